Source: an optimization exercise on an open RTL-to-GDS flow (aim: small area). Production flows keep margins and buffers that such runs may drop. At most, simulation tests tie the RTL to the original design; equivalence was not proved. The runs stand in the order in which they began. Some may have run side by side, so a run need not build on the results above it, and the first need not be the original design. Not every run is shown, and edits may drop behaviour that the tests do not exercise. The RTL of runs 9 to 11 and 13 was laid out without a check of its function. Power is estimated from default activity; no workload was simulated.

--- flow/design.v ---
module FIFO #(parameter WIDTH=16,DEPTH=32)(
            input clk,rst,
            input [WIDTH-1:0]data_in,
            input wr,rd,
            output reg[WIDTH-1:0]data_out,
            output reg empty,
            output reg full
            );
localparam AW=$clog2(DEPTH);
reg [AW-1:0] wr_ptr;
reg [AW-1:0] rd_ptr;
reg [WIDTH-1:0] mem[DEPTH-1:0];
wire do_wr = wr & !full & !(rd & empty);
wire do_rd = rd & !empty & !(wr & full);
wire [AW-1:0] wr_nxt = wr_ptr + 1'b1;
wire [AW-1:0] rd_nxt = rd_ptr + 1'b1;
reg [WIDTH-1:0] rdata;
integer k;
always @* begin
  rdata = {WIDTH{1'b0}};
  for (k = 0; k < DEPTH; k = k + 1)
    rdata = rdata | (mem[k] & {WIDTH{rd_ptr == k}});
end
always @(posedge clk)
  if (do_wr) mem[wr_ptr] <= data_in;
always @(posedge clk or negedge rst)
begin
  if (!rst) begin
    data_out <= 0;
    wr_ptr <= 0;
    rd_ptr <= 0;
    empty <= 1'b1;
    full <= 1'b0;
  end else begin
    if (do_rd) begin
      data_out <= rdata;
      rd_ptr <= rd_nxt;
    end
    if (do_wr) wr_ptr <= wr_nxt;
    if (do_wr & !do_rd) begin
      empty <= 1'b0;
      full <= (wr_nxt == rd_ptr);
    end else if (do_rd & !do_wr) begin
      full <= 1'b0;
      empty <= (rd_nxt == wr_ptr);
    end
  end
end
endmodule
--- flow/run.sh ---
#!/bin/bash
# synth_recipe.tcl (not shown) runs the flow's synth.tcl, then flattens the netlist and writes it again
# the make line also repeats each setting of config.mk as NAME=value (left out here)
make -C /OpenROAD-flow-scripts/flow DESIGN_CONFIG=/design/flow/config.mk WORK_HOME=/design/flow/orfs CLKGATE_MAP_FILE= SYNTH_SCRIPT=/design/flow/synth_recipe.tcl finish
--- flow/config.mk ---
export PLATFORM = sky130hd
export DESIGN_NAME = FIFO
export DESIGN_NICKNAME = FIFO
export VERILOG_FILES = /design/flow/design.v
export SDC_FILE = /design/flow/constraint.sdc
export NUM_CORES = 4
export LEC_CHECK = 0
export CAP_MARGIN = 20
export CORE_MARGIN = 2
export CORE_UTILIZATION = 40
export SLEW_MARGIN = 20
--- flow/constraint.sdc ---
create_clock -name core_clock -period 5.0 [get_ports {clk}]
set_input_delay 1.0000 -clock core_clock [delete_from_list [all_inputs] [get_ports {clk}]]
set_output_delay 1.0000 -clock core_clock [all_outputs]
set_load 0.01 [all_outputs]
==> notes.md, run 1 <==
final worst slack=1638 ps; largest net degree at the start of global routing=51; Initial Util=40.40%; via count=11830; PwrDens=531.6 nW/µm²; clk sinks=540; Tightest Pin Transition=1070 ps; Worst Skew=16.11 ps; row count=83; switch share=30.29%; Worst-path clk slew=60 ps; DR WL met3=4147 µm; initial antenna violation count=0; # fillers=4419; met2 routed WL=25240 µm; # DRC=0; CP Data Required Time=5490 ps; TritonCTS buffer count=55; Final setup viols=0; area leader, netlist=edfxtp_1; sequential element share of the synthesized area=between 70% and 80%; CP bufs+invs=1; critical path peak fanout=50; worst reg2reg path startpoint=rd_ptr[4]; f_max=297.5 MHz; CP endpoint kind=flop; Routed WL per cell=26.68 µm; Comb power frac=23.0%; Hold EP=empty; Synth Flop Type=edfxtp_1; Area Overhead vs Synth=16.10%; die height=231.6 µm; Worst-Skew Late Latency=roughly 600 ps; Inserted Diodes=0; DRT iter0 DRCs=1244; Net Sw Power=3874 µW; netlist area before placement=between 20000 and 25000 µm²; DR pass1 iterations=5; leading post-synthesis cells by cell area=edfxtp_1, a22oi_1, dfrtp_1; critical path class=flop to flop; reg2reg path depth=6; first-pass GRT wire length=roughly 79000 µm; htree depth=2; pins over their slew limit=0; leak pwr=0.007811 µW; clk buf depth=3; DRT Wirelength=53730 µm; critical path's top delay family=flip-flops; status=no timing/DRC/antenna violations; core area=51300 µm²; # IOs=38; Tcrit/Tclk final=67.23%; crit path from=rd_ptr[4]; Synth cell types=61; crit-path max cell delay=980 ps; Setup Buffers After CTS=0; Worst slew margin=between 20 and 30%; Clock power frac=32.7%; CTS tree=built; P_int=8916 µW; Post-synth EDFFs=between 500 and 600; RSZ-0062 raised after global routing=no; vias in the first global route=11810; GRT Total Usage=20.12%; cell chain of the critical path=inv_1 -> ha_1 -> a22oi_1 -> o2111ai_1 -> or4_1 -> o32a_1; Avg Cell Area, Syn=17.31 µm²; vias per cell=5.871; reg2reg end=data_out[4]; Port Buffers=37; Max Cap Viol=0; ANT nets after route=0; placed cell count=1912; Final nets=around 1300; Post-CTS Resized=0; Max IR drop VDD=~0.28 mV; register bit total from synthesis=540; commonest cells after routing, fill and taps aside=edfxtp_1, a22oi_1, buf_4; Synth warnings=1; Slowest-stage cell, CP=dfrtp_4; hold path start=empty; Syn Nets=around 1200; grt ovf=0; Worst setup SP type=flop; WP data arrival=3850 ps; DP Worst Slack=around 1500 ps; DPL Wire Length=33950 µm; GPL Wtd Cong=0.8699; register-to-register setup slack=1640 ps; endpoints failing hold=0; Post-CTS Hold Buffers=0; layout cells sized above 1=around 16%; Flop pwr share=between 40% and 50%; Die ar.=about 54000 µm²; path category of the worst min-delay check=flop to flop; commonest non-fill, non-tap cell in the layout=edfxtp_1; routed length on met1=22880 µm; Period minus WS final=approximately 3400 ps; final std cells w/o fill=between 2000 and 2500; share of the synthesized area in the top cell type=74.19%; Root Buffer=clkbuf_16; hold depth=2; Post-Route Setup TNS=0 ps; DR top layer=met4; fraction of registers with async set/reset=a little over 5%; Post-Syn Instances=approximately 1200; Die W=231.6 µm
-- cell families (layout without fill, tap and decap cells) --
group | after synthesis | after routing | synth area share, %
AOI/OAI and AO/OA | 300 | 300 | 11.24
and+or+nand+nor | 194 | 194 | 5.011
muxes | 58 | 58 | 3.121
adders and majority gates | 11 | 11 | 0.6641
xor gates and xnor gates | 14 | 14 | 0.5917
buffers and inverters | 80 | 217 | 1.793
DFF | 540 | 540 | 77.58
-- Yosys cell counts, drive strengths merged, types with 11 or more instances --
cell and count:
nand2 46, nor2 56, mux2i 17, a221oi 11, edfxtp 512, xnor2 11, o2111ai 11, a22o 54
dfrtp 27, nand4 22, a31oi 11, a211oi 11, a22oi 149, o22ai 16, buf 33, ha 11
mux2 41, clkbuf 38
-- state kept, by name (all words and copies together) (netlist names) --
register,cells
mem,512
data_out,16
rd_ptr,5
wr_ptr,5
empty,1
full,1
-- cell type report --
cell class              count  area (µm²)  share of cell area (%)
clock inverters            35       376.6                   1.565
clock buffers              67        1483                   6.163
repair buffers            106       888.4                   3.692
well taps                 680       850.8                   3.536
flip-flops and latches    540       16080                   66.84
multi-input cells         577        4345                   18.06
inverters                   9       33.78                  0.1404
-- worst max path at each step --
stage,end,slack [ps],cells past startpoint
floorplan,mem[31][0],2090,5
global placement,mem[26][14],1590,7
detailed placement,mem[26][14],1530,7
CTS,data_out[4],1640,6
global route,data_out[4],1470,6
finish,data_out[4],1640,6
-- power by group through the flow --
stage	Sequential, µW	Clock [µW]	Combinational, µW
2_1_floorplan	5560	0	1830
3_3_place_gp	5740	0	2860
3_5_place_dp	5760	0	2890
4_1_cts	5670	4250	2900
5_1_grt	5710	4430	3130
6_report	5670	4190	2940
-- through the flow --
step                hold slack (ps)  util [%]  total power (µW)  cell area, µm²
global placement              528.6     43.23              8603           22180
finish                        540.0     46.90             12790           24060
detailed placement            545.3     43.26              8647           22190
global route                  578.8     46.90             13260           24060
floorplan                     500.0         -              7390           20720
CTS                           553.5     46.88             12810           24050
-- metal layers --
layer	vias up	global-route usage (%)
met3	91	4.072
li1	5106	-
met5	-	0
met4	0	6.671
met2	472	31.53
met1	6156	28.19
-- tightest hold or removal path, cell delays in order (launching register included) --
cell	delay, ps
dfstp_2	400
nand2_1	60
o21ai_0	80
==> run 2, diff against run 1 <==
==> flow/design.v (replaced) <==
module FIFO #(parameter WIDTH=16,DEPTH=32)(
            input clk,rst,
            input [WIDTH-1:0]data_in,
            input wr,rd,
            output reg[WIDTH-1:0]data_out,
            output reg empty,
            output reg full
            );
localparam AW=$clog2(DEPTH);
reg [AW-1:0] idx;
reg [WIDTH-1:0] mem[DEPTH-1:0];
wire do_wr = wr & !full & !(rd & empty);
wire do_rd = rd & !empty & !(wr & full);
reg [WIDTH-1:0] rdata;
integer k;
always @* begin
  rdata = {WIDTH{1'b0}};
  for (k = 0; k < DEPTH; k = k + 1)
    rdata = rdata | (mem[k] & {WIDTH{idx == k}});
end
always @(posedge clk)
  if (do_wr) begin
    mem[0] <= data_in;
    for (k = 1; k < DEPTH; k = k + 1)
      mem[k] <= mem[k-1];
  end
always @(posedge clk or negedge rst)
begin
  if (!rst) begin
    data_out <= 0;
    idx <= {AW{1'b1}};
    empty <= 1'b1;
    full <= 1'b0;
  end else begin
    if (do_rd)
      data_out <= rdata;
    if (do_wr & !do_rd) begin
      idx <= idx + 1'b1;
      empty <= 1'b0;
      full <= (idx == DEPTH-2);
    end else if (do_rd & !do_wr) begin
      idx <= idx - 1'b1;
      full <= 1'b0;
      empty <= (idx == 0);
    end
  end
end
endmodule
--- a/flow/config.mk
+++ b/flow/config.mk
@@ -9,3 +9,5 @@
 export CORE_MARGIN = 2
 export CORE_UTILIZATION = 40
+export CTS_BUF_LIST = sky130_fd_sc_hd__clkbuf_8
+export CTS_CLUSTER_SIZE = 20
 export SLEW_MARGIN = 20
==> run 2 against run 1 <==
  * Still clean on timing, DRC and antenna
  * First-iteration DRC count is 24% higher
  * Design area shrank 3.7%
  * Setup slack lost 140 ps
  * Wire length up 3.7%
  * Critical path depth grew 2
==> notes.md, run 2 <==
Seq. cell area=15970 µm²; first-pass GRT wire length=79870 µm; via count=11880; critical path class=flop to flop; crit path from=idx[0]; Post-synth EDFFs=512; Setup Buffers After CTS=0; netlist area before placement=roughly 20000 µm²; endpoints failing hold=0; Top reg by flops=mem; status=no timing/DRC/antenna violations; Area Overhead vs Synth=14.24%; Final nets=1277; Tcrit/Tclk final=70.11%; DR pass1 iterations=8; Root Buffer=clkbuf_8; pins over their slew limit=0; die height=229.2 µm; path category of the worst min-delay check=flop to flop; ANT nets after route=0; Worst-path clk slew=60 ps; Post-Syn Instances=1157; max FFs per register=512; Max Cap Viol=0; clk sinks=roughly 540; CP endpoint kind=flop; WP data arrival=4060 ps; Worst Setup EP=data_out[15]; Max IR drop VDD=0.2855 mV; DPL Wire Length=31820 µm; leak pwr=0.007981 µW; Post-CTS Hold Buffers=0; fraction of registers with async set/reset=4.299%; Final setup viols=0; CP Data Required Time=5550 ps; register bit total from synthesis=approximately 540; core area=50070 µm²; Synth Flop Type=edfxtp_1; Post-CTS Resized=0; CTS tree=built; multi-input logic area=4081 µm²; hold_ws=437.9 ps; Top Registers=mem x512, data_out x16, idx x5; Synth warnings=2; Routed WL per cell=27.98 µm; leading post-synthesis cells by cell area=edfxtp_1, a22oi_1, mux2i_1; htree depth=3; Worst Skew=28.06 ps; clk buf depth=3; DRT iter0 DRCs=1547; row count=82; RSZ-0062 raised after global routing=no; Syn Nets=1185; initial antenna violation count=0; sequential element share of the synthesized area=78.69%; fin area=~23000 µm²; reg2reg path depth=8; vias per cell=5.964; commonest cells after routing, fill and taps aside=edfxtp_1, a22oi_1, clkbuf_8; critical path peak fanout=18; Inserted Diodes=0; PwrDens=538.9 nW/µm²; Tightest Pin Transition=1228 ps; # DRC=0; DRT Wirelength=55730 µm; TritonCTS buffer count=87; # IOs=38; count leader, synth=edfxtp_1; Initial Util=40.50%; Period minus WS final=3505 ps; Avg Cell Area, Syn=17.53 µm²; Die ar.=52520 µm²; fin util=46.27%; largest net degree at the start of global routing=115; layout cells sized above 1=13.41%; commonest non-fill, non-tap cell in the layout=edfxtp_1; Area after DPL=about 22000 µm²; # fillers=roughly 4400; GPL Wtd Cong=0.8294; Port Buffers=37; Worst slew margin=17.83%; grt ovf=0; Worst-Skew Late Latency=670 ps; reg2reg end=data_out[15]; share of the synthesized area in the top cell type=75.81%; area leader, netlist=edfxtp_1; GRT Total Usage=21.10%; Synth cell types=63; Worst setup SP type=flop; f_max=between 200 and 300 MHz; Die W=about 230 µm; top cells by count, synth=edfxtp_1, a22oi_1, nand2_1, clkbuf_1, mux2i_1; register-to-register setup slack=1490 ps; worst reg2reg path startpoint=idx[0]; vias in the first global route=around 12000
-- run 2: cell count changes after synthesis, moves of 12 or more --
cell,change
mux2_2,-27
a221o_1,+15
a22oi_1,-46
mux2i_1,+28
a22o_1,-13
nor4_1,+12
o21ai_0,+15
nor2_1,-16
a32o_1,+20
-- run 2: worst min path at each step --
stage	startpoint	end	slack, ps	cells past startpoint
after floorplan	mem[22][15]	mem[23][15]	420	0
after global placement	mem[22][15]	mem[23][15]	430	0
after detailed placement	mem[1][5]	mem[2][5]	430	0
after CTS	rst	data_out[15]	440	1
after global routing	mem[30][7]	mem[31][7]	450	0
final	mem[30][11]	mem[31][11]	440	0
-- run 2: layout make-up --
cell class | count | share of cell area [%]
flip-flops and latches | 535 | 68.91
repair buffers | 74 | 3.100
well taps | 672 | 3.629
clock inverters | 70 | 1.296
inverters | 6 | 0.09721
clock buffers | 90 | 5.347
multi-input cells | 545 | 17.62
-- run 2: worst max-delay path: stages (launching register included) --
cell,delay (ps)
dfstp_2,390
ha_1,500
and3_1,360
ha_1,560
a22o_1,360
a211oi_1,200
nand3_1,130
or4_1,520
o32a_1,360
-- run 2: metrics by stage --
step / setup WS, ps / instances / setup TNS (ps) / total power (µW)
after floorplan: -10650 / 1157 / -4846910 / 7858
after global placement: 1571 / 1831 / 0 / 9040
after detailed placement: 1490 / 1831 / 0 / 9067
after CTS: 1487 / 1991 / 0 / 12500
after global routing: 1430 / 1992 / 0 / 12940
final: 1495 / 1992 / 0 / 12480
-- run 2: cell families after synthesis --
logic type	share of synthesized area, %
AOI/OAI and AO/OA	10.88
muxes	2.906
DFF	78.69
buffers and inverters	1.709
xor gates and xnor gates	0.1728
adders and majority gates	0.4936
and+or+nand+nor	5.152
-- run 2: metal layers --
layer | global-route usage [%] | routed length, µm | part of all wire, % | up-vias
li1 | - | - | - | 4988
met1 | 28.60 | 22470 | 40 | 6034
met2 | 31.45 | 24900 | 45 | 714
met3 | 6.375 | 6073 | 11 | 144
met4 | 9.436 | 2283 | 4.1 | 0
met5 | 0 | 0 | 0 | -
-- run 2: power by group --
part	internal [µW]	leakage (µW)	switching, µW	total (µW)
clock	1670	0.000921	1750	3430
combinational	1020	0.00180	1770	2790
sequential	5650	0.00526	614	6260
==> run 3, diff against run 2 <==
==> flow/flow/run.sh (new file) <==
#!/bin/bash
cp standard.sh out/standard.sh.txt 2>/dev/null
bash standard.sh > standard.log 2>&1
==> flow/standard.sh (new file) <==
#!/bin/bash
# synth_recipe.tcl (not shown) runs the flow's synth.tcl, then flattens the netlist and writes it again
# the make line also repeats each setting of config.mk as NAME=value (left out here)
make -C /OpenROAD-flow-scripts/flow DESIGN_CONFIG=/design/flow/config.mk WORK_HOME=/design/flow/orfs CLKGATE_MAP_FILE= SYNTH_SCRIPT=/design/flow/synth_recipe.tcl "${@:-finish}"
--- a/flow/config.mk
+++ b/flow/config.mk
@@ -9,5 +9,3 @@
 export CORE_MARGIN = 2
 export CORE_UTILIZATION = 40
-export CTS_BUF_LIST = sky130_fd_sc_hd__clkbuf_8
-export CTS_CLUSTER_SIZE = 20
 export SLEW_MARGIN = 20
removed: flow/run.sh
==> run 3 against run 2 <==
  * Clock-buffer cell count decreased by 25
  * Clock skew decreased by 5.1 ps
  * Combinational power about the same
  * Global-route usage decreased by 0.38 points
  * Clock power increased by 19%
  * Critical endpoint unchanged
  * Highest routed layer unchanged
  * Setup slack improved by 5.8 ps
  * Largest cell class unchanged
==> notes.md, run 3 <==
status=no timing/DRC/antenna violations; Tightest Pin Transition=between 1000 and 1500 ps; RSZ-0062 raised after global routing=no; sequential element share of the synthesized area=78.69%; Area after DPL=between 20000 and 25000 µm²; clk buf depth=3; leak pwr=0.007924 µW; cell chain of the critical path=ha_1 -> and3_1 -> ha_1 -> a22o_1 -> a211oi_1 -> nand3_1 -> or4_1 -> o32a_1; endpoints failing hold=0; cell mode on critical path=ha_1; Hold EP=mem[24][7]; reg2reg end=data_out[15]; worst reg2reg path startpoint=idx[0]; Die W=between 200 and 250 µm; via count=11580; commonest cells after routing, fill and taps aside=edfxtp_1, a22oi_1, nand2_1, clkbuf_16, mux2i_1; Syn Nets=roughly 1200; area leader, netlist=edfxtp_1; hold depth=0; Post-CTS Resized=0; Setup Buffers After CTS=0; CP bufs+invs=0; critical path class=flop to flop; layout cells sized above 1=between 10% and 20%; Synth Flop Type=edfxtp_1; f_max=285.7 MHz; Slowest-stage cell, CP=ha_1; path category of the worst min-delay check=flop to flop; pins over their slew limit=0; clk sinks=approximately 540; register-to-register setup slack=1500 ps; Root Buffer=clkbuf_16; Top reg by flops=mem; Final nets=between 1000 and 1500; Post-Syn Instances=between 1000 and 1500; Inserted Diodes=0; Period minus WS final=3500 ps; Routed WL per cell=approximately 28 µm; Worst-path clk slew=60 ps; Initial Util=40.50%; Final setup viols=0; GPL Wtd Cong=around 0.83; core area=50070 µm²; Tcrit/Tclk final=69.99%; DRT iter0 DRCs=around 1600; Area Overhead vs Synth=15.30%; # DRC=0; commonest non-fill, non-tap cell in the layout=edfxtp_1; Max Cap Viol=0; Synth cell types=between 60 and 70; CTS tree=built; DPL Wire Length=approximately 32000 µm; initial antenna violation count=0; critical path peak fanout=18; Port Buffers=37; grt ovf=0; reg2reg path depth=8; Post-synth EDFFs=512; vias in the first global route=roughly 11000; fraction of registers with async set/reset=4.299%; netlist area before placement=around 20000 µm²; vias per cell=6.005; CP endpoint kind=flop; Avg Cell Area, Syn=17.53 µm²; top cells by count, synth=edfxtp_1, a22oi_1, nand2_1, clkbuf_1, mux2i_1; critical path's top delay family=adder cells; Synth warnings=2; DRT Wirelength=54870 µm; largest net degree at the start of global routing=roughly 120; hold_ws=445.2 ps; crit-path max cell delay=560 ps; leading post-synthesis cells by cell area=edfxtp_1, a22oi_1, mux2i_1; CP Data Required Time=~5500 ps; htree depth=2; die height=229.2 µm; ANT nets after route=0; TritonCTS buffer count=54; count leader, synth=edfxtp_1; DR pass1 iterations=6; Worst slew margin=between 20% and 30%; # IOs=38; max FFs per register=512; share of the synthesized area in the top cell type=between 70% and 80%; Die ar.=52520 µm²; Max IR drop VDD=0.2859 mV; GRT Total Usage=20.72%; Worst setup SP type=flop; Worst Skew=22.97 ps; register bit total from synthesis=535; Worst-Skew Late Latency=between 600 and 700 ps; fin area=approximately 23000 µm²; first-pass GRT wire length=approximately 79000 µm; Post-CTS Hold Buffers=0; WP data arrival=4000 ps; PwrDens=between 500 and 600 nW/µm²; row count=82; Top Registers=mem x512, data_out x16, idx x5; hold path start=mem[23][7]
-- run 3: cell counts after synthesis --
Identical to the previous run, type by type.
-- run 3: metal layers --
metal,vias up,part of all wire (%),wire length [µm],global-route usage (%)
li1,4892,-,-,-
met1,5955,42,22910,29.14
met2,637,46,25130,31.71
met3,99,9.5,5227,5.092
met4,0,2.9,1599,6.879
met5,-,0,0,0
-- run 3: logic make-up (layout without fill, tap and decap cells) --
logic type	after synthesis	count (layout)	synth area share, %
compound gates	282	282	10.88
fa+ha+maj	8	8	0.4936
mux	56	56	2.906
buf+inv	77	177	1.709
xor+xnor	4	4	0.1728
simple gates	195	195	5.152
flops	535	535	78.69
-- run 3: worst max-delay path by stage --
stage | to | from | depth (start not counted)
6_report | data_out[15] | idx[0] | 8
5_1_grt | data_out[15] | idx[0] | 8
4_1_cts | data_out[15] | idx[0] | 8
3_5_place_dp | data_out[15] | idx[0] | 8
3_3_place_gp | data_out[15] | idx[0] | 8
2_1_floorplan | idx[3] | rd | 5
-- run 3: metrics by stage --
step	std cells	utilization (%)	power, µW	setup TNS (ps)	setup WS, ps
finish	1929	46.70	13090	0	1500
global route	1929	46.70	13550	0	1405
CTS	1929	46.69	13130	0	1466
detailed placement	1831	43.16	9067	0	1490
global placement	1831	43.16	9040	0	1571
floorplan	1157	-	7858	-4846910	-10650
-- run 3: layout make-up --
type                       count  area [µm²]
fill                        4347       26690
tap                          672       840.8
sequential                   535       15970
clock buffer                  65        1444
multi-input combinational    545        4081
inverter                       6       22.52
clock inverter                33       325.3
timing repair buffer          73       701.9
-- run 3: where the power goes --
part	internal (µW)	leakage, µW	switching [µW]
Sequential	5650	0.00526	609
Combinational	1020	0.00179	1750
Clock	2360	0.000872	1710
==> run 4, diff against run 3 <==
==> flow/flow/run.sh (replaced) <==
#!/bin/bash
# Standard ORFS flow (standard.sh) with:
#  - an area-oriented ABC script in synthesis (flow/synth.tcl, flow/area.abc)
#  - CTS with smaller clock buffers and no dummy loads
D=$(pwd)
export MY_ABC_SCRIPT=$D/flow/area.abc
export CTS_ARGS="-sink_clustering_enable -repair_clock_nets -dont_use_dummy_load -buf_list {sky130_fd_sc_hd__clkbuf_4 sky130_fd_sc_hd__clkbuf_8}"
bash standard.sh SYNTH_SCRIPT=$D/flow/synth.tcl finish > $D/flow.log 2>&1
==> flow/flow/area.abc (new file) <==
strash
&get -n
&fraig -x
&put
scorr
dc2
strash
&get -n
&dch -f
&nf -R 1000
&put
==> flow/flow/synth.tcl (new file) <==
# The standard flow's synthesis (synth_recipe.tcl) with the ABC script swapped for an
# area-oriented one; everything else, including dfflibmap, is unchanged.
proc synth {args} { yosys synth -nofsm -noshare {*}$args }
proc my_abc_args {a} {
  set i [lsearch -exact $a -script]
  return [lreplace $a [expr {$i+1}] [expr {$i+1}] $::env(MY_ABC_SCRIPT)]
}
set f [open $::env(SCRIPTS_DIR)/synth.tcl r]; set s [read $f]; close $f
set s [string map [list {log_cmd abc {*}$abc_args} {log_cmd abc {*}[my_abc_args $abc_args]}] $s]
set f [open $::env(OBJECTS_DIR)/synth_patched.tcl w]; puts $f $s; close $f
source $::env(OBJECTS_DIR)/synth_patched.tcl
# left out here: clear keep_hierarchy, flatten, clean up, hide names made inside functions, write 1_2_yosys.v
==> run 4 against run 3 <==
  * Sequential cell count unchanged
  * Clock power decreased by 26%
  * Clock skew increased by 30 ps
  * Global-route usage about the same
  * First-iteration DRC count increased by 33%
  * Sequential share of layout area increased by 5.7 points
  * Area after synthesis decreased by 7.1%
  * Setup slack improved by 140 ps
  * Maximum frequency increased by 4.2%
  * Still clean
  * Non-clock buffer count increased by 3
==> notes.md, run 4 <==
status=no timing/DRC/antenna violations; Post-Syn Instances=930; Root Buffer=clkbuf_8; Synth Area in Simple Gates=about 4.2%; Top Registers=mem x512, data_out x16, idx x5; path category of the worst min-delay check=flop to flop; Port Buffers=37; grt ovf=0; via count=10880; P_int=around 8000 µW; cell chain of the critical path=clkinv_1 -> and3_1 -> buf_4 -> a221oi_1 -> and4_1 -> nand4_1 -> o32a_1; TritonCTS buffer count=86; Period minus WS final=3360 ps; commonest non-fill, non-tap cell in the layout=edfxtp_1; crit-path max cell delay=780 ps; first-pass GRT wire length=74050 µm; leading post-synthesis cells by cell area=edfxtp_1, a222oi_1, dfrtp_1; clk sinks=535; Flop pwr share=56.2%; Slowest-stage cell, CP=dfstp_2; DR pass1 iterations=8; Synth Area in XOR/XNOR=less than 1%; Worst Skew=53.44 ps; fraction of registers with async set/reset=4.299%; top cells by count, synth=edfxtp_1, a222oi_1, nand2_1, a22oi_1, nor2_1; count leader, synth=edfxtp_1; reg2reg path depth=7; PwrDens=513.1 nW/µm²; Initial Util=between 40% and 50%; largest net degree at the start of global routing=126; Post-synth EDFFs=512; critical path class=flop to flop; Top reg by flops=mem; Syn Nets=958; Worst-path clk slew=about 60 ps; Setup Buffers After CTS=0; WP data arrival=3870 ps; Tcrit/Tclk final=about two thirds; endpoints failing hold=0; commonest cells after routing, fill and taps aside=edfxtp_1, a222oi_1, clkbuf_8; f_max=297.6 MHz; critical path peak fanout=19; clk buf depth=3; netlist area before placement=18830 µm²; register bit total from synthesis=535; Post-CTS Hold Buffers=0; vias per cell=roughly 6.4; # IOs=38; area leader, netlist=edfxtp_1; GRT Total Usage=20.71%; die height=221.0 µm; CP Data Required Time=around 5500 ps; Area after DPL=20380 µm²; Routed WL per cell=approximately 30 µm; Worst-Skew Late Latency=630 ps; row count=79; htree depth=3; vias in the first global route=11020; Worst slew margin=30.54%; Clock power frac=between 20 and 30%; initial antenna violation count=0; Max Cap Viol=0; Tightest Pin Transition=1042 ps; Inserted Diodes=0; largest family of logic cells by synthesized area=compound AO/OA/AOI/OAI gates; Synth cell types=29; CP endpoint kind=flop; Synth Flop Type=edfxtp_1; core area=between 40000 and 50000 µm²; Die W=about 220 µm; share of the synthesized area in the top cell type=81.63%; sequential element share of the synthesized area=between 80% and 90%; # fillers=3898; DPL Wire Length=29560 µm; Avg Cell Area, Syn=20.25 µm²; Compound-Gate Fraction of Synth Area=10.30%; Final nets=between 1000 and 1500; Comb power frac=16.5%; Max IR drop VDD=around 0.26 mV; GPL Wtd Cong=0.7888; Die ar.=48840 µm²; layout cells sized above 1=between 10 and 15%; Area Overhead vs Synth=14.50%; Worst setup SP type=flop; pins over their slew limit=0; CTS tree=built; post-synthesis mux area share=0%; Seq. cell area=15960 µm²; # DRC=0; leak pwr=0.007119 µW; fin area=21570 µm²; DRT iter0 DRCs=approximately 2200; RSZ-0062 raised after global routing=no; max FFs per register=512; Synth warnings=2; fin util=between 40% and 50%; DRT Wirelength=51190 µm; Net Sw Power=3105 µW; Final setup viols=0; ANT nets after route=0; multi-input logic area=2925 µm²; switch share=28.06%; hold depth=0; Post-Synth Adder-Cell Area=0.5315%; Post-CTS Resized=0
[run 4: cell type report]
cell class | instances | area share, %
Clock buffer | 86 | 5.489
Tap cell | 607 | 3.522
Timing Repair Buffer | 76 | 3.342
Sequential cell | 535 | 74.00
Multi-Input combinational cell | 390 | 13.56
Inverter | 5 | 0.08703
[run 4: worst paths after layout]
kind	startpoint	endpoint	slack (ps)
hold / removal	mem[21][13]	mem[22][13]	420
hold reg to reg	mem[21][13]	mem[22][13]	420
min in group asynchronous	rst	data_out[15]	530
max in group asynchronous	rst	data_out[2]	3810
setup / recovery	idx[4]	data_out[8]	1640
setup reg to reg	idx[4]	data_out[8]	1640
[run 4: per-layer routing]
metal	vias to the layer above	part of all wire (%)	GRT usage, %
met5	-	0	0
met4	0	3.5	7.339
met3	138	12	5.351
met2	799	43	29.31
met1	5516	41	30.93
li1	4427	-	-
[run 4: stage by stage]
stage	setup TNS [ps]	total power (µW)	std cells	setup WS, ps	hold WS [ps]
after floorplan	-2128130	7192	930	-5181	421.1
after global placement	0	8052	1613	1590	429.5
after detailed placement	0	8081	1613	1592	428.9
after CTS	0	11120	1699	1732	412.0
after global routing	0	11510	1699	1514	418.8
final	0	11070	1699	1640	415.6
[run 4: critical path, delay by kind of cell (launching register included)]
| kind | cells | cell delay [ps] |
|---|---|---|
| compound gates | 2 | 590 |
| simple gates | 3 | 980 |
| flops | 1 | 780 |
| buf+inv | 2 | 890 |
[run 4: power groups by stage]
stage / registers, µW / logic, µW / clock network, µW
floorplan: 6250 / 945 / 0
global placement: 6280 / 1770 / 0
detailed placement: 6280 / 1800 / 0
CTS: 6210 / 1800 / 3100
global route: 6290 / 1930 / 3290
finish: 6220 / 1820 / 3020
[run 4: logic make-up (layout without fill, tap and decap cells)]
group / count (synthesis) / after routing
xor gates and xnor gates: 3 / 3
buffers and inverters: 5 / 167
AOI/OAI and AO/OA: 217 / 217
DFF: 535 / 535
adders and majority gates: 8 / 8
and+or+nand+nor: 162 / 162
==> run 5, diff against run 4 <==
--- a/flow/config.mk
+++ b/flow/config.mk
@@ -8,4 +8,4 @@
 export CAP_MARGIN = 20
 export CORE_MARGIN = 2
-export CORE_UTILIZATION = 40
+export CORE_UTILIZATION = 65
 export SLEW_MARGIN = 20
==> run 5 against run 4 <==
  * Total power shrank 1.1%
  * First-iteration DRC count rose by 10%
  * Synthesized cell count unchanged
  * Utilization is 28 points higher
  * Global-route usage grew 13 points
  * Wire length is 2.4% lower
  * Critical path depth is 1 higher
  * Clock skew up 2.0 ps
  * Critical endpoint unchanged
==> notes.md, run 5 <==
Post-synth EDFFs=approximately 500; Worst-Skew Late Latency=610 ps; Max IR drop VDD=0.2729 mV; Tcrit/Tclk final=70.46%; leading post-synthesis cells by cell area=edfxtp_1, a222oi_1, dfrtp_1; Worst Skew=55.40 ps; TritonCTS buffer count=82; layout cells sized above 1=13.14%; cell chain of the critical path=clkinv_1 -> and3_1 -> buf_4 -> a22o_1 -> a221oi_1 -> and4_1 -> nand4_1 -> o32a_1; DPL Wire Length=29110 µm; Max Cap Viol=0; Port Buffers=37; critical path's top delay family=simple AND/OR/NAND/NOR gates; Post-Syn Instances=930; Slowest-stage cell, CP=dfstp_2; Root Buffer=clkbuf_8; Synth warnings=2; die height=174.2 µm; CP bufs+invs=2; clk buf depth=3; Flop pwr share=56.9%; status=no timing/DRC/antenna violations; DRT Wirelength=approximately 50000 µm; Die ar.=30350 µm²; endpoints failing hold=0; max FFs per register=512; ANT nets after route=0; DR pass1 iterations=7; fraction of registers with async set/reset=4.299%; commonest non-fill, non-tap cell in the layout=edfxtp_1; DRT iter0 DRCs=2406; clk sinks=535; P_int=roughly 8000 µW; grt ovf=0; Worst setup SP type=flop; critical path class=flop to flop; CP endpoint kind=flop; Top reg by flops=mem; Worst slew margin=roughly a fifth; switch share=27.88%; Period minus WS final=3523 ps; f_max=283.8 MHz; Post-CTS Hold Buffers=0; CP Data Required Time=between 5000 and 6000 ps; register bit total from synthesis=535; Inserted Diodes=0; vias in the first global route=10940; Seq. cell area=between 15000 and 20000 µm²; # fillers=1661; CTS tree=built; top cells by count, synth=edfxtp_1, a222oi_1, nand2_1, a22oi_1, nor2_1; Comb power frac=16.5%; area leader, netlist=edfxtp_1; Avg Cell Area, Syn=20.25 µm²; fin util=74.24%; core area=28630 µm²; WP data arrival=approximately 4000 ps; via count=11110; Post-CTS Resized=0; Final setup viols=0; DP Worst Slack=1581 ps; Routed WL per cell=around 34 µm; count leader, synth=edfxtp_1; multi-input logic area=between 2000 and 3000 µm²; Tightest Pin Transition=1199 ps; # IOs=38; share of the synthesized area in the top cell type=81.63%; RSZ-0062 raised after global routing=no; critical path peak fanout=19; first-pass GRT wire length=72070 µm; vias per cell=roughly 7.5; path category of the worst min-delay check=flop to flop; netlist area before placement=about 19000 µm²; Clock power frac=26.6%; largest net degree at the start of global routing=100; htree depth=3; Final nets=1118; row count=slightly above 60; crit-path max cell delay=around 770 ps; GRT Total Usage=about a third; Worst-path clk slew=60 ps; Setup Buffers After CTS=0; Syn Nets=958; Initial Util=65.80%; Top Registers=mem x512, data_out x16, idx x5; commonest cells after routing, fill and taps aside=edfxtp_1, a222oi_1, clkbuf_8; pins over their slew limit=0; final worst slack=~1500 ps; GPL Wtd Cong=about 0.95; Synth cell types=29; sequential element share of the synthesized area=84.73%; Synth Flop Type=edfxtp_1; PwrDens=515.2 nW/µm²; Die W=174.2 µm; initial antenna violation count=0; leak pwr=around 0.0071 µW; Net Sw Power=just over 3000 µW; Area Overhead vs Synth=12.83%; # DRC=0
## run 5: power by group through the flow
stage / Sequential (µW) / Clock, µW / Combinational [µW]
finish: 6230 / 2910 / 1810
detailed placement: 6290 / 0 / 1760
global route: 6280 / 3120 / 1900
floorplan: 6250 / 0 / 945
CTS: 6220 / 2940 / 1760
global placement: 6250 / 0 / 1710
## run 5: cell type report
cell class	instances	share of cell area, %
clock buffers	82	5.311
inverters	5	0.08831
repair buffers	76	3.474
flip-flops and latches	535	75.09
multi-input cells	390	13.78
well taps	384	2.261
## run 5: path summary, 6_finish.rpt
| check | start | end | slack (ps) | cells after the start |
|---|---|---|---|---|
| max | idx[4] | data_out[8] | 1480 | 8 |
| max reg2reg | idx[4] | data_out[8] | 1480 | 8 |
| min in group asynchronous | rst | data_out[10] | 860 | 2 |
| min reg2reg | mem[0][10] | mem[1][10] | 410 | 0 |
| max in group asynchronous | rst | idx[0] | 3710 | 2 |
| min | mem[0][10] | mem[1][10] | 410 | 0 |
## run 5: per-stage QoR
step	std cells	power (µW)	cell area, µm²	hold slack (ps)	TNS (ps)
2_1_floorplan	930	7192	18850	421.1	-2128130
3_3_place_gp	1390	7964	20120	431.1	0
3_5_place_dp	1390	8043	20120	435.0	0
4_1_cts	1472	10920	21250	409.5	0
5_1_grt	1472	11300	21250	417.2	0
6_report	1472	10950	21250	408.8	0
## run 5: cell families (layout without fill, tap and decap cells)
logic type | Yosys count | after routing | share of synthesized area [%]
and+or+nand+nor | 162 | 162 | 4.205
DFF | 535 | 535 | 84.73
buffers and inverters | 5 | 163 | 0.09966
xor gates and xnor gates | 3 | 3 | 0.1395
adders and majority gates | 8 | 8 | 0.5315
AOI/OAI and AO/OA | 217 | 217 | 10.30
## run 5: routing by layer
metal	global-route usage (%)	share of wire [%]	vias to the layer above
met3	8.377	14	156
li1	-	-	4420
met1	47.49	36	5535
met5	0	0	-
met2	50.02	46	996
met4	14.22	4.2	0
==> run 6, diff against run 5 <==
==> flow/flow/run.sh (replaced) <==
#!/bin/bash
# Standard ORFS flow (standard.sh) with:
#  - an area-oriented ABC script in synthesis (flow/synth.tcl, flow/area.abc)
#  - CTS with larger sink clusters of clkbuf_8 and no dummy loads
#  - port buffers made with buf_1
D=$(pwd)
export MY_ABC_SCRIPT=$D/flow/area.abc
export CTS_ARGS="-sink_clustering_enable -repair_clock_nets -dont_use_dummy_load -buf_list {sky130_fd_sc_hd__clkbuf_8} -sink_clustering_size 16 -sink_clustering_max_diameter 60"
export BUFFER_PORTS_ARGS="-buffer_cell sky130_fd_sc_hd__buf_1"
bash standard.sh SYNTH_SCRIPT=$D/flow/synth.tcl finish > $D/flow.log 2>&1
--- a/flow/config.mk
+++ b/flow/config.mk
@@ -8,4 +8,4 @@
 export CAP_MARGIN = 20
 export CORE_MARGIN = 2
-export CORE_UTILIZATION = 65
+export CORE_UTILIZATION = 40
 export SLEW_MARGIN = 20
==> run 6 against run 5 <==
  * Still clean on timing, DRC and antenna
  * Clock power is 27% lower
  * Critical path depth stayed put
  * Die area is 61% higher
  * Final cell count is 12% higher
  * Register-to-register slack better by 130 ps
  * Total power is 8.4% lower
  * Wire length is 2.7% higher
  * Maximum frequency is 3.8% higher
  * Combinational power is 6% lower
  * Hold slack worse by 2.4 ps
  * Clock-buffer cell count is 40 lower
  * Synthesized cell count stayed put
==> notes.md, run 6 <==
count leader, synth=edfxtp_1; Inserted Diodes=0; layout cells sized above 1=approximately 9.8%; vias in the first global route=10310; Period minus WS final=3393 ps; endpoints failing hold=0; GRT Total Usage=20.33%; Synth warnings=2; largest net degree at the start of global routing=163; critical path class=flop to flop; Worst-Skew Late Latency=about 630 ps; RSZ-0062 raised after global routing=no; # DRC=0; first-pass GRT wire length=just over 70000 µm; Final nets=1071; cell chain of the critical path=clkinv_1 -> nor2_2 -> buf_4 -> a22oi_1 -> nand3_1 -> a221oi_1 -> nand3_1 -> o32a_1; met3 Resource Use GR=5.484%; top cells by count, synth=edfxtp_1, a222oi_1, nand2_1, a22oi_1, nor2_1; fin area=20660 µm²; vias per cell=between 6 and 7; Die ar.=between 40000 and 50000 µm²; share of the synthesized area in the top cell type=approximately 82%; pins over their slew limit=0; final std cells w/o fill=1648; Post-Route Setup TNS=0 ps; fraction of registers with async set/reset=between 4 and 5%; ANT nets after route=0; Seq. cell area=15960 µm²; Port Buffers=37; CP endpoint kind=flop; GR peak layer=met1; commonest cells after routing, fill and taps aside=edfxtp_1, a222oi_1, clkbuf_8; Top Registers=mem x512, data_out x16, idx x5; Post-Syn Instances=930; netlist area before placement=18830 µm²; register bit total from synthesis=535; Max Cap Viol=0; initial antenna violation count=0; DR pass1 iterations=9; path category of the worst min-delay check=flop to flop; Post-synth EDFFs=about 510; # IOs=38; Max IR drop VDD=approximately 0.30 mV; global routing met1 resource utilization=between 30% and 40%; leak pwr=0.006654 µW; critical path peak fanout=19; Syn Nets=958; Top reg by flops=mem; core area=about 47000 µm²; WP data arrival=3930 ps; leading post-synthesis cells by cell area=edfxtp_1, a222oi_1, dfrtp_1; Area after DPL=around 20000 µm²; Synth cell types=29; # fillers=3937; multi-input logic area=2943 µm²; PwrDens=485.6 nW/µm²; CP Data Required Time=around 5500 ps; status=no timing/DRC/antenna violations; clk sinks=535; Worst-path clk slew=about 100 ps; Synth Flop Type=edfxtp_1; crit-path max cell delay=1100 ps; cell mode on critical path=nand3_1; Worst setup SP type=flop; fin util=between 40% and 50%; GPL Wtd Cong=slightly above 0.8; Post-CTS Resized=0; grt ovf=0; f_max=slightly below 300 MHz; via count=10660; Final setup viols=0; Area Overhead vs Synth=9.706%; row count=79; htree depth=2; DRT Wirelength=51290 µm; max FFs per register=between 500 and 600; Tightest Pin Transition=1188 ps; TritonCTS buffer count=42; placed cell count=1606; Post-CTS Hold Buffers=0; clk buf depth=3; Avg Cell Area, Syn=20.25 µm²; Slowest-stage cell, CP=nor2_2; Initial Util=40.46%; met2 Use GR=approximately 29%; Setup Buffers After CTS=0; Worst Skew=43.90 ps; sequential element share of the synthesized area=84.73%; DPL Wire Length=28330 µm; Worst slew margin=20.73%; die height=221.0 µm; CTS tree=built; DRT iter0 DRCs=2324; commonest non-fill, non-tap cell in the layout=edfxtp_1; Tcrit/Tclk final=67.86%; Die W=221.0 µm; Root Buffer=clkbuf_8; area leader, netlist=edfxtp_1; Routed WL per cell=31.13 µm
[run 6: cell counts after synthesis]
No cell type changed its count.
[run 6: logic make-up after synthesis]
kind of cell               Yosys count  share of synthesized area (%)
DFF                                535                          84.73
adders and majority gates            8                         0.5315
buffers and inverters                5                        0.09966
and+or+nand+nor                    162                          4.205
AOI/OAI and AO/OA                  217                          10.30
xor gates and xnor gates             3                         0.1395
[run 6: worst paths after layout]
| kind | slack [ps] | cells after the start | endpoint | from |
|---|---|---|---|---|
| setup / recovery | 1610 | 8 | data_out[11] | idx[4] |
| hold / removal | 410 | 0 | mem[2][1] | mem[1][1] |
| setup reg to reg | 1610 | 8 | data_out[11] | idx[4] |
| hold reg to reg | 410 | 0 | mem[2][1] | mem[1][1] |
| max in group asynchronous | 3800 | 1 | full | rst |
| min in group asynchronous | 540 | 1 | data_out[13] | rst |
[run 6: metal layers]
metal / wire, µm / up-vias
met4: 1802 / 0
met2: 21980 / 773
met5: 0 / -
met1: 20640 / 5447
li1: - / 4316
met3: 6874 / 123
[run 6: layout make-up]
cell class	instances	share of cell area (%)
inverter	5	0.09083
tap	607	3.676
clock buffer	42	2.798
sequential	535	77.23
timing repair buffer	69	1.962
multi-input combinational	390	14.24
[run 6: power by group]
group | leakage (µW) | switching (µW) | internal [µW]
Sequential | 0.00526 | 429 | 5790
Clock | 0.000302 | 1360 | 756
Combinational | 0.00109 | 1160 | 537
[run 6: critical path: cells and delay by family, from the launching register on]
kind	cells	cell delay (ps)
DFF	1	800
AOI/OAI and AO/OA	3	280
buffers and inverters	2	930
and+or+nand+nor	3	1300
[run 6: metrics by stage]
step	hold WS (ps)	total power (µW)	setup WS, ps
6_report	406.4	10030	1607
3_3_place_gp	428.5	7931	1813
4_1_cts	412.4	10050	1702
3_5_place_dp	433.2	7965	1737
2_1_floorplan	421.1	7192	-5181
5_1_grt	424.9	10390	1476
==> run 7, diff against run 6 <==
--- a/flow/config.mk
+++ b/flow/config.mk
@@ -6,6 +6,6 @@
 export NUM_CORES = 4
 export LEC_CHECK = 0
-export CAP_MARGIN = 20
+export CAP_MARGIN = 5
 export CORE_MARGIN = 2
 export CORE_UTILIZATION = 40
-export SLEW_MARGIN = 20
+export SLEW_MARGIN = 5
==> run 7 against run 6 <==
  * Synthesized cell count is the same
  * Clock skew down 1.7 ps
  * Wire length up 0.13%
  * Still clean
  * Largest power group unchanged
  * Final cell count is the same
  * Global-route usage unchanged
  * Combinational power about the same
  * Die area did not move
  * Maximum frequency increased by 0.43%
  * Clock power barely moved
  * Sequential cell count is the same
  * Hold slack hardly changed
  * Critical path type unchanged
==> notes.md, run 7 <==
vias in the first global route=just over 10000; Die ar.=48840 µm²; Hold EP=mem[2][1]; Max IR drop VDD=0.2968 mV; fraction of registers with async set/reset=4.299%; Root Buffer=clkbuf_8; DRT Wirelength=51360 µm; Tightest Pin Transition=1173 ps; reg2reg end=data_out[11]; PwrDens=485.7 nW/µm²; Port Buffers=37; CP bufs+invs=2; Final setup viols=0; hold depth=0; top cells by count, synth=edfxtp_1, a222oi_1, nand2_1, a22oi_1, nor2_1; Slowest-stage cell, CP=nor2_2; Avg Cell Area, Syn=20.25 µm²; placed cell count=1606; DR pass1 iterations=7; DPL Wire Length=28330 µm; via count=10660; Area Overhead vs Synth=9.706%; Synth warnings=2; endpoints failing hold=0; Worst Skew=about 42 ps; Max Cap Viol=0; Worst setup SP type=flop; RSZ-0062 raised after global routing=no; die height=221.0 µm; ANT nets after route=0; critical path's top delay family=simple AND/OR/NAND/NOR gates; pins over their slew limit=0; Setup Buffers After CTS=0; final std cells w/o fill=1648; Post-synth EDFFs=512; crit-path max cell delay=1090 ps; commonest cells after routing, fill and taps aside=edfxtp_1, a222oi_1, clkbuf_8; layout cells sized above 1=9.798%; Top Registers=mem x512, data_out x16, idx x5; GRT Total Usage=20.33%; area leader, netlist=edfxtp_1; leading post-synthesis cells by cell area=edfxtp_1, a222oi_1, dfrtp_1; register-to-register setup slack=1620 ps; Tcrit/Tclk final=approximately two thirds; Synth cell types=29; hold path start=mem[1][1]; Worst-path clk slew=100 ps; max FFs per register=512; commonest non-fill, non-tap cell in the layout=edfxtp_1; sequential element share of the synthesized area=84.73%; netlist area before placement=roughly 19000 µm²; hold_ws=406.3 ps; WP data arrival=3920 ps; leak pwr=0.006654 µW; Post-Syn Instances=930; row count=79; Worst-Skew Late Latency=630 ps; core area=46560 µm²; Post-CTS Resized=0; fin util=between 40 and 50%; critical path class=flop to flop; DRT iter0 DRCs=2324; grt ovf=0; Die W=221.0 µm; # IOs=38; CTS tree=built; Inserted Diodes=0; initial antenna violation count=0; status=no timing/DRC/antenna violations; Post-CTS Hold Buffers=0; number of cells on the critical path=8; critical path peak fanout=19; Worst slew margin=21.69%; Routed WL per cell=31.17 µm; # DRC=0; largest net degree at the start of global routing=163; reg2reg path depth=8; clk buf depth=3; CP Data Required Time=5540 ps; worst reg2reg path startpoint=idx[4]; htree depth=2; share of the synthesized area in the top cell type=81.63%; f_max=a little under 300 MHz; vias per cell=6.471; GPL Wtd Cong=0.8049; Final nets=between 1000 and 1500; cell mode on critical path=nand3_1; TritonCTS buffer count=42; clk sinks=roughly 540; Top reg by flops=mem; Period minus WS final=3378 ps; CP endpoint kind=flop; register bit total from synthesis=~540; Synth Flop Type=edfxtp_1; count leader, synth=edfxtp_1; Initial Util=between 40% and 50%; cell chain of the critical path=clkinv_1 -> nor2_2 -> buf_4 -> a22oi_1 -> nand3_1 -> a221oi_1 -> nand3_1 -> o32a_1; first-pass GRT wire length=72260 µm; path category of the worst min-delay check=flop to flop; Syn Nets=958
run 7: cell types whose count changed in the layout (fill, tap and decap cells not counted):
cell,before,now
buf_2,1,0
clkbuf_2,0,1
run 7: logic make-up after synthesis:
kind of cell / synth area share (%)
AOI/OAI and AO/OA: 10.30
adders and majority gates: 0.5315
DFF: 84.73
xor gates and xnor gates: 0.1395
and+or+nand+nor: 4.205
buffers and inverters: 0.09966
run 7: layout make-up:
type / instances / area (µm²)
multi-input cells: 390 / 2943
well taps: 607 / 759.5
clock buffers: 42 / 578.1
fillers: 3937 / 25890
repair buffers: 69 / 405.4
flip-flops and latches: 535 / 15960
inverters: 5 / 18.77
run 7: how the worst max path moves through the flow:
stage / from / endpoint / slack [ps]
after floorplan: rd / idx[2] / -5180
after global placement: idx[4] / data_out[9] / 1810
after detailed placement: idx[4] / data_out[9] / 1740
after CTS: idx[4] / data_out[9] / 1700
after global routing: idx[4] / data_out[0] / 1480
final: idx[4] / data_out[11] / 1620
run 7: routing by layer:
metal | vias to the layer above | GRT usage [%] | share of wire (%)
li1 | 4314 | - | -
met1 | 5445 | 30.32 | 40
met2 | 788 | 28.53 | 43
met3 | 117 | 5.484 | 13
met4 | 0 | 7.491 | 3.5
met5 | - | 0 | 0
run 7: metrics by stage:
stage | worst slack (ps) | power [µW] | setup TNS (ps) | cell area, µm²
after floorplan | -5181 | 7192 | -2128130 | 18850
after global placement | 1813 | 7931 | 0 | 20080
after detailed placement | 1737 | 7965 | 0 | 20080
after CTS | 1702 | 10050 | 0 | 20660
after global routing | 1476 | 10390 | 0 | 20660
final | 1622 | 10030 | 0 | 20660
run 7: worst register-to-register path, cell delays in order, from the launching register on:
cell      delay (ps)
dfstp_2          790
clkinv_1         580
nor2_2          1090
buf_4            360
a22oi_1           90
nand3_1           90
a221oi_1          50
nand3_1          110
o32a_1           140
run 7: power by group:
group / total, µW / switching, µW / internal [µW]
logic: 1700 / 1160 / 537
registers: 6220 / 429 / 5790
clock network: 2120 / 1360 / 756
==> run 8, diff against run 7 <==
--- a/flow/config.mk
+++ b/flow/config.mk
@@ -6,6 +6,7 @@
 export NUM_CORES = 4
 export LEC_CHECK = 0
-export CAP_MARGIN = 5
+export CAP_MARGIN = 20
 export CORE_MARGIN = 2
 export CORE_UTILIZATION = 40
-export SLEW_MARGIN = 5
+export GPL_TIMING_DRIVEN = 0
+export SLEW_MARGIN = 20
==> run 8 against run 7 <==
  * Clock skew grew 6.3 ps
  * Largest cell class unchanged
  * Final cell count is 0.24% higher
  * Setup slack lost 360 ps
  * Combinational power up 12%
  * Die area unchanged
  * Critical endpoint is now data_out[8]
  * Clock power decreased by 2%
  * Sequential power fell by 0.6%
==> notes.md, run 8 <==
Post-Route Setup TNS=0 ps; Slowest-stage cell, CP=dfstp_2; Routed WL per cell=30.27 µm; sequential element share of the synthesized area=84.73%; DR pass1 iterations=6; initial antenna violation count=1; number of cells on the critical path=7; share of the synthesized area in the top cell type=81.63%; via count=10650; Root Buffer=clkbuf_8; Worst-path clk slew=~100 ps; Top Registers=mem x512, data_out x16, idx x5; core area=46560 µm²; TritonCTS buffer count=42; WP data arrival=4270 ps; critical path's top delay family=simple AND/OR/NAND/NOR gates; path category of the worst min-delay check=input pin to asynchronous set/reset pin; vias in the first global route=10400; reg2reg path depth=7; critical path peak fanout=19; cell chain of the critical path=clkinv_1 -> and3_2 -> a22o_1 -> a221oi_1 -> and4_1 -> nand4_1 -> o32a_1; DRT Wirelength=50010 µm; Worst slew margin=36.02%; Synth Flop Type=edfxtp_1; Period minus WS final=~3700 ps; Post-CTS Hold Buffers=0; final std cells w/o fill=1652; fin util=45.84%; clk buf depth=3; pins over their slew limit=0; Worst Skew=48.44 ps; Final nets=about 1100; fin area=approximately 21000 µm²; row count=~80; netlist area before placement=18830 µm²; Max IR drop VDD=~0.23 mV; endpoints failing hold=0; placed cell count=around 1600; max FFs per register=between 500 and 600; Post-Syn Instances=just over 900; die height=221.0 µm; Synth cell types=29; Tightest Pin Transition=953.8 ps; ANT nets after route=0; Avg Cell Area, Syn=just over 20 µm²; GRT Total Usage=20.13%; count leader, synth=edfxtp_1; clk sinks=535; Max Cap Viol=0; Worst-Skew Late Latency=630 ps; Worst setup SP type=flop; fraction of registers with async set/reset=under 10%; htree depth=2; PwrDens=476.1 nW/µm²; register bit total from synthesis=535; CP Data Required Time=5530 ps; top cells by count, synth=edfxtp_1, a222oi_1, nand2_1, a22oi_1, nor2_1; Area Overhead vs Synth=13.32%; Post-CTS Resized=0; leak pwr=0.006857 µW; Inserted Diodes=0; Port Buffers=37; f_max=267.3 MHz; # IOs=38; leading post-synthesis cells by cell area=edfxtp_1, a222oi_1, dfrtp_1; CTS tree=built; first-pass GRT wire length=71820 µm; Tcrit/Tclk final=74.83%; Die W=221.0 µm; Final setup viols=0; Initial Util=40.46%; commonest non-fill, non-tap cell in the layout=edfxtp_1; critical path class=flop to flop; Top reg by flops=mem; RSZ-0062 raised after global routing=no; Synth warnings=2; status=no timing/DRC/antenna violations; area leader, netlist=edfxtp_1; DRT iter0 DRCs=2038; layout cells sized above 1=about an eighth; commonest cells after routing, fill and taps aside=edfxtp_1, a222oi_1, clkbuf_8; Area after DPL=20760 µm²; Syn Nets=958; DPL Wire Length=28980 µm; CP bufs+invs=1; vias per cell=6.444; GPL Wtd Cong=0.7592; DP Worst Slack=897.0 ps; Die ar.=48840 µm²; final worst slack=1259 ps; largest net degree at the start of global routing=31; # DRC=0; crit-path max cell delay=~900 ps; Post-synth EDFFs=512; CP endpoint kind=flop; grt ovf=0; Setup Buffers After CTS=0
==> run 8: cell count changes in the layout (fill, tap and decap cells not counted), moves of 2 or more <==
cell    previous run  this run
ha_1               8         6
buf_4             30         0
buf_12             2        14
and3_2             2        16
ha_2               0         2
nor2_4             6        16
and3_1            18         4
nor2_2            10         0
buf_16             0        21
==> run 8: cell families (layout without fill, tap and decap cells) <==
kind of cell / after synthesis / count (layout) / share of synthesized area (%)
adder cells (fa/ha/maj): 8 / 8 / 0.5315
buffers and inverters: 5 / 120 / 0.09966
AND/OR/NAND/NOR: 162 / 162 / 4.205
AO/OA/AOI/OAI: 217 / 217 / 10.30
flip-flops: 535 / 535 / 84.73
XOR/XNOR: 3 / 3 / 0.1395
==> run 8: power breakdown <==
part / internal (µW) / leakage [µW] / switching [µW]
clock: 755 / 0.000302 / 1330
sequential: 5780 / 0.00526 / 405
combinational: 677 / 0.00130 / 1220
==> run 8: final timing paths <==
kind | from | to | slack (ps)
worst min register to register | mem[11][5] | mem[12][5] | 420
worst max-delay path | idx[4] | data_out[8] | 1260
max in group asynchronous | rst | empty | 4110
worst max register to register | idx[4] | data_out[8] | 1260
worst min-delay path | rst | data_out[4] | 310
min in group core_clock | mem[11][5] | mem[12][5] | 420
==> run 8: layer usage <==
layer	up-vias	GRT usage, %	wire length [µm]
li1	4336	-	-
met4	0	5.629	1173
met2	693	29.72	22400
met1	5527	29.23	20510
met5	-	0	0
met3	90	5.776	5926
==> run 8: final cells by class <==
cell class	count	area (µm²)
inverter	5	18.77
sequential	535	15960
timing repair buffer	73	1013
clock buffer	42	578.1
tap	607	759.5
fill	3881	25210
multi-input combinational	390	3015
==> run 8: stage by stage <==
stage	hold slack (ps)	power (µW)
6_report	311.1	10160
5_1_grt	308.2	10560
4_1_cts	299.7	10200
3_5_place_dp	432.0	8143
3_3_place_gp	429.3	7993
2_1_floorplan	421.1	7192
==> run 9, diff against run 8 <==
==> flow/design.v (replaced) <==
module FIFO #(parameter WIDTH=16,DEPTH=32)(
            input clk,rst,
            input [WIDTH-1:0]data_in,
            input wr,rd,
            output reg[WIDTH-1:0]data_out,
            output empty,
            output reg full
            );
localparam AW=$clog2(DEPTH);
reg [AW-1:0] nidx;
wire [AW-1:0] idx = ~nidx;
reg nempty;
assign empty = !nempty;
reg [WIDTH-1:0] mem[DEPTH-1:0];
wire do_wr = wr & !full & !(rd & empty);
wire do_rd = rd & nempty & !(wr & full);
reg [WIDTH-1:0] rdata;
integer k;
always @* begin
  rdata = data_out & {WIDTH{!do_rd}};
  for (k = 0; k < DEPTH; k = k + 1)
    rdata = rdata | (mem[k] & {WIDTH{do_rd && idx == k}});
end
always @(posedge clk)
  if (do_wr) begin
    mem[0] <= data_in;
    for (k = 1; k < DEPTH; k = k + 1)
      mem[k] <= mem[k-1];
  end
always @(posedge clk or negedge rst)
begin
  if (!rst) begin
    data_out <= 0;
    nidx <= {AW{1'b0}};
    nempty <= 1'b0;
    full <= 1'b0;
  end else begin
    data_out <= rdata;
    if (do_wr & !do_rd) begin
      nidx <= nidx - 1'b1;
      nempty <= 1'b1;
      full <= (idx == DEPTH-2);
    end else if (do_rd & !do_wr) begin
      nidx <= nidx + 1'b1;
      full <= 1'b0;
      nempty <= (idx != 0);
    end
  end
end
endmodule
--- a/flow/config.mk
+++ b/flow/config.mk
@@ -9,4 +9,3 @@
 export CORE_MARGIN = 2
 export CORE_UTILIZATION = 40
-export GPL_TIMING_DRIVEN = 0
 export SLEW_MARGIN = 20
==> run 9 against run 8 <==
  * Final cell count fell by 0.67%
  * Clock-buffer cell count fell by 1
  * Die area fell by 0.47%
  * Non-clock buffer count rose by 10
  * Maximum frequency rose by 15%
  * Largest cell class unchanged
  * Design area fell by 2.6%
  * Highest routed layer unchanged
==> notes.md, run 9 <==
GRT Total Usage=20.43%; Setup Buffers After CTS=0; largest net degree at the start of global routing=198; vias in the first global route=10130; area leader, netlist=edfxtp_1; row count=79; Worst-path clk slew=100 ps; clk buf depth=3; Synth Flop Type=edfxtp_1; Worst-Skew Late Latency=610 ps; f_max=306.1 MHz; DRT iter0 DRCs=~2200; vias per cell=6.427; Root Buffer=clkbuf_8; worst reg2reg path startpoint=full; sequential element share of the synthesized area=roughly 85%; Final nets=1061; DPL Wire Length=between 20000 and 30000 µm; Post-Route Setup TNS=0 ps; reg2reg end=data_out[3]; htree depth=2; Routed WL per cell=29.93 µm; RSZ-0062 raised after global routing=no; Max Cap Viol=0; endpoints failing hold=0; grt ovf=0; DRT Wirelength=49120 µm; Worst slew margin=between 20% and 30%; critical path peak fanout=11; cell chain of the critical path=buf_1 -> nand2_1 -> nand4_1 -> nor4_2 -> buf_4 -> a222oi_1 -> nand4_1 -> a211oi_1 -> nand4_1; hold path start=mem[25][9]; hold_ws=395.2 ps; pins over their slew limit=0; # IOs=38; Die W=220.5 µm; Worst Skew=47.24 ps; # DRC=0; initial antenna violation count=0; Avg Cell Area, Syn=20.60 µm²; crit-path max cell delay=between 1000 and 1500 ps; layout cells sized above 1=12.19%; DR pass1 iterations=6; via count=10550; TritonCTS buffer count=41; Top reg by flops=mem; Initial Util=about two fifths; Tightest Pin Transition=1134 ps; clk sinks=535; Synth cell types=30; placed cell count=1600; path category of the worst min-delay check=flop to flop; Max IR drop VDD=approximately 0.19 mV; CP endpoint kind=flop; register-to-register setup slack=1850 ps; Die ar.=approximately 50000 µm²; count leader, synth=edfxtp_1; # fillers=3937; Syn Nets=935; GPL Wtd Cong=around 0.82; Slowest-stage cell, CP=nor4_2; Synth warnings=2; CP Data Required Time=~5500 ps; Area Overhead vs Synth=10.91%; die height=220.5 µm; ANT nets after route=0; Post-CTS Resized=0; critical path class=input pin to flop; reg2reg path depth=8; Post-synth EDFFs=512; status=no timing/DRC/antenna violations; crit path from=wr; final std cells w/o fill=1641; share of the synthesized area in the top cell type=between 80 and 90%; Port Buffers=37; leak pwr=0.006683 µW; CTS tree=built; WP data arrival=between 3000 and 4000 ps; Final setup viols=0; register bit total from synthesis=535; Hold EP=mem[26][9]; commonest cells after routing, fill and taps aside=edfxtp_1, a222oi_1, a22oi_1; commonest non-fill, non-tap cell in the layout=edfxtp_1; PwrDens=454.7 nW/µm²; Inserted Diodes=0; Post-Syn Instances=910; cell mode on critical path=nand4_1; Worst setup SP type=input pin; hold depth=0; Post-CTS Hold Buffers=0; top cells by count, synth=edfxtp_1, a222oi_1, a22oi_1, nand3_1, nand4_1; Period minus WS final=between 3000 and 4000 ps; Tot Pwr=9453 µW; Top Registers=mem x512, data_out x16, nidx x5; core area=46360 µm²; Tcrit/Tclk final=around two thirds; first-pass GRT wire length=71090 µm; leading post-synthesis cells by cell area=edfxtp_1, a222oi_1, a22oi_1; fraction of registers with async set/reset=about 4.3%; max FFs per register=512; netlist area before placement=18740 µm²
## run 9: changes by cell type after synthesis, sizes merged, moves of 9 or more
cell,change
a22o,-16
and3,-20
nand3,+18
nand2,-14
a22oi,+39
a221oi,-14
nor4,+9
nor2,-31
## run 9: logic make-up after synthesis
logic type,synth area share (%)
buf+inv,0.1001
xor+xnor,0.1869
fa+ha+maj,0.3738
flops,85.09
compound gates,10.58
simple gates,3.665
## run 9: cell type report
type                       instances  area [µm²]  area share (%)
inverter                           5       33.78          0.1625
clock buffer                      41       564.3           2.714
sequential                       535       15950           76.72
multi-input combinational        370        2972           14.29
timing repair buffer              83       510.5           2.455
tap                              607       759.5           3.653
## run 9: worst max-delay path, delay by kind of cell
family          cells  cell delay [ps]
compound gates      2              210
simple gates        5             2010
buf+inv             2              580
## run 9: through the flow
step	area [µm²]	util (%)	setup WS [ps]
floorplan	18790	-	-11310
global placement	20220	43.61	1110
detailed placement	20230	43.63	1178
CTS	20790	44.85	1827
global route	20790	44.85	1633
finish	20790	44.85	1733
## run 9: how the worst max path moves through the flow
stage / endpoint / cells after the start
2_1_floorplan: nidx[4] / 11
3_3_place_gp: data_out[11] / 8
3_5_place_dp: data_out[3] / 9
4_1_cts: data_out[3] / 9
5_1_grt: data_out[11] / 10
6_report: data_out[3] / 9
## run 9: power breakdown
group / switching (µW) / internal, µW / total [µW]
Sequential: 437 / 5680 / 6120
Clock: 1330 / 738 / 2070
Combinational: 849 / 421 / 1270
## run 9: layer usage
metal  vias up  track usage (%)  part of all wire [%]
li1       4307                -                     -
met1      5483            31.00                    41
met2       679            29.81                    44
met3        78            4.220                    12
met4         0            5.973                   2.5
met5         -                0                     0
==> run 10, diff against run 9 <==
==> flow/flow/run.sh (replaced) <==
#!/bin/bash
# Standard ORFS flow (standard.sh) with:
#  - an area-oriented ABC script in synthesis (flow/synth.tcl, flow/area.abc)
#  - CTS with larger sink clusters of clkbuf_4 and no dummy loads
#  - port buffers made with buf_1
D=$(pwd)
export MY_ABC_SCRIPT=$D/flow/area.abc
export CTS_ARGS="-sink_clustering_enable -repair_clock_nets -dont_use_dummy_load -buf_list {sky130_fd_sc_hd__clkbuf_4} -sink_clustering_size 10 -sink_clustering_max_diameter 40"
export BUFFER_PORTS_ARGS="-buffer_cell sky130_fd_sc_hd__buf_1"
bash standard.sh SYNTH_SCRIPT=$D/flow/synth.tcl finish > $D/flow.log 2>&1
==> run 10 against run 9 <==
  * Total power increased by 0.39%
  * Largest power group unchanged
  * Register-to-register slack gained 20 ps
  * Clock power barely moved
  * Die area unchanged
  * Sequential share of layout area decreased by 0.11 points
  * Clock-buffer cell count rose by 37
  * Critical path type is now flop to flop
  * Maximum frequency up 4.2%
  * Setup slack gained 130 ps
  * Critical path depth down 1
==> notes.md, run 10 <==
status=no timing/DRC/antenna violations; vias per cell=~6.4; crit-path max cell delay=approximately 1100 ps; Final setup viols=0; critical path class=flop to flop; largest net degree at the start of global routing=198; Initial Util=40.43%; pins over their slew limit=0; Avg Cell Area, Syn=20.60 µm²; # DRC=0; Worst slew margin=20.57%; Tightest Pin Transition=1191 ps; critical path peak fanout=11; endpoints failing hold=0; Setup Buffers After CTS=0; Top Registers=mem x512, data_out x16, nidx x5; Worst Skew=72.52 ps; TritonCTS buffer count=78; Slowest-stage cell, CP=nor4_2; register bit total from synthesis=about 540; GRT Total Usage=about 21%; row count=79; CP Data Required Time=5680 ps; Synth warnings=2; share of the synthesized area in the top cell type=~80%; Top reg by flops=mem; DP Worst Slack=1178 ps; critical path's top delay family=simple AND/OR/NAND/NOR gates; Worst-path clk slew=roughly 100 ps; DPL Wire Length=28340 µm; htree depth=3; commonest cells after routing, fill and taps aside=edfxtp_1, a222oi_1, clkbuf_4; DR pass1 iterations=9; count leader, synth=edfxtp_1; final worst slack=1866 ps; Area Overhead vs Synth=11.07%; Synth Flop Type=edfxtp_1; Post-CTS Hold Buffers=0; cell mode on critical path=nand4_1; max FFs per register=512; grt ovf=0; Final nets=between 1000 and 1500; Port Buffers=37; Period minus WS final=3134 ps; Worst setup SP type=flop; # IOs=38; GPL Wtd Cong=0.8170; DRT Wirelength=49650 µm; Root Buffer=clkbuf_4; Routed WL per cell=29.53 µm; layout cells sized above 1=15.22%; Worst-Skew Late Latency=780 ps; area leader, netlist=edfxtp_1; sequential element share of the synthesized area=between 80 and 90%; cell chain of the critical path=nand2_1 -> nand4_1 -> nor4_2 -> buf_4 -> a222oi_1 -> nand4_1 -> a211oi_1 -> nand4_1; fin area=20820 µm²; clk buf depth=3; top cells by count, synth=edfxtp_1, a222oi_1, a22oi_1, nand3_1, nand4_1; PwrDens=455.8 nW/µm²; Post-synth EDFFs=512; Die ar.=48610 µm²; Post-CTS Resized=0; via count=10700; vias in the first global route=about 11000; Synth cell types=30; CP bufs+invs=1; commonest non-fill, non-tap cell in the layout=edfxtp_1; CP endpoint kind=flop; first-pass GRT wire length=about 72000 µm; netlist area before placement=between 15000 and 20000 µm²; initial antenna violation count=2; leading post-synthesis cells by cell area=edfxtp_1, a222oi_1, a22oi_1; CTS tree=built; DRT iter0 DRCs=2276; Max IR drop VDD=0.2126 mV; die height=220.5 µm; clk sinks=between 500 and 600; Die W=220.5 µm; Max Cap Viol=0; path category of the worst min-delay check=input pin to flop; leak pwr=0.006747 µW; Syn Nets=roughly 940; ANT nets after route=0; Tcrit/Tclk final=62.69%; Post-Syn Instances=roughly 900; fraction of registers with async set/reset=4.299%; Area after DPL=just over 20000 µm²; core area=46360 µm²; WP data arrival=approximately 3800 ps; f_max=319.0 MHz; RSZ-0062 raised after global routing=no
==> run 10: cell types whose count changed in the layout (fill, tap and decap cells not counted), sizes merged <==
| cell | change |
|---|---|
| clkbuf | +37 |
| diode | +3 |
==> run 10: worst paths after layout <==
kind	startpoint	endpoint	slack, ps	cells after the start
worst max-delay path	full	data_out[3]	1870	8
max in group asynchronous	rst	data_out[1]	3870	1
worst min-delay path	data_in[2]	mem[0][2]	390	1
min in group asynchronous	rst	data_out[7]	410	1
worst max register to register	full	data_out[3]	1870	8
worst min register to register	mem[30][0]	mem[31][0]	390	0
==> run 10: stage by stage <==
| step | setup TNS [ps] | hold WS [ps] | total power [µW] | std cells | util, % |
|---|---|---|---|---|---|
| after floorplan | -4864660 | 425.2 | 6916 | 910 | - |
| after global placement | 0 | 425.9 | 7421 | 1600 | 43.61 |
| after detailed placement | 0 | 432.7 | 7467 | 1600 | 43.63 |
| after CTS | 0 | 330.3 | 9561 | 1678 | 44.89 |
| after global routing | 0 | 340.9 | 9916 | 1681 | 44.91 |
| final | 0 | 386.2 | 9490 | 1681 | 44.91 |
==> run 10: logic make-up after synthesis <==
kind of cell               count (synthesis)  synth area share (%)
and+or+nand+nor                          132                 3.665
buffers and inverters                      5                0.1001
adders and majority gates                  5                0.3738
AOI/OAI and AO/OA                        229                 10.58
xor gates and xnor gates                   4                0.1869
DFF                                      535                 85.09
==> run 10: routing by layer <==
metal  track usage (%)  wire length, µm  vias up
li1                  -                -     4403
met1             30.94            20480     5502
met2             30.07            22040      700
met3             4.976             5882       97
met4             6.107             1249        0
met5                 0                0        -
==> run 10: final cells by class <==
type                    instances  area [µm²]
well taps                     607       759.5
repair buffers                 83       510.5
fillers                      3965       25540
inverters                       5       33.78
multi-input cells             370        2972
diodes                          3       7.507
clock buffers                  78       585.6
flip-flops and latches        535       15950
==> run 10: report_power, final <==
group	internal (µW)	switching [µW]	total [µW]	leakage [µW]
Combinational	421	849	1270	0.00111
Clock	718	1380	2100	0.000359
Sequential	5680	438	6120	0.00528
Total	6820	2670	9490	0.00675
==> run 11, diff against run 10 <==
--- a/flow/config.mk
+++ b/flow/config.mk
@@ -8,4 +8,4 @@
 export CAP_MARGIN = 20
 export CORE_MARGIN = 2
-export CORE_UTILIZATION = 40
+export CORE_UTILIZATION = 60
 export SLEW_MARGIN = 20
==> run 11 against run 10 <==
  * Clock power fell by 9%
  * Synthesized cell count did not move
  * Largest power group unchanged
  * Clock skew fell by 12 ps
==> notes.md, run 11 <==
top cells by count, synth=edfxtp_1, a222oi_1, a22oi_1, nand3_1, nand4_1; f_max=approximately 300 MHz; share of the synthesized area in the top cell type=about 82%; WP data arrival=3840 ps; Syn Nets=935; commonest non-fill, non-tap cell in the layout=edfxtp_1; CTS tree=built; Final nets=1094; Slowest-stage cell, CP=dfrtp_1; Worst slew margin=between 20% and 30%; layout cells sized above 1=between 10 and 15%; status=no timing/DRC/antenna violations; critical path peak fanout=12; CP endpoint kind=flop; via count=10780; Comb power frac=about 14%; Worst Skew=60.60 ps; DR pass1 iterations=8; Synth Area in Simple Gates=3.665%; commonest cells after routing, fill and taps aside=edfxtp_1, a222oi_1, a22oi_1; final worst slack=1704 ps; Synth warnings=2; Max IR drop VDD=0.2197 mV; register-to-register setup slack=around 1700 ps; row count=64; Post-synth EDFFs=512; hold_ws=400.7 ps; area leader, netlist=edfxtp_1; Clock power frac=slightly above 20%; count leader, synth=edfxtp_1; final std cells w/o fill=1464; Post-CTS Resized=0; # IOs=38; Worst setup SP type=flop; Die ar.=around 33000 µm²; initial antenna violation count=1; switch share=28.05%; netlist area before placement=18740 µm²; Die W=180.8 µm; DRT iter0 DRCs=2195; register bit total from synthesis=535; GRT Total Usage=30.54%; Post-CTS Hold Buffers=0; largest family of logic cells by synthesized area=compound AO/OA/AOI/OAI gates; DRT Wirelength=49670 µm; DPL Wire Length=28640 µm; DP Worst Slack=1391 ps; htree depth=3; Setup Buffers After CTS=0; Root Buffer=clkbuf_4; Tightest Pin Transition=1168 ps; core area=30670 µm²; critical path class=flop to flop; cell mode on critical path=or3_1; Avg Cell Area, Syn=20.60 µm²; Tot Pwr=9335 µW; Post-Synth Adder-Cell Area=0.3738%; clk sinks=535; vias in the first global route=10760; crit-path max cell delay=730 ps; clk buf depth=3; pins over their slew limit=0; cell chain of the critical path=clkinv_1 -> nand2_1 -> or3_1 -> nor2_2 -> buf_4 -> a221o_1 -> a221oi_1 -> nand4_1 -> or3_1; Max Cap Viol=0; Post-Syn Instances=910; largest net degree at the start of global routing=206; Synth Area in XOR/XNOR=0.1869%; Initial Util=61.12%; die height=180.8 µm; Period minus WS final=3296 ps; CP Data Required Time=5540 ps; Synth cell types=30; leak pwr=a little under 0.007 µW; TritonCTS buffer count=66; endpoints failing hold=0; vias per cell=7.365; Net Sw Power=2618 µW; Top reg by flops=mem; Final setup viols=0; GPL Wtd Cong=0.8479; leading post-synthesis cells by cell area=edfxtp_1, a222oi_1, a22oi_1; RSZ-0062 raised after global routing=no; # DRC=0; placed cell count=1397; Worst-path clk slew=approximately 110 ps; Area Overhead vs Synth=9.425%; Synth Flop Type=edfxtp_1; Worst-Skew Late Latency=about 700 ps; Flop pwr share=65.4%; sequential element share of the synthesized area=85.09%; Tcrit/Tclk final=65.92%; Port Buffers=37; post-synthesis mux area share=0%; path category of the worst min-delay check=flop to flop; Routed WL per cell=33.92 µm; Top Registers=mem x512, data_out x16, nidx x5; grt ovf=0; max FFs per register=512; first-pass GRT wire length=71770 µm; fraction of registers with async set/reset=approximately 4.3%; PwrDens=455.1 nW/µm²; ANT nets after route=0; Compound-Gate Fraction of Synth Area=10.58%; P_int=between 6000 and 7000 µW
run 11: cell counts after synthesis:
Identical to the previous run, type by type.
run 11: worst max-delay path, delay by kind of cell (launching register included):
family	cells	cell delay [ps]
AO/OA/AOI/OAI	2	570
buffers and inverters	2	510
flip-flops	1	730
AND/OR/NAND/NOR	5	1300
run 11: logic make-up after synthesis:
| logic type | count (synthesis) |
|---|---|
| flip-flops | 535 |
| AND/OR/NAND/NOR | 132 |
| AO/OA/AOI/OAI | 229 |
| adder cells (fa/ha/maj) | 5 |
| buffers and inverters | 5 |
| XOR/XNOR | 4 |
run 11: layer usage:
metal	wire (µm)	part of all wire [%]	track usage (%)	vias to the layer above
met1	18620	37	43.74	5382
met2	22150	45	44.53	861
met4	1827	3.7	10.45	0
met5	0	0	0	-
li1	-	-	-	4407
met3	7068	14	10.58	132
run 11: power groups by stage:
stage	Combinational (µW)	Sequential, µW	Clock (µW)
CTS	1290	6090	1970
floorplan	723	6190	0
detailed placement	1290	6180	0
global placement	1250	6160	0
finish	1310	6100	1920
global route	1400	6160	2140
run 11: layout make-up:
class | count | area (µm²)
Fill cell | 2058 | 10160
Tap cell | 396 | 495.5
Sequential cell | 535 | 15950
Timing Repair Buffer | 91 | 570.5
Clock buffer | 66 | 495.5
Antenna cell | 1 | 2.502
Multi-Input combinational cell | 370 | 2963
Inverter | 5 | 33.78
run 11: through the flow:
step	instance area, µm²	setup TNS (ps)	util [%]
after floorplan	18790	-4864660	-
after global placement	20010	0	65.25
after detailed placement	20010	0	65.25
after CTS	20510	0	66.87
after global routing	20510	0	66.88
final	20510	0	66.88
run 11: worst paths after layout:
kind,startpoint,to,depth (start not counted)
worst max-delay path,nidx[1],data_out[6],9
worst min-delay path,mem[16][12],mem[17][12],0
worst max register to register,nidx[1],data_out[6],9
worst min register to register,mem[16][12],mem[17][12],0
max in group asynchronous,rst,data_out[6],1
min in group asynchronous,rst,data_out[14],1
==> run 12, diff against run 11 <==
==> flow/design.v (replaced) <==
module FIFO #(parameter WIDTH=16,DEPTH=32)(
            input clk,rst,
            input [WIDTH-1:0]data_in,
            input wr,rd,
            output reg[WIDTH-1:0]data_out,
            output reg empty,
            output reg full
            );
localparam AW=$clog2(DEPTH);
reg [AW-1:0] idx;
reg [WIDTH-1:0] mem[DEPTH-1:0];
wire do_wr = wr & !full & !(rd & empty);
wire do_rd = rd & !empty & !(wr & full);
reg [WIDTH-1:0] rdata;
integer k;
always @* begin
  rdata = {WIDTH{1'b0}};
  for (k = 0; k < DEPTH; k = k + 1)
    rdata = rdata | (mem[k] & {WIDTH{idx == k}});
end
always @(posedge clk)
  if (do_wr) begin
    mem[0] <= data_in;
    for (k = 1; k < DEPTH; k = k + 1)
      mem[k] <= mem[k-1];
  end
always @(posedge clk or negedge rst)
begin
  if (!rst) begin
    data_out <= 0;
    idx <= {AW{1'b1}};
    empty <= 1'b1;
    full <= 1'b0;
  end else begin
    if (do_rd)
      data_out <= rdata;
    if (do_wr & !do_rd) begin
      idx <= idx + 1'b1;
      empty <= 1'b0;
      full <= (idx == DEPTH-2);
    end else if (do_rd & !do_wr) begin
      idx <= idx - 1'b1;
      full <= 1'b0;
      empty <= (idx == 0);
    end
  end
end
endmodule
==> flow/flow/run.sh (replaced) <==
#!/bin/bash
# Standard ORFS flow (standard.sh) with:
#  - an area-oriented ABC script in synthesis (flow/synth.tcl, flow/area.abc)
#  - CTS with larger sink clusters of clkbuf_8 and no dummy loads
#  - port buffers made with buf_1
D=$(pwd)
export MY_ABC_SCRIPT=$D/flow/area.abc
export CTS_ARGS="-sink_clustering_enable -repair_clock_nets -dont_use_dummy_load -buf_list {sky130_fd_sc_hd__clkbuf_8} -sink_clustering_size 16 -sink_clustering_max_diameter 60"
export BUFFER_PORTS_ARGS="-buffer_cell sky130_fd_sc_hd__buf_1"
bash standard.sh SYNTH_SCRIPT=$D/flow/synth.tcl finish > $D/flow.log 2>&1
==> run 12 against run 11 <==
  * Still clean on timing, DRC and antenna
  * Setup slack got worse by 200 ps
  * First-iteration DRC count rose by 2.5%
  * Area after synthesis rose by 0.48%
  * Clock-buffer cell count fell by 27
  * Synthesized cell count rose by 2.2%
  * Via count rose by 0.17%
  * Non-clock buffer count fell by 23
  * Wire length rose by 1.9%
  * Combinational power rose by 31%
  * Critical endpoint is now data_out[12]
==> notes.md, run 12 <==
Worst Skew=a little under 30 ps; Synth Flop Type=edfxtp_1; first-pass GRT wire length=slightly above 70000 µm; final worst slack=approximately 1500 ps; vias per cell=7.537; # DRC=0; DR pass1 iterations=8; status=no timing/DRC/antenna violations; netlist area before placement=18830 µm²; clk buf depth=3; max FFs per register=512; Avg Cell Area, Syn=20.25 µm²; initial antenna violation count=1; Top Registers=mem x512, data_out x16, idx x5; row count=64; DPL Wire Length=about 29000 µm; critical path class=flop to flop; top cells by count, synth=edfxtp_1, a222oi_1, nand2_1, a22oi_1, nor2_1; commonest cells after routing, fill and taps aside=edfxtp_1, a222oi_1, clkbuf_8; Final setup viols=0; Inserted Diodes=0; DP Worst Slack=1633 ps; core area=30750 µm²; Max IR drop VDD=0.2590 mV; TritonCTS buffer count=39; Worst-Skew Late Latency=580 ps; leading post-synthesis cells by cell area=edfxtp_1, a222oi_1, dfrtp_1; die height=181.2 µm; via count=10800; Period minus WS final=about 3500 ps; Post-Syn Instances=930; clk sinks=between 500 and 600; Final nets=1067; Die ar.=32820 µm²; Slowest-stage cell, CP=dfstp_2; Post-CTS Resized=0; leak pwr=0.006638 µW; count leader, synth=edfxtp_1; Area Overhead vs Synth=8.251%; ANT nets after route=0; CTS tree=built; Synth cell types=29; Syn Nets=958; area leader, netlist=edfxtp_1; Post-synth EDFFs=512; path category of the worst min-delay check=flop to flop; cell chain of the critical path=clkinv_1 -> and3_1 -> buf_4 -> a222oi_1 -> nand4_1 -> nor3_1 -> nor2_1; sequential element share of the synthesized area=84.73%; fin util=approximately two thirds; vias in the first global route=10450; Top reg by flops=mem; register bit total from synthesis=535; grt ovf=0; Synth warnings=2; critical path peak fanout=19; CP Data Required Time=5430 ps; RSZ-0062 raised after global routing=no; Post-Route Setup TNS=0 ps; htree depth=2; Worst setup SP type=flop; WP data arrival=3930 ps; Routed WL per cell=35.30 µm; GRT Total Usage=roughly 31%; Tcrit/Tclk final=69.96%; Port Buffers=37; DRT Wirelength=50590 µm; Worst-path clk slew=110 ps; commonest non-fill, non-tap cell in the layout=edfxtp_1; f_max=285.9 MHz; largest net degree at the start of global routing=~150; Root Buffer=clkbuf_8; share of the synthesized area in the top cell type=between 80% and 90%; Initial Util=61.25%; DRT iter0 DRCs=approximately 2200; endpoints failing hold=0; # IOs=38; layout cells sized above 1=under 10%; Post-CTS Hold Buffers=0; Worst slew margin=27.90%; Max Cap Viol=0; Setup Buffers After CTS=0; GPL Wtd Cong=about 0.88; crit-path max cell delay=800 ps; Tightest Pin Transition=roughly 1100 ps; PwrDens=486.1 nW/µm²; Die W=about 180 µm; CP endpoint kind=flop; fraction of registers with async set/reset=4.299%; pins over their slew limit=0
## run 12: changes by cell type after synthesis, moves of 9 or more
cell and change:
a22oi_1 -39, a22o_1 +16, nor2_1 +31, nor4_1 -9
and3_1 +20, nand3_1 -18, nand2_1 +14, a221oi_1 +14
## run 12: metal layers
metal	global-route usage, %	part of all wire (%)	vias up
met3	8.043	14	122
li1	-	-	4312
met2	46.64	46	852
met1	44.48	37	5514
met5	0	0	-
met4	10.83	3.7	0
## run 12: cell type report
type	count	area, µm²
Fill cell	2078	10360
Tap cell	396	495.5
Sequential cell	535	15960
Inverter	5	18.77
Timing Repair Buffer	68	422.9
Multi-Input combinational cell	390	2957
Clock buffer	39	536.8
## run 12: kinds of logic after synthesis
family | Yosys count | synth area share [%]
XOR/XNOR | 3 | 0.1395
AO/OA/AOI/OAI | 217 | 10.30
adder cells (fa/ha/maj) | 8 | 0.5315
flip-flops | 535 | 84.73
buffers and inverters | 5 | 0.09966
AND/OR/NAND/NOR | 162 | 4.205
## run 12: critical path, delay by kind of cell (launching register included)
kind                   cells  cell delay, ps
buffers and inverters      2             910
AOI/OAI and AO/OA          1             480
DFF                        1             800
and+or+nand+nor            4            1140
## run 12: metrics by stage
stage,instance area (µm²),total power [µW],hold WS (ps),instances
floorplan,18850,7192,421.1,930
global placement,19850,7905,430.5,1394
detailed placement,19850,7969,433.4,1394
CTS,20390,9913,452.4,1433
global route,20390,10270,459.7,1433
finish,20390,9912,446.9,1433
## run 12: final timing paths
kind,start,to,slack (ps),depth (start not counted)
setup / recovery,idx[4],data_out[12],1500,7
setup reg to reg,idx[4],data_out[12],1500,7
hold reg to reg,mem[9][6],mem[10][6],450,0
hold / removal,mem[9][6],mem[10][6],450,0
min in group asynchronous,rst,data_out[0],590,1
max in group asynchronous,rst,data_out[4],3740,1
## run 12: power breakdown
| group | internal (µW) | switching, µW | total, µW | leakage (µW) |
|---|---|---|---|---|
| sequential | 5780 | 423 | 6210 | 0.00526 |
| clock | 705 | 1290 | 1990 | 0.000280 |
| combinational | 547 | 1170 | 1710 | 0.00110 |
| total | 7040 | 2880 | 9910 | 0.00664 |
==> run 13, diff against run 12 <==
--- a/flow/design.v
+++ b/flow/design.v
@@ -4,12 +4,15 @@
             input wr,rd,
             output reg[WIDTH-1:0]data_out,
-            output reg empty,
+            output empty,
             output reg full
             );
 localparam AW=$clog2(DEPTH);
-reg [AW-1:0] idx;
+reg [AW-1:0] nidx;
+wire [AW-1:0] idx = ~nidx;
+reg nempty;
+assign empty = !nempty;
 reg [WIDTH-1:0] mem[DEPTH-1:0];
 wire do_wr = wr & !full & !(rd & empty);
-wire do_rd = rd & !empty & !(wr & full);
+wire do_rd = rd & nempty & !(wr & full);
 reg [WIDTH-1:0] rdata;
 integer k;
@@ -29,6 +32,6 @@
   if (!rst) begin
     data_out <= 0;
-    idx <= {AW{1'b1}};
-    empty <= 1'b1;
+    nidx <= {AW{1'b0}};
+    nempty <= 1'b0;
     full <= 1'b0;
   end else begin
@@ -36,11 +39,11 @@
       data_out <= rdata;
     if (do_wr & !do_rd) begin
-      idx <= idx + 1'b1;
-      empty <= 1'b0;
+      nidx <= nidx - 1'b1;
+      nempty <= 1'b1;
       full <= (idx == DEPTH-2);
     end else if (do_rd & !do_wr) begin
-      idx <= idx - 1'b1;
+      nidx <= nidx + 1'b1;
       full <= 1'b0;
-      empty <= (idx == 0);
+      nempty <= (idx != 0);
     end
   end
--- a/flow/config.mk
+++ b/flow/config.mk
@@ -8,4 +8,4 @@
 export CAP_MARGIN = 20
 export CORE_MARGIN = 2
-export CORE_UTILIZATION = 60
+export CORE_UTILIZATION = 40
 export SLEW_MARGIN = 20
==> run 13 against run 12 <==
  * Still clean on timing, DRC and antenna
  * Via count decreased by 2.1%
  * Clock skew increased by 8.6 ps
  * Non-clock buffer count increased by 13
  * Wire length increased by 0.25%
  * Sequential share of layout area decreased by 1.4 points
  * Maximum frequency increased by 15%
  * Total power increased by 13%
  * Sequential cell count unchanged
  * Design area increased by 1.8%
  * Clock-buffer cell count increased by 2
  * Register-to-register slack improved by 450 ps
  * Critical endpoint unchanged
  * Largest cell class unchanged
  * Largest power group unchanged
==> notes.md, run 13 <==
Worst slew margin=24.11%; max FFs per register=512; Tot Pwr=11210 µW; met2 Use GR=about 31%; reg2reg path depth=10; Tcrit/Tclk final=61.00%; clk buf depth=3; Final setup viols=0; WP data arrival=roughly 3600 ps; hold_ws=423.4 ps; # DRC=0; vias in the first global route=10300; critical path class=flop to flop; Tightest Pin Transition=1132 ps; Post-Syn Instances=a little over 900; DPL Wire Length=about 29000 µm; first-pass GRT wire length=72250 µm; Slowest-stage cell, CP=and3_1; critical path's top delay family=simple AND/OR/NAND/NOR gates; Final nets=1071; hold path start=mem[6][4]; Top Registers=mem x512, data_out x16, nidx x5; worst reg2reg path startpoint=nidx[0]; commonest non-fill, non-tap cell in the layout=edfxtp_1; Max IR drop VDD=0.2731 mV; endpoints failing hold=0; Area after DPL=20190 µm²; clk sinks=535; PwrDens=540.1 nW/µm²; ANT nets after route=0; GR peak layer=met2; Max Cap Viol=0; CP Data Required Time=5530 ps; Worst setup SP type=flop; netlist area before placement=18800 µm²; TritonCTS buffer count=41; Synth cell types=31; die height=~220 µm; fin area=20760 µm²; Top reg by flops=mem; GRT Total Usage=a little over a fifth; Synth warnings=2; DRT iter0 DRCs=2133; path category of the worst min-delay check=flop to flop; layout cells sized above 1=10.44%; CP endpoint kind=flop; final worst slack=1950 ps; core area=about 46000 µm²; CP bufs+invs=2; fraction of registers with async set/reset=4.299%; Seq. cell area=approximately 16000 µm²; pins over their slew limit=0; Period minus WS final=between 3000 and 4000 ps; vias per cell=between 6 and 7; Worst-path clk slew=approximately 100 ps; grt ovf=0; row count=79; # fillers=4048; Avg Cell Area, Syn=around 20 µm²; Setup Buffers After CTS=0; Inserted Diodes=0; register-to-register setup slack=slightly below 2000 ps; register bit total from synthesis=~540; largest net degree at the start of global routing=160; status=no timing/DRC/antenna violations; Worst Skew=37.79 ps; DRT Wirelength=50720 µm; Worst-Skew Late Latency=~600 ps; initial antenna violation count=1; Port Buffers=37; htree depth=2; CTS tree=built; Root Buffer=clkbuf_8; Post-CTS Hold Buffers=0; Syn Nets=947; Hold EP=mem[7][4]; area leader, netlist=edfxtp_1; multi-input logic area=between 2000 and 3000 µm²; leading post-synthesis cells by cell area=edfxtp_1, a222oi_1, dfrtp_1; hold depth=0; Post-synth EDFFs=512; top cells by count, synth=edfxtp_1, a222oi_1, nand2_1, a22oi_1, nand4_1; Routed WL per cell=30.72 µm; Initial Util=40.47%; commonest cells after routing, fill and taps aside=edfxtp_1, a222oi_1, nand2_1; RSZ-0062 raised after global routing=no; via count=roughly 11000; Post-CTS Resized=0; Die ar.=48750 µm²; count leader, synth=edfxtp_1; crit-path max cell delay=870 ps; GPL Wtd Cong=around 0.80; f_max=327.9 MHz; fin util=between 40% and 50%; share of the synthesized area in the top cell type=81.78%; DR pass1 iterations=9; met3 Resource Use GR=between 5 and 6%; DP Worst Slack=between 1000 and 1500 ps; Area Overhead vs Synth=10.41%; sequential element share of the synthesized area=between 80% and 90%; # IOs=38; cell chain of the critical path=clkinv_1 -> nor2_1 -> and3_1 -> buf_4 -> a22oi_1 -> nand2_1 -> a221oi_1 -> nand3_1 -> nor4_1 -> a31oi_1; reg2reg end=data_out[12]; critical path peak fanout=10; leak pwr=0.006603 µW; Die W=220.8 µm; Synth Flop Type=edfxtp_1; global routing met1 resource utilization=29.64%
run 13: cell families (layout without fill, tap and decap cells):
| logic type | Yosys count | in the layout | synth area share [%] |
|---|---|---|---|
| AOI/OAI and AO/OA | 215 | 215 | 10.22 |
| xor gates and xnor gates | 4 | 4 | 0.1864 |
| adders and majority gates | 5 | 5 | 0.3727 |
| buffers and inverters | 7 | 129 | 0.1398 |
| DFF | 535 | 535 | 84.84 |
| and+or+nand+nor | 156 | 156 | 4.239 |
run 13: worst max path at each step:
stage                   end    start  slack (ps)  cells past startpoint
3_5_place_dp        nidx[4]       wr        1370                     14
3_3_place_gp        nidx[4]       wr        1400                     14
4_1_cts         data_out[7]  nidx[4]        1940                      6
5_1_grt             nidx[4]       wr        1780                     14
6_report       data_out[12]  nidx[0]        1950                     10
2_1_floorplan       nidx[4]       wr      -11370                     11
run 13: metal layers:
| metal | share of wire (%) | vias up |
|---|---|---|
| li1 | - | 4336 |
| met1 | 39 | 5416 |
| met2 | 45 | 709 |
| met3 | 12 | 105 |
| met4 | 3.3 | 2 |
| met5 | 0.026 | - |
run 13: layout make-up:
class                           count  area share, %
Multi-Input combinational cell    380          14.19
Sequential cell                   535          76.85
Timing Repair Buffer               81          2.387
Inverter                            7         0.1989
Tap cell                          607          3.659
Clock buffer                       41          2.719
run 13: report_power, final:
group	internal (µW)	switching [µW]
registers	6380	671
logic	621	1450
clock network	739	1340
run 13: metrics by stage:
stage	setup TNS, ps	instances
finish	0	1651
global route	0	1651
global placement	0	1610
detailed placement	0	1610
CTS	0	1651
floorplan	-4864530	922
run 13: worst register-to-register path, cell delays in order (launching register included):
cell      delay, ps
dfrtp_1         600
clkinv_1        260
nor2_1          280
and3_1          870
buf_4           380
a22oi_1         100
nand2_1         130
a221oi_1         50
nand3_1         100
nor4_1           50
a31oi_1         160
==> run 14, diff against run 13 <==
--- a/flow/design.v
+++ b/flow/design.v
@@ -4,15 +4,12 @@
             input wr,rd,
             output reg[WIDTH-1:0]data_out,
-            output empty,
+            output reg empty,
             output reg full
             );
 localparam AW=$clog2(DEPTH);
-reg [AW-1:0] nidx;
-wire [AW-1:0] idx = ~nidx;
-reg nempty;
-assign empty = !nempty;
+reg [AW-1:0] idx;
 reg [WIDTH-1:0] mem[DEPTH-1:0];
 wire do_wr = wr & !full & !(rd & empty);
-wire do_rd = rd & nempty & !(wr & full);
+wire do_rd = rd & !empty & !(wr & full);
 reg [WIDTH-1:0] rdata;
 integer k;
@@ -32,6 +29,6 @@
   if (!rst) begin
     data_out <= 0;
-    nidx <= {AW{1'b0}};
-    nempty <= 1'b0;
+    idx <= {AW{1'b1}};
+    empty <= 1'b1;
     full <= 1'b0;
   end else begin
@@ -39,11 +36,11 @@
       data_out <= rdata;
     if (do_wr & !do_rd) begin
-      nidx <= nidx - 1'b1;
-      nempty <= 1'b1;
+      idx <= idx + 1'b1;
+      empty <= 1'b0;
       full <= (idx == DEPTH-2);
     end else if (do_rd & !do_wr) begin
-      nidx <= nidx + 1'b1;
+      idx <= idx - 1'b1;
       full <= 1'b0;
-      nempty <= (idx != 0);
+      empty <= (idx == 0);
     end
   end
==> flow/flow/run.sh (replaced) <==
#!/bin/bash
# Standard ORFS flow (standard.sh) with:
#  - an area-oriented ABC script in synthesis (flow/synth.tcl, flow/area.abc)
#  - CTS with larger sink clusters of clkbuf_8 and no dummy loads
#  - port buffers made with buf_1
D=$(pwd)
export MY_ABC_SCRIPT=$D/flow/area.abc
export CTS_ARGS="-sink_clustering_enable -repair_clock_nets -dont_use_dummy_load -buf_list {sky130_fd_sc_hd__clkbuf_8} -sink_clustering_size 20 -sink_clustering_max_diameter 50"
export BUFFER_PORTS_ARGS="-buffer_cell sky130_fd_sc_hd__buf_1"
bash standard.sh SYNTH_SCRIPT=$D/flow/synth.tcl finish > $D/flow.log 2>&1
--- a/flow/config.mk
+++ b/flow/config.mk
@@ -8,4 +8,4 @@
 export CAP_MARGIN = 20
 export CORE_MARGIN = 2
-export CORE_UTILIZATION = 40
+export CORE_UTILIZATION = 50
 export SLEW_MARGIN = 20
==> run 14 against run 13 <==
  * Critical path depth shrank 2
  * Largest power group unchanged
  * Non-clock buffer count shrank 12
  * Clock power grew 5%
  * First-iteration DRC count shrank 1.2%
  * Total power shrank 10%
==> notes.md, run 14 <==
grt ovf=0; Port Buffers=37; critical path's top delay family=simple AND/OR/NAND/NOR gates; Setup Buffers After CTS=0; status=no timing/DRC/antenna violations; endpoints failing hold=0; fin util=between 50% and 60%; Syn Nets=958; crit path from=idx[4]; via count=roughly 11000; htree depth=2; global routing met1 resource utilization=around 40%; CP endpoint kind=flop; Routed WL per cell=32.34 µm; Inserted Diodes=0; top cells by count, synth=edfxtp_1, a222oi_1, nand2_1, a22oi_1, nor2_1; Worst-Skew Late Latency=610 ps; Top Registers=mem x512, data_out x16, idx x5; GRT Total Usage=26.12%; largest net degree at the start of global routing=207; Final setup viols=0; final worst slack=1502 ps; clk sinks=535; Top reg by flops=mem; Final nets=1076; Post-Route Setup TNS=0 ps; Post-Syn Instances=930; core area=37400 µm²; Die ar.=39240 µm²; Worst Setup EP=data_out[8]; layout cells sized above 1=between 10% and 20%; DPL Wire Length=28500 µm; Die W=198.1 µm; Area Overhead vs Synth=9.553%; # IOs=38; commonest non-fill, non-tap cell in the layout=edfxtp_1; # fillers=just under 3000; Tightest Pin Transition=1219 ps; Root Buffer=clkbuf_8; leak pwr=0.006699 µW; fraction of registers with async set/reset=4.299%; first-pass GRT wire length=roughly 70000 µm; Tcrit/Tclk final=roughly 70%; DR pass1 iterations=6; commonest cells after routing, fill and taps aside=edfxtp_1, a222oi_1, clkbuf_8; reg2reg path depth=8; RSZ-0062 raised after global routing=no; Initial Util=50.36%; CP bufs+invs=2; DP Worst Slack=around 1500 ps; leading post-synthesis cells by cell area=edfxtp_1, a222oi_1, dfrtp_1; worst reg2reg path startpoint=idx[4]; register-to-register setup slack=around 1500 ps; Worst slew margin=18.72%; Avg Cell Area, Syn=~20 µm²; share of the synthesized area in the top cell type=81.63%; Synth warnings=2; initial antenna violation count=0; DRT iter0 DRCs=2108; final std cells w/o fill=1557; Post-CTS Resized=0; reg2reg end=data_out[8]; critical path peak fanout=19; Synth cell types=29; path category of the worst min-delay check=flop to flop; number of cells on the critical path=8; Worst setup SP type=flop; TritonCTS buffer count=47; count leader, synth=edfxtp_1; sequential element share of the synthesized area=84.73%; f_max=~290 MHz; Post-synth EDFFs=512; CTS tree=built; # DRC=0; crit-path max cell delay=770 ps; vias in the first global route=10330; placed cell count=~1500; Worst Skew=52.44 ps; max FFs per register=512; area leader, netlist=edfxtp_1; cell chain of the critical path=clkinv_1 -> and3_1 -> buf_4 -> a22o_1 -> a221oi_1 -> and4_1 -> nand4_1 -> o32a_1; row count=71; die height=just under 200 µm; ANT nets after route=0; GPL Wtd Cong=0.8250; multi-input logic area=2945 µm²; critical path class=flop to flop; WP data arrival=4020 ps; Post-CTS Hold Buffers=0; netlist area before placement=18830 µm²; pins over their slew limit=0; Max Cap Viol=0; Period minus WS final=3498 ps; Synth Flop Type=edfxtp_1; Worst-path clk slew=about 120 ps; PwrDens=488.3 nW/µm²; CP Data Required Time=5520 ps; Seq. cell area=15960 µm²; met3 Resource Use GR=under 10%; hold_ws=about 400 ps; DRT Wirelength=~50000 µm; clk buf depth=3; vias per cell=6.849; GR peak layer=met1; met2 Use GR=39.11%; Slowest-stage cell, CP=dfstp_2; Max IR drop VDD=around 0.23 mV; register bit total from synthesis=roughly 540
-- run 14: cell families (layout without fill, tap and decap cells) --
family                     count (synthesis)  in the layout  share of synthesized area, %
adders and majority gates                  8              8                        0.5315
AOI/OAI and AO/OA                        217            217                         10.30
buffers and inverters                      5            121                       0.09966
and+or+nand+nor                          162            162                         4.205
DFF                                      535            535                         84.73
xor gates and xnor gates                   3              3                        0.1395
-- run 14: where the power goes --
part | internal [µW] | switching, µW
Combinational | 547 | 1140
Clock | 839 | 1340
Sequential | 5790 | 419
Total | 7170 | 2900
-- run 14: worst reg2reg max path: stages (launching register included) --
cell and delay, ps:
dfstp_2 770, clkinv_1 640, and3_1 610, buf_4 290, a22o_1 240, a221oi_1 240, and4_1 220, nand4_1 90
o32a_1 310
-- run 14: worst min path at each step --
stage               slack (ps)     endpoint         from  cells past startpoint
floorplan                  420  mem[29][14]  mem[28][14]                      0
global placement           430   mem[17][5]   mem[16][5]                      0
detailed placement         430   mem[9][14]   mem[8][14]                      0
CTS                        410  mem[29][14]  mem[28][14]                      0
global route               400    mem[4][2]    mem[3][2]                      0
finish                     400  mem[29][14]  mem[28][14]                      0
-- run 14: stage by stage --
| stage | area [µm²] | power (µW) |
|---|---|---|
| after floorplan | 18850 | 7192 |
| after global placement | 19960 | 7931 |
| after detailed placement | 19960 | 7955 |
| after CTS | 20610 | 10110 |
| after global routing | 20630 | 10470 |
| final | 20630 | 10080 |
-- run 14: per-layer routing --
| layer | wire [µm] | vias up |
|---|---|---|
| li1 | - | 4336 |
| met1 | 20660 | 5542 |
| met2 | 22640 | 680 |
| met3 | 5286 | 106 |
| met4 | 1761 | 0 |
| met5 | 0 | - |
-- run 14: area by class of cell --
cell class	count	share of cell area (%)
multi-input combinational	390	14.27
inverter	5	0.09096
clock buffer	47	3.135
sequential	535	77.34
timing repair buffer	69	2.062
tap	511	3.099
==> run 15, diff against run 14 <==
==> flow/flow/run.sh (replaced) <==
#!/bin/bash
# Standard ORFS flow (standard.sh) with:
#  - an area-oriented ABC script in synthesis (flow/synth.tcl, flow/area.abc)
#  - CTS with larger sink clusters of clkbuf_8 and no dummy loads
#  - port buffers made with buf_1
D=$(pwd)
export MY_ABC_SCRIPT=$D/flow/area.abc
export CTS_ARGS="-sink_clustering_enable -repair_clock_nets -dont_use_dummy_load -buf_list {sky130_fd_sc_hd__clkbuf_8} -root_buf sky130_fd_sc_hd__clkbuf_4 -sink_clustering_size 16 -sink_clustering_max_diameter 60"
export BUFFER_PORTS_ARGS="-buffer_cell sky130_fd_sc_hd__buf_1"
bash standard.sh SYNTH_SCRIPT=$D/flow/synth.tcl finish > $D/flow.log 2>&1
--- a/flow/config.mk
+++ b/flow/config.mk
@@ -8,4 +8,4 @@
 export CAP_MARGIN = 20
 export CORE_MARGIN = 2
-export CORE_UTILIZATION = 50
+export CORE_UTILIZATION = 60
 export SLEW_MARGIN = 20
==> run 15 against run 14 <==
  * Still clean on timing, DRC and antenna
  * Clock skew down 15 ps
  * Utilization increased by 11 points
  * Area after synthesis is the same
  * Wire length increased by 0.66%
  * Sequential cell count unchanged
  * Total power down 2.1%
  * Maximum frequency decreased by 0.17%
  * Via count grew 1.1%
  * Non-clock buffer count fell by 1
  * Register-to-register slack about the same
  * Critical endpoint is now data_out[12]
  * Largest power group unchanged
  * Highest routed layer unchanged
==> notes.md, run 15 <==
DRT iter0 DRCs=approximately 2200; Setup Buffers After CTS=0; Post-Syn Instances=930; hold_ws=438.0 ps; path category of the worst min-delay check=input pin to flop; Period minus WS final=3504 ps; Final setup viols=0; # IOs=38; Post-synth EDFFs=512; Routed WL per cell=between 30 and 40 µm; # DRC=0; DPL Wire Length=28870 µm; Worst Skew=37.67 ps; top cells by count, synth=edfxtp_1, a222oi_1, nand2_1, a22oi_1, nor2_1; Max Cap Viol=0; post-synthesis mux area share=0%; Slowest-stage cell, CP=dfstp_2; Syn Nets=958; Die W=181.2 µm; Post-Synth Adder-Cell Area=0.5315%; Net Sw Power=2880 µW; commonest cells after routing, fill and taps aside=edfxtp_1, a222oi_1, a22oi_1, nand2_1; Flop pwr share=a little over three fifths; Worst-Skew Late Latency=710 ps; CP bufs+invs=2; die height=181.2 µm; via count=~11000; Root Buffer=clkbuf_4; Worst slew margin=about a quarter; initial antenna violation count=2; Synth Area in Simple Gates=approximately 4.2%; Post-CTS Resized=0; Max IR drop VDD=0.2583 mV; P_int=around 7000 µW; GRT Total Usage=30.89%; fraction of registers with async set/reset=4.299%; CP endpoint kind=flop; Port Buffers=37; max FFs per register=roughly 500; status=no timing/DRC/antenna violations; Top reg by flops=mem; register bit total from synthesis=535; cell chain of the critical path=clkinv_1 -> and3_1 -> buf_4 -> a222oi_1 -> nand4_1 -> nor3_1 -> nor2_1; Worst-path clk slew=110 ps; row count=64; htree depth=2; vias per cell=between 7 and 8; Area Overhead vs Synth=8.098%; area leader, netlist=edfxtp_1; critical path class=flop to flop; CP Data Required Time=5570 ps; Initial Util=61.25%; Compound-Gate Fraction of Synth Area=10.30%; netlist area before placement=18830 µm²; RSZ-0062 raised after global routing=no; Synth warnings=2; clk sinks=about 540; Avg Cell Area, Syn=20.25 µm²; share of the synthesized area in the top cell type=81.63%; Post-Route Setup TNS=0 ps; core area=30750 µm²; Worst setup SP type=flop; DR pass1 iterations=8; GPL Wtd Cong=0.8849; commonest non-fill, non-tap cell in the layout=edfxtp_1; leading post-synthesis cells by cell area=edfxtp_1, a222oi_1, dfrtp_1; crit-path max cell delay=800 ps; Die ar.=32820 µm²; clk buf depth=3; vias in the first global route=approximately 10000; layout cells sized above 1=a little under a tenth; endpoints failing hold=0; PwrDens=slightly below 500 nW/µm²; f_max=285.4 MHz; largest net degree at the start of global routing=152; pins over their slew limit=0; TritonCTS buffer count=39; Synth Flop Type=edfxtp_1; CTS tree=built; first-pass GRT wire length=just over 70000 µm; largest family of logic cells by synthesized area=compound AO/OA/AOI/OAI gates; Clock power frac=19.6%; sequential element share of the synthesized area=84.73%; DRT Wirelength=between 50000 and 60000 µm; switch share=29.20%; Synth cell types=29; critical path's top delay family=simple AND/OR/NAND/NOR gates; count leader, synth=edfxtp_1; grt ovf=0; Tcrit/Tclk final=70.08%; Comb power frac=17.4%; Top Registers=mem x512, data_out x16, idx x5; WP data arrival=roughly 4000 ps; Synth Area in XOR/XNOR=less than 1%; Tightest Pin Transition=1109 ps; leak pwr=0.006625 µW; Final nets=1067; ANT nets after route=0; critical path peak fanout=19; Post-CTS Hold Buffers=0
[run 15: cell counts after synthesis]
No cell type changed its count.
[run 15: area by class of cell]
type | instances | area, µm²
tap | 396 | 495.5
multi-input combinational | 390 | 2957
clock buffer | 39 | 505.5
sequential | 535 | 15960
fill | 2081 | 10390
timing repair buffer | 68 | 422.9
antenna | 1 | 2.502
inverter | 5 | 18.77
[run 15: worst paths after layout]
check | startpoint | slack [ps] | to | cells after the start
hold / removal | data_in[0] | 440 | mem[0][0] | 1
max in group asynchronous | rst | 3880 | data_out[4] | 1
hold reg to reg | mem[9][6] | 440 | mem[10][6] | 0
setup reg to reg | idx[4] | 1500 | data_out[12] | 7
min in group asynchronous | rst | 450 | data_out[0] | 1
setup / recovery | idx[4] | 1500 | data_out[12] | 7
[run 15: metal layers]
| layer | vias to the layer above | global-route usage [%] | wire, µm |
|---|---|---|---|
| li1 | 4314 | - | - |
| met1 | 5510 | 44.61 | 18990 |
| met2 | 824 | 46.64 | 23090 |
| met3 | 137 | 7.801 | 6536 |
| met4 | 0 | 10.99 | 2065 |
| met5 | - | 0 | 0 |
[run 15: logic make-up after synthesis]
group / after synthesis
xor+xnor: 3
compound gates: 217
simple gates: 162
fa+ha+maj: 8
buf+inv: 5
flops: 535
[run 15: worst register-to-register path: stages, from the launching register on]
cell,delay [ps]
dfstp_2,800
clkinv_1,650
and3_1,550
buf_4,280
a222oi_1,500
nand4_1,140
nor3_1,380
nor2_1,70
[run 15: power groups by stage]
| stage | Sequential (µW) | Clock (µW) | Combinational, µW |
|---|---|---|---|
| finish | 6210 | 1940 | 1720 |
| global placement | 6260 | 0 | 1650 |
| floorplan | 6250 | 0 | 945 |
| detailed placement | 6280 | 0 | 1690 |
| global route | 6270 | 2120 | 1810 |
| CTS | 6200 | 1970 | 1690 |
[run 15: metrics by stage]
step                      instances  setup WS [ps]  util, %  area [µm²]  power [µW]
after global placement         1394           1760    64.56       19850        7905
final                          1434           1496    66.21       20360        9862
after global routing           1434           1371    66.21       20360       10210
after floorplan                 930          -5181        -       18850        7192
after CTS                      1433           1598    66.20       20360        9852
after detailed placement       1394           1633    64.56       19850        7969
==> run 16, diff against run 15 <==
--- a/flow/design.v
+++ b/flow/design.v
@@ -12,11 +12,23 @@
 wire do_wr = wr & !full & !(rd & empty);
 wire do_rd = rd & !empty & !(wr & full);
-reg [WIDTH-1:0] rdata;
+reg [DEPTH:0] sel;
 integer k;
 always @* begin
-  rdata = {WIDTH{1'b0}};
   for (k = 0; k < DEPTH; k = k + 1)
-    rdata = rdata | (mem[k] & {WIDTH{idx == k}});
+    sel[k] = do_rd & (idx == k);
+  sel[DEPTH] = !do_rd;
 end
+wire [WIDTH-1:0] dnext;
+genvar b, e;
+generate
+  for (b = 0; b < WIDTH; b = b + 1) begin : rdmux
+    wire [DEPTH:0] col;
+    for (e = 0; e < DEPTH; e = e + 1) begin : c
+      assign col[e] = mem[e][b];
+    end
+    assign col[DEPTH] = data_out[b];
+    FIFO_aoi33 u (.d(col), .s(sel), .y(dnext[b]));
+  end
+endgenerate
 always @(posedge clk)
   if (do_wr) begin
@@ -33,6 +45,5 @@
     full <= 1'b0;
   end else begin
-    if (do_rd)
-      data_out <= rdata;
+    data_out <= dnext;
     if (do_wr & !do_rd) begin
       idx <= idx + 1'b1;
@@ -47,2 +58,5 @@
 end
 endmodule
+module FIFO_aoi33 (input [32:0] d, input [32:0] s, output y);
+  assign y = |(d & s);
+endmodule
==> flow/flow/run.sh (replaced) <==
#!/bin/bash
# Standard ORFS flow (standard.sh) with:
#  - synthesis through flow/synth.tcl: an area-oriented ABC script
#    (flow/area.abc) and a hand-mapped read mux (flow/rdmux_cells.v)
#  - CTS with larger sink clusters of clkbuf_8 and no dummy loads
#  - port buffers made with buf_1
# ORFS writes each step's full log under orfs/logs; make's output goes to flow.log.
D=$(pwd)
export MY_ABC_SCRIPT=$D/flow/area.abc
export MY_OVERLAY=$D/flow/rdmux_cells.v
export CTS_ARGS="-sink_clustering_enable -repair_clock_nets -dont_use_dummy_load -buf_list {sky130_fd_sc_hd__clkbuf_8} -root_buf sky130_fd_sc_hd__clkbuf_4 -sink_clustering_size 16 -sink_clustering_max_diameter 60"
export BUFFER_PORTS_ARGS="-buffer_cell sky130_fd_sc_hd__buf_1"
bash standard.sh SYNTH_SCRIPT=$D/flow/synth.tcl finish > $D/flow.log 2>&1
==> flow/flow/rdmux_cells.v (new file) <==
// Hand-mapped FIFO_aoi33 (y = |(d & s)) for sky130hd: 11 a222oi, then a
// NAND/OR tree. Replaces the RTL's behavioural module during synthesis.
module FIFO_aoi33 (input [32:0] d, input [32:0] s, output y);
  wire [10:0] t;
  wire n0, n1, n2;
  genvar i;
  generate
    for (i = 0; i < 11; i = i + 1) begin : g
      sky130_fd_sc_hd__a222oi_1 a (.A1(d[3*i]), .A2(s[3*i]), .B1(d[3*i+1]), .B2(s[3*i+1]),
                                   .C1(d[3*i+2]), .C2(s[3*i+2]), .Y(t[i]));
    end
  endgenerate
  sky130_fd_sc_hd__nand4_1 c0 (.A(t[0]), .B(t[1]), .C(t[2]), .D(t[3]), .Y(n0));
  sky130_fd_sc_hd__nand4_1 c1 (.A(t[4]), .B(t[5]), .C(t[6]), .D(t[7]), .Y(n1));
  sky130_fd_sc_hd__nand3_1 c2 (.A(t[8]), .B(t[9]), .C(t[10]), .Y(n2));
  sky130_fd_sc_hd__or3_1 c3 (.A(n0), .B(n1), .C(n2), .X(y));
endmodule
==> flow/flow/synth.tcl (replaced) <==
# The standard flow's synthesis (synth_recipe.tcl) with two changes:
#  - the ABC script is swapped for an area-oriented one (flow/area.abc)
#  - the read-mux module FIFO_aoi33 is replaced, right after the design is
#    read, by a hand-mapped version of the same function (flow/rdmux_cells.v)
# Everything else, including dfflibmap, flattening and renaming, is unchanged.
proc synth {args} { yosys synth -nofsm -noshare {*}$args }
proc my_abc_args {a} {
  set i [lsearch -exact $a -script]
  return [lreplace $a [expr {$i+1}] [expr {$i+1}] $::env(MY_ABC_SCRIPT)]
}
set f [open $::env(SCRIPTS_DIR)/synth.tcl r]; set s [read $f]; close $f
set s [string map [list {log_cmd abc {*}$abc_args} {log_cmd abc {*}[my_abc_args $abc_args]}] $s]
set rc {read_checkpoint $::env(RESULTS_DIR)/1_1_yosys_canonicalize.rtlil}
if {[string first $rc $s] < 0} { error "synth.tcl: checkpoint line not found" }
set s [string map [list $rc "$rc\nread_verilog -overwrite $::env(MY_OVERLAY)"] $s]
set f [open $::env(OBJECTS_DIR)/synth_patched.tcl w]; puts $f $s; close $f
source $::env(OBJECTS_DIR)/synth_patched.tcl
# left out here: clear keep_hierarchy, flatten, clean up, hide names made inside functions, write 1_2_yosys.v
==> run 16 against run 15 <==
  * Still clean
  * Design area is 1.6% lower
  * Global-route usage is 6.9 points lower
  * Wire length fell by 22%
  * Sequential share of layout area rose by 1.2 points
  * Hold slack worse by 120 ps
  * Clock skew increased by 24 ps
  * Combinational power is about 30% lower
  * Setup slack better by 280 ps
  * Final cell count is 5.2% lower
  * Maximum frequency grew 8.6%
  * Register-to-register slack gained 280 ps
  * Largest power group unchanged
==> notes.md, run 16 <==
Final setup viols=0; die height=around 180 µm; clk buf depth=3; placed cell count=1318; critical path peak fanout=16; Synth warnings=2; RSZ-0062 raised after global routing=no; Area after DPL=19500 µm²; leading post-synthesis cells by cell area=edfxtp_1, a222oi_1, dfrtp_1; vias in the first global route=about 9500; Max Cap Viol=0; final std cells w/o fill=between 1000 and 1500; area leader, netlist=edfxtp_1; DR pass1 iterations=9; row count=64; CP endpoint kind=flop; CP Data Required Time=5640 ps; PwrDens=460.7 nW/µm²; netlist area before placement=18590 µm²; Slowest-stage cell, CP=nor2_2; via count=9932; Worst Skew=a little over 60 ps; Avg Cell Area, Syn=between 20 and 25 µm²; fin area=20040 µm²; core area=30590 µm²; Worst-Skew Late Latency=700 ps; Tightest Pin Transition=1203 ps; CP bufs+invs=0; grt ovf=0; GRT Total Usage=23.98%; Post-CTS Resized=0; Max IR drop VDD=0.2271 mV; leak pwr=0.006466 µW; Die W=between 150 and 200 µm; Top Registers=mem x512, data_out x16, idx x5; share of the synthesized area in the top cell type=82.70%; Post-Syn Instances=870; largest net degree at the start of global routing=162; Syn Nets=about 900; # IOs=38; ANT nets after route=0; DRT Wirelength=39550 µm; Routed WL per cell=29.08 µm; GPL Wtd Cong=between 0.7 and 0.8; Synth cell types=23; Area Overhead vs Synth=7.814%; Setup Buffers After CTS=0; TritonCTS buffer count=40; fraction of registers with async set/reset=between 4 and 5%; Post-Route Setup TNS=0 ps; crit-path max cell delay=1140 ps; Final nets=993; # DRC=0; Initial Util=60.77%; critical path's top delay family=simple AND/OR/NAND/NOR gates; status=no timing/DRC/antenna violations; top cells by count, synth=edfxtp_1, a222oi_1, nor2_1, nand4_1, nand2_1; layout cells sized above 1=9.657%; DPL Wire Length=about 23000 µm; Tcrit/Tclk final=64.55%; critical path class=flop to flop; pins over their slew limit=0; initial antenna violation count=3; sequential element share of the synthesized area=85.84%; Post-CTS Hold Buffers=0; count leader, synth=edfxtp_1; path category of the worst min-delay check=input pin to asynchronous set/reset pin; Root Buffer=clkbuf_4; endpoints failing hold=0; Period minus WS final=3228 ps; Worst-path clk slew=100 ps; DRT iter0 DRCs=between 2000 and 2500; WP data arrival=3870 ps; Top reg by flops=mem; reg2reg path depth=8; Worst setup SP type=flop; Synth Flop Type=edfxtp_1; cell mode on critical path=nand2_1; clk sinks=about 540; Worst slew margin=about a fifth; DP Worst Slack=1155 ps; max FFs per register=512; Port Buffers=37; final worst slack=1772 ps; number of cells on the critical path=8; first-pass GRT wire length=about 59000 µm; vias per cell=between 7 and 8; commonest non-fill, non-tap cell in the layout=edfxtp_1; hold_ws=314.7 ps; Post-synth EDFFs=512; f_max=309.8 MHz; commonest cells after routing, fill and taps aside=edfxtp_1, a222oi_1, buf_1; Die ar.=~32000 µm²; htree depth=2; cell chain of the critical path=nand2_1 -> nand2_1 -> nor2_1 -> nand2_1 -> nor2_2 -> a222oi_1 -> nand3_1 -> or3_1; register bit total from synthesis=535; CTS tree=built
[run 16: changes by cell type in the layout (fill, tap and decap cells not counted), moves of 14 or more]
cell	before	now
nor2_1	22	8
nand2_1	38	20
or3_1	0	16
and3_1	19	1
a22oi_1	38	0
buf_4	27	11
a221oi_1	36	0
a22o_1	24	0
a222oi_1	96	176
[run 16: cells by family (layout without fill, tap and decap cells)]
family,Yosys count,after routing,synth area share (%)
AOI/OAI and AO/OA,186,186,9.786
xor gates and xnor gates,3,3,0.1414
adders and majority gates,8,8,0.5385
buffers and inverters,6,99,0.1211
DFF,535,535,85.84
other,0,1,0
and+or+nand+nor,132,132,3.574
[run 16: report_power, final]
part,switching [µW],total (µW),internal (µW)
Combinational,823,1200,381
Sequential,371,6100,5730
Clock,1260,1930,668
Total,2460,9230,6780
[run 16: final cells by class]
cell class              count  area (µm²)
repair buffers             53       311.5
flip-flops and latches    535       15960
multi-input cells         329        2733
clock buffers              40       519.2
inverters                   6       23.77
diodes                      1       2.502
fillers                  2043       10550
well taps                 396       495.5
[run 16: worst register-to-register path, cell delays in order (launching register included)]
cell and delay (ps):
dfrtp_1 440, nand2_1 80, nand2_1 50, nor2_1 220, nand2_1 600, nor2_2 1140, a222oi_1 330, nand3_1 230
or3_1 130
[run 16: stage by stage]
step / total power [µW] / utilization, %
after global placement: 7286 / 63.62
after detailed placement: 7374 / 63.74
after CTS: 9267 / 65.43
after floorplan: 6858 / -
final: 9233 / 65.52
after global routing: 9598 / 65.52
[run 16: routing by layer]
layer | part of all wire [%] | track usage (%) | wire length (µm) | up-vias
met3 | 10 | 4.163 | 3945 | 59
met5 | 0.25 | 2.222 | 99 | -
met1 | 41 | 36.15 | 16160 | 5083
met2 | 47 | 37.24 | 18580 | 643
li1 | - | - | - | 4145
met4 | 1.9 | 5.871 | 771 | 2
[run 16: path summary, 6_finish.rpt]
kind                       startpoint      endpoint  slack [ps]
max in group asynchronous         rst         empty        4290
hold reg to reg             mem[1][9]     mem[2][9]         430
setup reg to reg                 full   data_out[0]        1770
min in group core_clock     mem[1][9]     mem[2][9]         430
setup / recovery                 full   data_out[0]        1770
hold / removal                    rst  data_out[15]         310

[static timing again, ports no longer ideal]
How much do the figures lean on ideal ports? The routed layouts below were timed once more, with nothing changed but the port constraints. Step 1 assumes that a clkbuf_16 drives the clock port and a buf_2 every other input. Step 2 adds t to the input delays and takes it off the output delays; t is the mean of the earliest and latest rising clock arrival at the registers after step 1. Input paths then give back, and output paths get back, about the clock's delay inside the block. Slacks: ideal / step 1 / step 2; pairs: ideal / step 1.
run | t (ns) | setup slack, ns | worst hold slack (ns) | slew at the worst register clock pin (ns) | pins driven straight from the clock port
run 1 | 0.649 | 1.638 / 1.638 / 1.479 | 0.540 / 0.540 / 0.540 | 0.06 / 0.06 | 1
run 2 | 0.704 | 1.495 / 1.495 / 1.495 | 0.438 / 0.438 / 0.438 | 0.07 / 0.07 | 1
run 3 | 0.665 | 1.500 / 1.500 / 1.490 | 0.445 / 0.445 / 0.445 | 0.06 / 0.06 | 1
run 4 | 0.654 | 1.640 / 1.640 / 1.533 | 0.416 / 0.416 / 0.416 | 0.07 / 0.07 | 1
run 5 | 0.627 | 1.477 / 1.477 / 1.477 | 0.409 / 0.409 / 0.409 | 0.06 / 0.06 | 1
run 6 | 0.663 | 1.607 / 1.607 / 1.607 | 0.406 / 0.406 / 0.406 | 0.11 / 0.11 | 1
run 7 | 0.663 | 1.622 / 1.622 / 1.622 | 0.406 / 0.406 / 0.406 | 0.11 / 0.11 | 1
run 8 | 0.659 | 1.259 / 1.259 / 0.960 | 0.311 / 0.290 / 0.419 | 0.10 / 0.10 | 1
run 9 | 0.649 | 1.733 / 1.762 / 1.113 | 0.395 / 0.395 / 0.395 | 0.11 / 0.11 | 1
run 10 | 0.789 | 1.866 / 1.866 / 1.108 | 0.386 / 0.360 / 0.386 | 0.12 / 0.12 | 1
run 11 | 0.736 | 1.704 / 1.704 / 1.318 | 0.401 / 0.401 / 0.401 | 0.11 / 0.11 | 1
run 12 | 0.617 | 1.502 / 1.502 / 1.502 | 0.447 / 0.447 / 0.447 | 0.11 / 0.11 | 1
run 13 | 0.635 | 1.950 / 1.950 / 1.387 | 0.423 / 0.423 / 0.423 | 0.11 / 0.11 | 1
run 14 | 0.645 | 1.502 / 1.502 / 1.502 | 0.398 / 0.398 / 0.398 | 0.12 / 0.12 | 1
run 15 | 0.744 | 1.496 / 1.496 / 1.496 | 0.438 / 0.417 / 0.443 | 0.11 / 0.11 | 1
run 16 | 0.719 | 1.772 / 1.772 / 1.077 | 0.315 / 0.290 / 0.430 | 0.10 / 0.10 | 1
After both steps setup and hold are still met in every run listed. The setup slack of run 10, which loses most, moves by 0.000 ns with the drivers and by -0.758 ns with both steps.
